Source: an optimization exercise on an open RTL-to-GDS flow (aim: small area). Production flows keep margins and buffers that such runs may drop. At most, simulation tests tie the RTL to the original design; equivalence was not proved. Runs are listed by start time; runs that overlapped did not see each other's results, and the first one shown may already differ from the original design. Not every run is shown, and edits may drop behaviour that the tests do not exercise. No functional check of the RTL was part of run 1.

<file path="flow/constraint.sdc">
create_clock -name core_clock -period 10.0 [get_ports {clk_in}]
set_input_delay 2.0000 -clock core_clock [delete_from_list [all_inputs] [get_ports {clk_in}]]
set_output_delay 2.0000 -clock core_clock [all_outputs]
set_load 0.01 [all_outputs]
</file>
<file path="flow/config.mk">
export PLATFORM = sky130hd
export DESIGN_NAME = Top_SR
export DESIGN_NICKNAME = Top_SR
export VERILOG_FILES = /design/flow/design.v
export SDC_FILE = /design/flow/constraint.sdc
export NUM_CORES = 4
export LEC_CHECK = 0
export CAP_MARGIN = 20
export CORE_MARGIN = 2
export CORE_UTILIZATION = 40
export PLACE_DENSITY = 0.6
export SLEW_MARGIN = 20
</file>
<file path="flow/run.sh">
#!/bin/bash
# synth_recipe.tcl (not shown) runs the flow's synth.tcl, then flattens the netlist and writes it again
# the make line also repeats each setting of config.mk as NAME=value (left out here)
make -C /OpenROAD-flow-scripts/flow DESIGN_CONFIG=/design/flow/config.mk WORK_HOME=/design/flow/orfs CLKGATE_MAP_FILE= SYNTH_SCRIPT=/design/flow/synth_recipe.tcl finish
</file>
<file path="flow/design.v">
`timescale 1ns / 1ps
module SR_Control #(
    parameter DATA_WIDTH=170,  
    parameter CNT_WIDTH=8,  
    parameter SHIFT_DIRECTION=1  
   ) (
    input [DATA_WIDTH-1:0] din,  
    input clk,  
    input rst,  
    input start,  
    output reg data_out,  
    output reg load_sr,  
    output reg [CNT_WIDTH-1:0] count_delay,  
    output clk_sr_en  
    );
reg [4:0] current_state_out, next_state_out;
reg [CNT_WIDTH-1:0] count;
reg en_clk;
parameter s0=5'b00001;
parameter s1=5'b00010;
parameter s2=5'b00100;
parameter s3=5'b01000;
parameter s4=5'b10000;
assign clk_sr_en=en_clk;
always@(posedge clk or posedge rst)
 begin
  if(rst)
   begin
   current_state_out<=s0;
   end
  else
   begin
   current_state_out<=next_state_out;
   end
 end  
always@(current_state_out or rst or start or count)
 begin
  if(rst)
   begin
    next_state_out=s0;
   end
  else
   begin
    case(current_state_out)
     s0:
       begin
        if(start) begin next_state_out=s1; end
        else begin next_state_out=s0; end
       end
     s1,s2:
       begin
        if(count==DATA_WIDTH) 
         begin
         next_state_out=s3;
         end
        else
         begin
         next_state_out=s2;
         end
       end
     s3:
       begin
       next_state_out=s4;
       end
     s4:
       begin
       next_state_out=s0;
       end
     default: next_state_out=s0;
    endcase
   end
 end
always@(posedge clk)
 begin
  case(next_state_out)
    s1,s2:
      begin
        en_clk <= 1'b1;
      end
    default:
      begin
        en_clk <= 1'b0;
      end
  endcase
 end
always@(posedge clk or posedge rst)
begin
 if(rst)
  begin
  count<=0;
  count_delay<=0;
  data_out<=1'b0;
  load_sr<=1'b0;
  end
 else
  begin
   case(next_state_out)
    s0:
      begin
      count<=0;
      count_delay<=0;
      data_out<=1'b0;
      load_sr<=1'b0;
      end
    s1,s2:
      begin
       count<=count+1'b1;
       count_delay<=count_delay+1'b1;
       if(SHIFT_DIRECTION)
        begin
        data_out<=din[DATA_WIDTH-1-count];
        end
       else
        begin
        data_out<=din[count];
        end
       load_sr<=1'b0;
      end
    s3:
      begin
      count<=0;
      count_delay<=count_delay+1'b1;
      data_out<=1'b0;
      load_sr<=1'b1;
      end
    s4:
      begin
      count<=0;
      count_delay<=0;
      data_out<=1'b0;
      load_sr<=1'b0;
      end
    default:
      begin
      count<=0;
      count_delay<=0;
      data_out<=1'b0;
      load_sr<=1'b0;
      end
   endcase
  end
end
endmodule
`timescale 1ns / 1ps
module Receive_Data #(parameter DATA_WIDTH=170,   
                      parameter CNT_WIDTH=8,  
                      parameter SHIFT_DIRECTION=1,  
                      parameter READ_DELAY=0  
   ) (
    input data_in,  
    input clk,  
    input rst,  
    input start,  
    output reg [DATA_WIDTH-1:0] dout,  
    output reg valid  
    );
reg [2:0] current_state_in, next_state_in;
reg [DATA_WIDTH-1:0] dout_tmp;
reg [CNT_WIDTH:0] cnt;    
parameter s0=3'b001;
parameter s1=3'b010;
parameter s2=3'b100;
parameter s3=3'b000;
always@(posedge clk or posedge rst)
begin
if(rst)
 begin
 current_state_in<=s0;
 end
else
 begin
 current_state_in<=next_state_in;
 end
end
always@(current_state_in or rst or start or cnt)
begin
if(rst)
 begin
 next_state_in=s0;
 end
else
 begin
  case(current_state_in)
    s0: next_state_in=(start == 1'b1 && READ_DELAY == 0)?s2:
                      (start == 1'b1 && READ_DELAY == 1)?s3:
                      (start == 1'b1 && READ_DELAY == 2)?s1:s0; 
    s1: next_state_in=s3; 
    s3: next_state_in=s2;    
    s2: next_state_in=(cnt==DATA_WIDTH)?s0:s2;
    default: next_state_in=s0;
  endcase
 end
end
always@(posedge clk or posedge rst)
begin
 if(rst)
 begin
  cnt<=0;
  dout_tmp<=0;
 end
 else
 begin
  case(next_state_in)
   s0:
     begin
     cnt<=0;
     dout_tmp<=0;
     end
   s1,s3:  
     begin
     cnt<=0;
     dout_tmp<=0;
     end 
   s2:
     begin
     cnt<=cnt+1'b1;
     if(SHIFT_DIRECTION)
      begin
      dout_tmp[DATA_WIDTH-1-cnt]<=data_in;
      end
     else
      begin
      dout_tmp[cnt]<=data_in;
      end
     end
   default:
     begin
     cnt<=0;
     dout_tmp<=0;
     end
   endcase
 end
end
always@(posedge clk or posedge rst)
begin
 if(rst)
  begin
   dout<=0;
   valid<=0;
  end
 else
  begin
   if(cnt==DATA_WIDTH)
    begin
     dout<=dout_tmp;
     valid<=1;
    end
   else
    begin
     dout<=dout;
     valid<=0;
    end
  end
end
endmodule
`timescale 1ns / 1ps
module Format_Data #(parameter DATA_WIDTH=170,  
                     parameter VALID_WIDTH=32,  
                     parameter NUM_WIDTH=4,  
                     parameter FIFO_WIDTH=36,  
                     parameter NUMBER=DATA_WIDTH/VALID_WIDTH+1,  
                     parameter TOTAL_DATA_WIDTH=NUMBER*VALID_WIDTH  
   ) (
   input clk,
   input rst,
   input start,
   input [DATA_WIDTH-1:0] data_in,
   input fifo_full,
   input valid,
   output reg fifo_wr_en,
   output reg [FIFO_WIDTH-1:0] data_out
   );
reg [NUM_WIDTH-1:0] counter;
reg [TOTAL_DATA_WIDTH-1:0] multi;
reg [3:0] current_state, next_state;
parameter s0=4'b0001;
parameter s1=4'b0010;
parameter s2=4'b0100;
parameter s3=4'b1000;
always@(posedge clk or posedge rst)
begin
if(rst)
 begin
 current_state<=s0;
 end
else
 begin
 current_state<=next_state;
 end
end
always@(current_state or rst or valid or counter or start or fifo_full)
begin
 if(rst)
  begin
  next_state=s0;
  end
 else
  begin
   case(current_state)
     s0:next_state=(start==1)?s1:s0;
     s1:next_state=(valid==1&&fifo_full==0)?s2:s1;
     s2:next_state=(fifo_full==1)?s3:
                     (counter==0)?s0:s2;
     s3:next_state=(fifo_full==0)?s2:s3;                
     default:next_state=s0;
    endcase
  end
end
always@(posedge clk or posedge rst)
begin
if(rst)
 begin
 counter <= 0;
 multi <= 0;
 data_out <= 0;
 fifo_wr_en <= 0;
 end
else
 begin
  case(next_state)
   s0:
     begin
     counter <= 0;
     multi <= 0;
     data_out <= 0;
     fifo_wr_en <= 0;
     end
   s1:
     begin
     counter <= NUMBER;
     multi <= {VALID_WIDTH{1'b1}} << TOTAL_DATA_WIDTH-VALID_WIDTH;
     data_out <= 0;
     fifo_wr_en <= 0;
     end
   s2:
     begin
     counter <= counter - 1'b1;    
     data_out <= (data_in & multi)>> (counter-1'b1)*VALID_WIDTH;
     multi <= multi >> VALID_WIDTH;
     fifo_wr_en <= 1;
     end
   s3:
     begin
     counter <= counter;
     multi <= multi;
     data_out <= data_out;
     fifo_wr_en <= 0;
     end
   default:
     begin
     counter <= 0;
     multi <= 0;
     data_out <= 0;
     fifo_wr_en <= 0;
     end
  endcase
 end
end
endmodule
`timescale 1ns / 1ps
module Top_SR #(parameter WIDTH=170,  
                parameter CNT_WIDTH=8,  
                parameter VALID_WIDTH=32,  
                parameter NUM_WIDTH=4,  
                parameter FIFO_WIDTH=36,  
                parameter SHIFT_DIRECTION=1,  
                parameter READ_TRIG_SRC=0,  
                parameter READ_DELAY=1  
   ) (
    input clk_in,  
    input rst,  
    input start,  
    input [WIDTH-1:0] din,  
    input data_in,  
    input fifo_full,  
    output clk_sr_en,  
    output data_out,  
    output load_sr,  
    output fifo_wr_en,  
    output [FIFO_WIDTH-1:0] fifo_din  
    );
wire trig;
wire valid;
wire [CNT_WIDTH-1:0] count_delay;
wire [WIDTH-1:0] data_receive;
SR_Control #(.DATA_WIDTH(WIDTH), .CNT_WIDTH(CNT_WIDTH), .SHIFT_DIRECTION(SHIFT_DIRECTION))
     sr_control_0(
        .din(din),
        .clk(clk_in),
        .rst(rst),
        .start(start),
        .data_out(data_out),
        .load_sr(load_sr),
        .count_delay(count_delay),
        .clk_sr_en(clk_sr_en)
        );
assign trig= (READ_TRIG_SRC==1)? load_sr: start;
Receive_Data #(.DATA_WIDTH(WIDTH), .CNT_WIDTH(CNT_WIDTH), .SHIFT_DIRECTION(SHIFT_DIRECTION), .READ_DELAY(READ_DELAY))
     receive_data_0(
        .data_in(data_in),
        .clk(clk_in),
        .rst(rst),
        .start(trig),
        .valid(valid),
        .dout(data_receive)
        );
Format_Data #(.DATA_WIDTH(WIDTH), .VALID_WIDTH(VALID_WIDTH), .NUM_WIDTH(NUM_WIDTH), .FIFO_WIDTH(FIFO_WIDTH))
     format_data_inst (
        .clk(clk_in),
        .rst(rst),
        .start(start),
        .data_in(data_receive),
        .fifo_full(fifo_full),
        .valid(valid),
        .fifo_wr_en(fifo_wr_en),
        .data_out(fifo_din)
        );
endmodule
</file>
==> impl_metrics.yaml, run 1 <==
status:
  status: "no timing/DRC/antenna violations"
placement:
  dp_slack_ps: 4200
  placed_cells: 2811
  dp_hpwl_um: 49400
  gp_congestion: 0.907
  portBuffers: 214
sta:
  fin_ws_ps: 4070
  finalMaxSlewViolations: 0
  slew_headroom: 0.165
  clock_skew_ps: 29.5
  max_freq_mhz: 169
  fin_tns_setup_ps: 0
  rsz0062_at_grt: "false"
  finalHoldViolCount: 0
  min_period_ps: 5930
  fin_crit_sh: 0.593
  finalSetupViolCount: 0
  worst_pin_slew_ps: 1230
yosys:
  synthDistinctLibCells: 87
  netlist_area_sq_um: 21700
  ys.flop_type: "dfrtp_1"
  avgSynthCellArea_sq_um: 10.8
  ys_warn_count: 3
  synthCells: 2021
  ys_seq_area_frac: 0.482
  synth_edf_count: 0
  synth-seq-cells: 419
  async_flop_share: 0.998
clock_tree:
  clk_latency_ps: 600
  cts_buffers: 48
  cts_setup_buffers: 0
  cts_tree: "built"
  path_clk_slew_ps: 60
  hold_buffers: 0
  htreeDepth: 2
  clock_path_buffers: 3
  cts.sinks: 419
  post_cts_resized: 0
  cts_root_buffer: "clkbuf_16"
setup_path:
  ff2ff_path_depth: 15
  endpoint_kind: "flop"
  crit_path_start: "receive_data_0.cnt[1]$_DFF_PP0_"
  start_kind: "flop"
  worstSetupEndpoint: "receive_data_0.dout_tmp[158]$_DFF_PP0_"
  reg2reg_slack_ps: 4070
  path_max_fanout: 16
  r2r_end: "receive_data_0.dout_tmp[158]$_DFF_PP0_"
  critical_path_class: "flop to flop"
  critPathArrivalTime_ps: 6380
  cp.required_ps: 10460
  timing.rr.start: "receive_data_0.cnt[1]$_DFF_PP0_"
finish:
  fin_cells: 2901
  drive_gt1_frac: 0.178
  nFillCells: 4812
  utilization: 0.487
  layout.nets: 2359
  antennaDiodeCount: 0
  syn_to_final_growth_pct: 20.5
route:
  wirelength_um: 73500
  drc: 0
  via_per_inst: 6.23
  post_drt_wl_per_cell_um: 25.3
  vias: 18084
  drt_iter0_drc: 1886
  drt_pass1_iterations: 5
  antenna_left: 0
global_routing:
  antenna_found_initial: 2
  grt_max_degree: 174
  grt_pass1_vias: 17989
  grt.total_usage: 0.262
  grt_pass1_wl_um: 114000
  grt.overflow.total: 0
min_path:
  hold_class: "flop to flop"
floorplanning:
  rows: 85
  core_sq_um: 53800
  die_x_um: 237
  die_h_um: 237
  boundaryPins: 215
  fp.dieArea_sq_um: 56200
  initial_core_util: 0.404
flow_run:
  drv_cap: 0
==> cell usage in the layout, fill, tap and decap left out, drive strengths merged, types with 26 or more instances in the layout <==
| master | Yosys | routed |
|---|---|---|
| nor3 | 31 | 31 |
| dfrtp | 415 | 415 |
| clkbuf | 120 | 74 |
| a21oi | 127 | 127 |
| nor2 | 80 | 80 |
| o21ai | 139 | 139 |
| buf | 41 | 42 |
| inv | 24 | 26 |
| a22oi | 81 | 81 |
| mux2i | 64 | 64 |
| clkdlybuf4s50 | 0 | 213 |
| nand4 | 65 | 65 |
| mux4 | 48 | 48 |
| o31ai | 37 | 37 |
| mux2 | 170 | 170 |
| nand2 | 152 | 152 |
| nand3 | 109 | 109 |
==> sequential cells by signal (all words and copies together), names as in the netlist <==
| signal | flops |
|---|---|
| sr_control_0.count | 8 |
| sr_control_0.data_out | 1 |
| receive_data_0.dout_tmp | 170 |
| format_data_inst.fifo_wr_en | 1 |
| receive_data_0.cnt | 9 |
| receive_data_0.valid | 1 |
| format_data_inst.data_out | 36 |
| receive_data_0.current_state_in | 2 |
| format_data_inst.current_state | 4 |
| sr_control_0.en_clk | 1 |
| sr_control_0.load_sr | 1 |
| format_data_inst.multi | 6 |
| receive_data_0.dout | 170 |
| format_data_inst.counter | 4 |
| sr_control_0.current_state_out | 5 |
==> through the flow <==
stage	hold slack [ps]	instance area, sq um
after floorplan	471	21700
after global placement	464	24500
after detailed placement	470	24500
after CTS	483	26200
after global routing	505	26200
final	474	26200
==> final cells by class <==
cell class	instances	area [sq um]	area share
Clock buffer	74	1400	0.0534
Clock inverter	16	228	0.00869
Inverter	27	105	0.00401
Multi-Input combinational cell	1414	10600	0.406
Sequential cell	419	10500	0.400
Tap cell	696	871	0.0332
Timing Repair Buffer	255	2470	0.0942
==> cell families (layout without fill, tap and decap cells) <==
kind of cell,count (synthesis),count (layout),synth area share
XOR/XNOR,34,34,0.0140
adder cells (fa/ha/maj),19,19,0.0109
AND/OR/NAND/NOR,549,549,0.131
multiplexers,282,282,0.167
buffers and inverters,188,372,0.0342
flip-flops,419,419,0.482
AO/OA/AOI/OAI,530,530,0.160
==> Yosys cell counts, types with 9 or more instances <==
cell,count,share of area
o31ai_1,37,0.013
buf_2,28,0.0064
or3_1,13,0.0037
buf_1,12,0.0021
a22oi_1,81,0.028
nand4_1,65,0.019
inv_1,24,0.0041
xnor2_1,23,0.0093
nor2_1,77,0.013
nand2b_1,10,0.0029
xor2_1,10,0.0040
nor3_1,25,0.0058
mux2_2,170,0.088
a221oi_1,17,0.0068
nor4_1,16,0.0046
mux2i_1,64,0.029
o311ai_1,12,0.0048
dfrtp_1,415,0.48
clkbuf_1,120,0.021
ha_1,19,0.011
nand2_1,152,0.026
a31oi_1,9,0.0026
o41ai_1,14,0.0056
a21oi_1,127,0.029
mux4_2,48,0.050
nand3_1,109,0.025
and3_1,17,0.0049
o211ai_1,9,0.0031
and2_1,9,0.0026
o21ai_0,136,0.031
==> routing by layer <==
layer | up-vias | wire length (um) | GRT usage
met5 | - | 23 | 0
met4 | 4 | 1850 | 0.0783
met3 | 108 | 5280 | 0.0454
met2 | 714 | 32600 | 0.390
met1 | 9294 | 33700 | 0.390
li1 | 7964 | - | -
==> worst min path at each step <==
stage                                            startpoint                                            to  slack, ps  cells past startpoint
3_5_place_dp      format_data_inst.data_out[34]$_DFFE_PP0P_     format_data_inst.data_out[34]$_DFFE_PP0P_        470                      2
5_1_grt               receive_data_0.dout_tmp[28]$_DFF_PP0_           receive_data_0.dout[28]$_DFFE_PP0P_        500                      1
2_1_floorplan  receive_data_0.current_state_in[2]$_DFF_PP0_  receive_data_0.current_state_in[0]$_DFF_PP1_        470                      2
4_1_cts           format_data_inst.data_out[29]$_DFFE_PP0P_     format_data_inst.data_out[29]$_DFFE_PP0P_        480                      2
3_3_place_gp      format_data_inst.data_out[29]$_DFFE_PP0P_     format_data_inst.data_out[29]$_DFFE_PP0P_        460                      2
6_report          format_data_inst.data_out[29]$_DFFE_PP0P_     format_data_inst.data_out[29]$_DFFE_PP0P_        470                      2
==> critical path: stages, from the launching register on <==
cell and delay, ps:
dfrtp_1 560, inv_1 140, ha_1 400, or4b_1 610, nor3_2 170, o31ai_1 100, buf_4 190, or3_1 400
ha_1 220, or3_1 380, nor4_1 510, o211ai_1 370, nor3_2 990, buf_4 390, nand4_1 160, mux2i_1 180
Power of run 1 is not shown: the default activity estimate is doubtful for this run.
==> run 2: changes to the inputs <==
==> flow/design.v (replaced) <==
`timescale 1ns / 1ps
module SR_Control #(
    parameter DATA_WIDTH=170,
    parameter CNT_WIDTH=8
   ) (
    input [DATA_WIDTH-1:0] din,
    input clk,
    input rst,
    input start,
    output reg data_out,
    output reg load_sr,
    output reg clk_sr_en
    );
reg [CNT_WIDTH-1:0] count;
reg post;                                    
wire busy   = (count != 0);
wire last   = (count == DATA_WIDTH);
wire idle   = !busy && !load_sr && !post;
wire run    = (idle && start) || (busy && !last);
always @(posedge clk)
  clk_sr_en <= run && !rst;
always @(posedge clk or posedge rst)
  if (rst) begin
    count    <= 0;
    data_out <= 1'b0;
    load_sr  <= 1'b0;
    post     <= 1'b0;
  end else begin
    count    <= run ? count + 1'b1 : {CNT_WIDTH{1'b0}};
    data_out <= run & din[DATA_WIDTH-1-count];
    load_sr  <= busy && last;
    post     <= load_sr;
  end
endmodule
`timescale 1ns / 1ps
module Receive_Data #(parameter DATA_WIDTH=170,
                      parameter CNT_WIDTH=8
   ) (
    input data_in,
    input clk,
    input rst,
    input start,
    output reg [DATA_WIDTH-1:0] dout,
    output reg valid
    );
reg [CNT_WIDTH-1:0] cnt;
reg dly;                                     
reg [DATA_WIDTH:0] sr;
wire busy = (cnt != 0);
wire last = (cnt == DATA_WIDTH);
always @(posedge clk or posedge rst)
  if (rst) begin
    cnt   <= 0;
    dly   <= 1'b0;
    valid <= 1'b0;
  end else begin
    cnt   <= (dly || (busy && !last)) ? cnt + 1'b1 : {CNT_WIDTH{1'b0}};
    dly   <= !busy && !dly && start;
    valid <= last;
  end
always @(posedge clk)
  sr <= {sr[DATA_WIDTH-1:0], data_in};
always @(posedge clk)
  if (valid)
    dout <= sr[DATA_WIDTH:1];
endmodule
`timescale 1ns / 1ps
module Format_Data #(parameter DATA_WIDTH=170,
                     parameter VALID_WIDTH=32,
                     parameter FIFO_WIDTH=36
   ) (
    input clk,
    input rst,
    input start,
    input [DATA_WIDTH-1:0] data_in,
    input fifo_full,
    input valid,
    output reg fifo_wr_en,
    output [FIFO_WIDTH-1:0] data_out
    );
reg arm;                                     
reg hold;                                    
reg [3:0] k;                                 
reg z;                                       
wire idle = !arm && !fifo_wr_en && !hold;
wire go   = (arm && valid && !fifo_full) ||
            (fifo_wr_en && !fifo_full && k != 0) ||
            (hold && !fifo_full);
wire arm_n  = (idle && start) || (arm && !(valid && !fifo_full));
wire hold_n = (fifo_wr_en || hold) && fifo_full;
always @(posedge clk or posedge rst)
  if (rst) begin
    arm        <= 1'b0;
    fifo_wr_en <= 1'b0;
    hold       <= 1'b0;
  end else begin
    arm        <= arm_n;
    fifo_wr_en <= go;
    hold       <= hold_n;
  end
always @(posedge clk)
  if (arm_n) begin
    k <= 4'd6;
    z <= 1'b0;
  end else if (go) begin
    k <= k - 1'b1;
    z <= z || (k == 0);
  end
localparam NW = (DATA_WIDTH + VALID_WIDTH - 1) / VALID_WIDTH;
wire [NW*VALID_WIDTH-1:0] padded = {{(NW*VALID_WIDTH-DATA_WIDTH){1'b0}}, data_in};
reg [VALID_WIDTH-1:0] word;
integer i;
always @* begin
  word = {VALID_WIDTH{1'b0}};
  for (i = 0; i < NW; i = i + 1)
    if (!z && k == i)
      word = word | padded[i*VALID_WIDTH +: VALID_WIDTH];
end
assign data_out = {{(FIFO_WIDTH-VALID_WIDTH){1'b0}}, word};
endmodule
`timescale 1ns / 1ps
module Top_SR #(parameter WIDTH=170,
                parameter CNT_WIDTH=8,
                parameter VALID_WIDTH=32,
                parameter NUM_WIDTH=4,
                parameter FIFO_WIDTH=36,
                parameter SHIFT_DIRECTION=1,
                parameter READ_TRIG_SRC=0,
                parameter READ_DELAY=1
   ) (
    input clk_in,
    input rst,
    input start,
    input [WIDTH-1:0] din,
    input data_in,
    input fifo_full,
    output clk_sr_en,
    output data_out,
    output load_sr,
    output fifo_wr_en,
    output [FIFO_WIDTH-1:0] fifo_din
    );
wire valid;
wire [WIDTH-1:0] data_receive;
SR_Control #(.DATA_WIDTH(WIDTH), .CNT_WIDTH(CNT_WIDTH))
     sr_control_0(
        .din(din),
        .clk(clk_in),
        .rst(rst),
        .start(start),
        .data_out(data_out),
        .load_sr(load_sr),
        .clk_sr_en(clk_sr_en)
        );
Receive_Data #(.DATA_WIDTH(WIDTH), .CNT_WIDTH(CNT_WIDTH))
     receive_data_0(
        .data_in(data_in),
        .clk(clk_in),
        .rst(rst),
        .start(start),
        .valid(valid),
        .dout(data_receive)
        );
Format_Data #(.DATA_WIDTH(WIDTH), .VALID_WIDTH(VALID_WIDTH), .FIFO_WIDTH(FIFO_WIDTH))
     format_data_inst (
        .clk(clk_in),
        .rst(rst),
        .start(start),
        .data_in(data_receive),
        .fifo_full(fifo_full),
        .valid(valid),
        .fifo_wr_en(fifo_wr_en),
        .data_out(fifo_din)
        );
endmodule
==> impl_metrics.yaml, run 2 <==
status:
  status: "no timing/DRC/antenna violations"
setup_path:
  path_cells: "inv_1 -> ha_1 -> and3_1 -> buf_4 -> a22oi_1 -> nand3_1 -> clkdlybuf4s50_1"
  crit_path_start: "format_data_inst.k[0]$_SDFFE_PP0P_"
  path_max_fanout: 32
  critical_path_class: "flop to primary output"
  ff2ff_path_depth: 11
  critPathArrivalTime_ps: 2700
  start_kind: "flop"
  reg2reg_slack_ps: 6640
  timing.rr.start: "sr_control_0.count[1]$_DFF_PP0_"
  worstSetupEndpoint: "fifo_din[9]"
  endpoint_kind: "primary output"
  crit_path_top_delay_cell: "clkdlybuf4s50_1"
  r2r_end: "sr_control_0.data_out$_DFF_PP0_"
  cp_slowest_stage_delay_ps: 550
  cp.required_ps: 8000
min_path:
  hold_depth: 0
  hold_class: "flop to flop"
clock_tree:
  cts_buffers: 37
  htreeDepth: 2
  cts_setup_buffers: 0
  cts_tree: "built"
  path_clk_slew_ps: 60
  cts_root_buffer: "clkbuf_16"
  post_cts_resized: 0
  clock_path_buffers: 3
  hold_buffers: 0
  cts.sinks: 371
  clk_latency_ps: 520
yosys:
  synth.area.mux_share: 0.0816
  netlist_area_sq_um: 12500
  synth.area.top_cells: "edfxtp_1 (41%), dfxtp_1 (28%), mux4_2 (7.2%), dfrtp_1 (4.8%), a22oi_1 (4.5%)"
  ys.flop_type: "dfxtp_1"
  ys_seq_area_frac: 0.743
  synth_top_family_by_area: "multiplexers"
  avgSynthCellArea_sq_um: 15.9
  ys_warn_count: 3
  synth_compound_area_frac: 0.0655
  ys_top_cells_by_count: "dfxtp_1 (177), edfxtp_1 (170), a22oi_1 (75), nand2_1 (52), nand3_1 (42)"
  synth_xor_area_frac: 0.0140
  yosys.area_share.simple: 0.0616
  async_flop_share: 0.0647
  synth.most_common_cell: "dfxtp_1"
  synth_adder_area_share: 0.0131
  synthCells: 783
  synthDistinctLibCells: 53
  synth_edf_count: 170
  netlist.area_leader.share: 0.410
  synth-seq-cells: 371
  yosysTopAreaCell: "edfxtp_1"
floorplanning:
  initial_core_util: 0.407
  die_h_um: 180
  fp.dieArea_sq_um: 32600
  rows: 64
  core_sq_um: 30600
  die_x_um: 180
  boundaryPins: 215
route:
  drc: 0
  via_per_inst: 5.02
  post_drt_wl_per_cell_um: 19.0
  drt_pass1_iterations: 5
  drt_iter0_drc: 452
  vias: 7147
  wirelength_um: 27100
  antenna_left: 0
finish:
  largestRegisters: "receive_data_0.sr (171), receive_data_0.dout (170)"
  mostFrequentLayoutCells: "clkdlybuf4s50_1 (210), dfxtp_1 (177), edfxtp_1 (170)"
  largest_reg_flops: 171
  antennaDiodeCount: 0
  layout.nets: 1188
  syn_to_final_growth_pct: 29.3
  drive_gt1_frac: 0.115
  stdcell_area_sq_um: 16100
  ff_latch_area_sq_um: 9250
  layout_commonest_cell: "clkdlybuf4s50_1"
  multi_input_area_sq_um: 2960
  nFillCells: 2549
  regMostFlops: "receive_data_0.sr"
  fin_cells: 1424
placement:
  placed_cell_area_sq_um: 14900
  gp_congestion: 0.903
  portBuffers: 210
  placed_cells: 1357
  dp_hpwl_um: 18000
sta:
  max_freq_mhz: 213
  finalSetupViolCount: 0
  slew_headroom: 0.353
  fin_crit_sh: 0.470
  fin_tns_setup_ps: 0
  clock_skew_ps: 11.7
  worst_pin_slew_ps: 968
  finalHoldViolCount: 0
  min_period_ps: 4700
  rsz0062_at_grt: "false"
  finalMaxSlewViolations: 0
global_routing:
  grtUsageMet3: 0.0325
  grt_pass1_wl_um: 42800
  grt_max_degree: 62
  use_met2: 0.255
  grt.total_usage: 0.166
  grt.overflow.total: 0
  use_met1: 0.240
  grt_pass1_vias: 7436
  busiest_layer: "met2"
  antenna_found_initial: 0
flow_run:
  drv_cap: 0
==> run 2: cell types whose count changed after synthesis, moves of 57 or more <==
cell / change
o21ai_0: -131
nand4_1: -59
edfxtp_1: +170
mux2i_1: -57
a21oi_1: -121
mux2_2: -166
dfxtp_1: +176
clkbuf_1: -90
nand2_1: -100
nand3_1: -67
dfrtp_1: -391
==> run 2: per-layer routing <==
metal,vias up,part of all wire
li1,3382,-
met5,-,0
met3,48,0.050
met1,3520,0.48
met4,0,0.025
met2,197,0.45
==> run 2: worst min path at each step <==
stage / start / to / slack (ps)
floorplan: receive_data_0.sr[0]$_DFF_P_ / receive_data_0.sr[1]$_DFF_P_ / 310
global placement: receive_data_0.sr[0]$_DFF_P_ / receive_data_0.sr[1]$_DFF_P_ / 310
detailed placement: receive_data_0.sr[0]$_DFF_P_ / receive_data_0.sr[1]$_DFF_P_ / 310
CTS: receive_data_0.sr[0]$_DFF_P_ / receive_data_0.sr[1]$_DFF_P_ / 330
global route: receive_data_0.sr[0]$_DFF_P_ / receive_data_0.sr[1]$_DFF_P_ / 340
finish: receive_data_0.sr[0]$_DFF_P_ / receive_data_0.sr[1]$_DFF_P_ / 330
==> run 2: cell type report <==
cell class	count	area share
well taps	396	0.0308
flip-flops and latches	371	0.574
inverters	10	0.00233
repair buffers	221	0.136
multi-input cells	359	0.184
clock inverters	20	0.0102
clock buffers	47	0.0630
==> run 2: kinds of logic (layout without fill, tap and decap cells) <==
kind of cell,count (synthesis),after routing
AOI/OAI and AO/OA,111,111
and+or+nand+nor,161,161
adders and majority gates,13,13
buffers and inverters,56,298
other,1,4
muxes,51,51
xor gates and xnor gates,19,19
DFF,371,371
==> run 2: worst max-delay path: cells and delay by family (launching register included) <==
kind / cells / cell delay, ps
AO/OA/AOI/OAI: 1 / 170
AND/OR/NAND/NOR: 2 / 330
buffers and inverters: 3 / 1080
adder cells (fa/ha/maj): 1 / 230
flip-flops: 1 / 360
==> run 2: stage by stage <==
step | worst slack [ps] | hold slack, ps | util
after floorplan | 4840 | 310 | -
after global placement | 5830 | 314 | 0.488
after detailed placement | 5840 | 314 | 0.488
after CTS | 5280 | 335 | 0.527
after global routing | 5110 | 343 | 0.527
final | 5300 | 334 | 0.527
Power of run 2 is not shown: the default activity estimate is doubtful for this run.
==> run 3: changes to the inputs <==
--- a/flow/design.v
+++ b/flow/design.v
@@ -18,4 +18,25 @@
 wire idle   = !busy && !load_sr && !post;
 wire run    = (idle && start) || (busy && !last);
+wire [7:0] lo = 8'd1 << count[2:0];
+wire [20:0] hi;
+wire [20:0] grp;                             
+genvar g;
+generate for (g = 0; g < 21; g = g + 1) begin : gs
+  assign hi[g] = (count[7:3] == g);
+  wire [1:0] p;
+  SR_Aoi222 a0 (.a1(din[DATA_WIDTH-1-8*g]), .a2(lo[0]), .b1(din[DATA_WIDTH-2-8*g]), .b2(lo[1]),
+                .c1(din[DATA_WIDTH-3-8*g]), .c2(lo[2]), .y(p[0]));
+  SR_Aoi222 a1 (.a1(din[DATA_WIDTH-4-8*g]), .a2(lo[3]), .b1(din[DATA_WIDTH-5-8*g]), .b2(lo[4]),
+                .c1(din[DATA_WIDTH-6-8*g]), .c2(lo[5]), .y(p[1]));
+  SR_Tail  a2 (.p0(p[0]), .p1(p[1]), .a1(din[DATA_WIDTH-7-8*g]), .a2(lo[6]), .b1(din[DATA_WIDTH-8-8*g]), .b2(lo[7]),
+                .y(grp[g]));
+end endgenerate
+wire [7:0] part;                             
+generate for (g = 0; g < 7; g = g + 1) begin : fs
+  SR_Aoi222 f (.a1(grp[3*g]), .a2(hi[3*g]), .b1(grp[3*g+1]), .b2(hi[3*g+1]),
+               .c1(grp[3*g+2]), .c2(hi[3*g+2]), .y(part[g]));
+end endgenerate
+SR_Aoi22 ft (.a1(din[1]), .a2(count == 8'd168), .b1(din[0]), .b2(count == 8'd169), .y(part[7]));
+wire sel_bit = !(&part);
 always @(posedge clk)
   clk_sr_en <= run && !rst;
@@ -28,12 +49,30 @@
   end else begin
     count    <= run ? count + 1'b1 : {CNT_WIDTH{1'b0}};
-    data_out <= run & din[DATA_WIDTH-1-count];
+    data_out <= run & sel_bit;
     load_sr  <= busy && last;
     post     <= load_sr;
   end
 endmodule
+module SR_Aoi222 (
+    input a1, a2, b1, b2, c1, c2,
+    output y
+    );
+assign y = !((a1 & a2) | (b1 & b2) | (c1 & c2));
+endmodule
+module SR_Tail (
+    input p0, p1, a1, a2, b1, b2,
+    output y
+    );
+assign y = !(p0 & p1 & !((a1 & a2) | (b1 & b2)));
+endmodule
+module SR_Aoi22 (
+    input a1, a2, b1, b2,
+    output y
+    );
+assign y = !((a1 & a2) | (b1 & b2));
+endmodule
 `timescale 1ns / 1ps
 module Receive_Data #(parameter DATA_WIDTH=170,
-                      parameter CNT_WIDTH=8
+                      parameter TOP_WIDTH=10
    ) (
     input data_in,
@@ -41,12 +80,15 @@
     input rst,
     input start,
-    output reg [DATA_WIDTH-1:0] dout,
+    output reg [DATA_WIDTH-TOP_WIDTH-1:0] dout,
+    output [TOP_WIDTH-1:0] top,
     output reg valid
     );
-reg [CNT_WIDTH-1:0] cnt;
+localparam [7:0] LAST = 8'hB5;
+reg [7:0] cnt;
 reg dly;                                     
-reg [DATA_WIDTH:0] sr;
+reg [DATA_WIDTH+1:0] sr;
 wire busy = (cnt != 0);
-wire last = (cnt == DATA_WIDTH);
+wire last = (cnt == LAST);
+wire [7:0] cnt_step = {cnt[6:0], ~(cnt[7] ^ cnt[5] ^ cnt[4] ^ cnt[3])};
 always @(posedge clk or posedge rst)
   if (rst) begin
@@ -55,13 +97,25 @@
     valid <= 1'b0;
   end else begin
-    cnt   <= (dly || (busy && !last)) ? cnt + 1'b1 : {CNT_WIDTH{1'b0}};
+    cnt   <= (dly || (busy && !last)) ? cnt_step : 8'd0;
     dly   <= !busy && !dly && start;
     valid <= last;
   end
 always @(posedge clk)
-  sr <= {sr[DATA_WIDTH-1:0], data_in};
-always @(posedge clk)
-  if (valid)
-    dout <= sr[DATA_WIDTH:1];
+  sr <= {sr[DATA_WIDTH:0], data_in};
+wire load_n = !valid;
+wire [DATA_WIDTH-TOP_WIDTH-1:0] dout_d;
+genvar i;
+generate for (i = 0; i < DATA_WIDTH-TOP_WIDTH; i = i + 1) begin : h
+  RD_Hold m (.s(valid), .sn(load_n), .d1(sr[i+1]), .d0(dout[i]), .y(dout_d[i]));
+end endgenerate
+always @(posedge clk)
+  dout <= dout_d;
+assign top = sr[DATA_WIDTH+1:DATA_WIDTH-TOP_WIDTH+2];
+endmodule
+module RD_Hold (
+    input s, sn, d1, d0,
+    output y
+    );
+assign y = (s & d1) | (sn & d0);
 endmodule
 `timescale 1ns / 1ps
@@ -73,5 +127,6 @@
     input rst,
     input start,
-    input [DATA_WIDTH-1:0] data_in,
+    input [DATA_WIDTH-11:0] data_in,         
+    input [9:0] top,                         
     input fifo_full,
     input valid,
@@ -107,15 +162,42 @@
     z <= z || (k == 0);
   end
-localparam NW = (DATA_WIDTH + VALID_WIDTH - 1) / VALID_WIDTH;
-wire [NW*VALID_WIDTH-1:0] padded = {{(NW*VALID_WIDTH-DATA_WIDTH){1'b0}}, data_in};
-reg [VALID_WIDTH-1:0] word;
-integer i;
-always @* begin
-  word = {VALID_WIDTH{1'b0}};
-  for (i = 0; i < NW; i = i + 1)
-    if (!z && k == i)
-      word = word | padded[i*VALID_WIDTH +: VALID_WIDTH];
-end
+wire [5:0] e;
+genvar i;
+generate for (i = 0; i < 6; i = i + 1) begin : es
+  assign e[i] = !z && (k == i);
+end endgenerate
+wire [VALID_WIDTH-1:0] word;
+generate for (i = 0; i < VALID_WIDTH; i = i + 1) begin : ws
+  wire p0, p1;
+  FD_Aoi222 m0 (.a1(data_in[i]), .a2(e[0]), .b1(data_in[VALID_WIDTH+i]), .b2(e[1]),
+                .c1(data_in[2*VALID_WIDTH+i]), .c2(e[2]), .y(p0));
+  if (i < 10) begin : t
+    FD_Aoi222 m1 (.a1(data_in[3*VALID_WIDTH+i]), .a2(e[3]), .b1(data_in[4*VALID_WIDTH+i]), .b2(e[4]),
+                  .c1(top[i]), .c2(e[5]), .y(p1));
+    assign word[i] = !(p0 & p1);
+  end else begin : n
+    FD_Tail m1 (.p(p0), .a1(data_in[3*VALID_WIDTH+i]), .a2(e[3]), .b1(data_in[4*VALID_WIDTH+i]), .b2(e[4]),
+                 .y(word[i]));
+  end
+end endgenerate
 assign data_out = {{(FIFO_WIDTH-VALID_WIDTH){1'b0}}, word};
+endmodule
+module FD_Aoi222 (
+    input a1, a2, b1, b2, c1, c2,
+    output y
+    );
+assign y = !((a1 & a2) | (b1 & b2) | (c1 & c2));
+endmodule
+module FD_Tail (
+    input p, a1, a2, b1, b2,
+    output y
+    );
+assign y = !(p & !((a1 & a2) | (b1 & b2)));
+endmodule
+module FD_Aoi22 (
+    input a1, a2, b1, b2,
+    output y
+    );
+assign y = !((a1 & a2) | (b1 & b2));
 endmodule
 `timescale 1ns / 1ps
@@ -142,5 +224,6 @@
     );
 wire valid;
-wire [WIDTH-1:0] data_receive;
+wire [WIDTH-11:0] data_receive;
+wire [9:0] data_top;
 SR_Control #(.DATA_WIDTH(WIDTH), .CNT_WIDTH(CNT_WIDTH))
      sr_control_0(
@@ -153,5 +236,5 @@
         .clk_sr_en(clk_sr_en)
         );
-Receive_Data #(.DATA_WIDTH(WIDTH), .CNT_WIDTH(CNT_WIDTH))
+Receive_Data #(.DATA_WIDTH(WIDTH))
      receive_data_0(
         .data_in(data_in),
@@ -160,5 +243,6 @@
         .start(start),
         .valid(valid),
-        .dout(data_receive)
+        .dout(data_receive),
+        .top(data_top)
         );
 Format_Data #(.DATA_WIDTH(WIDTH), .VALID_WIDTH(VALID_WIDTH), .FIFO_WIDTH(FIFO_WIDTH))
@@ -168,4 +252,5 @@
         .start(start),
         .data_in(data_receive),
+        .top(data_top),
         .fifo_full(fifo_full),
         .valid(valid),
==> flow/flow/run.sh (new file) <==
#!/bin/bash
# The standard layout (standard.sh, all steps), except that the
# port buffers that global placement inserts are buf_1 cells rather than
# the buffer OpenROAD picks by default.
set -euo pipefail
cd "$(dirname "$0")/.."
export BUFFER_PORTS_ARGS="-buffer_cell sky130_fd_sc_hd__buf_1"
bash standard.sh finish > standard.log 2>&1
==> flow/standard.sh (new file) <==
#!/bin/bash
# synth_recipe.tcl (not shown) runs the flow's synth.tcl, then flattens the netlist and writes it again
# the make line also repeats each setting of config.mk as NAME=value (left out here)
make -C /OpenROAD-flow-scripts/flow DESIGN_CONFIG=/design/flow/config.mk WORK_HOME=/design/flow/orfs CLKGATE_MAP_FILE= SYNTH_SCRIPT=/design/flow/synth_recipe.tcl "${@:-finish}"
--- a/flow/config.mk
+++ b/flow/config.mk
@@ -8,5 +8,10 @@
 export CAP_MARGIN = 20
 export CORE_MARGIN = 2
-export CORE_UTILIZATION = 40
-export PLACE_DENSITY = 0.6
+export CORE_UTILIZATION = 50
+export CTS_BUF_LIST = sky130_fd_sc_hd__clkbuf_8
+export CTS_CLUSTER_DIAMETER = 40
+export CTS_CLUSTER_SIZE = 16
+export PLACE_DENSITY = 0.65
 export SLEW_MARGIN = 20
+export SYNTH_HIERARCHICAL = 1
+export SYNTH_MINIMUM_KEEP_SIZE = 0
removed: flow/run.sh
==> impl_metrics.yaml, run 3 <==
global_routing:
  grt_max_degree: 96
  grt.overflow.total: 0
  grt.total_usage: 0.231
  grt_pass1_vias: 8307
  antenna_found_initial: 0
  grt_pass1_wl_um: 45000
clock_tree:
  cts_setup_buffers: 0
  path_clk_slew_ps: 90
  clock_path_buffers: 3
  cts_tree: "built"
  clk_latency_ps: 530
  htreeDepth: 2
  cts_buffers: 35
  cts.sinks: 362
  hold_buffers: 0
  cts_root_buffer: "clkbuf_8"
  post_cts_resized: 0
finish:
  regMostFlops: "receive_data_0.sr"
  multi_input_area_sq_um: 3790
  syn_to_final_growth_pct: 16.4
  largest_reg_flops: 172
  layout_commonest_cell: "dfxtp_1"
  nFillCells: 1894
  mostFrequentLayoutCells: "dfxtp_1 (338), buf_1 (210), a22o_1 (160)"
  largestRegisters: "receive_data_0.sr (172), receive_data_0.dout (160)"
  drive_gt1_frac: 0.0784
  antennaDiodeCount: 0
  ff_latch_area_sq_um: 7370
  layout.nets: 1298
yosys:
  synth_compound_area_frac: 0.245
  netlist.area_leader.share: 0.597
  synth_adder_area_share: 0.0121
  ys.flop_type: "dfxtp_1"
  synthCells: 873
  synth_edf_count: 0
  ys_warn_count: 9
  synth.area.mux_share: 0.000883
  async_flop_share: 0.0663
  avgSynthCellArea_sq_um: 13.0
  synth.most_common_cell: "dfxtp_1"
  synth.area.top_cells: "dfxtp_1 (60%), a22o_1 (12%), a222oi_1 (8.0%), dfrtp_1 (5.3%), a22oi_1 (2.8%)"
  synth-seq-cells: 362
  yosys.area_share.simple: 0.0671
  synth_xor_area_frac: 0.00541
  synth_top_family_by_area: "compound AO/OA/AOI/OAI gates"
  ys_top_cells_by_count: "dfxtp_1 (338), a22o_1 (160), a222oi_1 (91), a22oi_1 (43), nand2_1 (36)"
  yosysTopAreaCell: "dfxtp_1"
  netlist_area_sq_um: 11300
  synthDistinctLibCells: 52
  ys_seq_area_frac: 0.650
floorplanning:
  boundaryPins: 215
  die_h_um: 155
  rows: 55
  die_x_um: 155
  fp.dieArea_sq_um: 23900
  core_sq_um: 22400
  initial_core_util: 0.505
sta:
  finalHoldViolCount: 0
  finalMaxSlewViolations: 0
  clock_skew_ps: 19.4
  min_period_ps: 5030
  max_freq_mhz: 199
  fin_tns_setup_ps: 0
  slew_headroom: 0.288
  fin_crit_sh: 0.503
  worst_pin_slew_ps: 1070
  finalSetupViolCount: 0
  rsz0062_at_grt: "false"
route:
  drc: 0
  drt_iter0_drc: 1207
  vias: 8503
  post_drt_wl_per_cell_um: 19.9
  antenna_left: 0
  wirelength_um: 28300
  via_per_inst: 5.99
  drt_pass1_iterations: 14
status:
  status: "no timing/DRC/antenna violations"
flow_run:
  drv_cap: 0
setup_path:
  ff2ff_path_depth: 10
  path_max_fanout: 17
  start_kind: "flop"
  critical_path_class: "flop to primary output"
  cp.required_ps: 8000
  endpoint_kind: "primary output"
  critPathArrivalTime_ps: 3030
min_path:
  hold_class: "flop to flop"
  hold_depth: 0
placement:
  portBuffers: 210
  gp_congestion: 0.937
  dp_hpwl_um: 18100
run 3: cell types whose count changed in the layout (fill, tap and decap cells not counted), sizes merged, moves of 16 or more:
cell and change:
a222oi +91, a22o +160, a22oi -31, buf +210
clkdlybuf4s50 -210, dfxtp +161, edfxtp -170, mux4 -40
nand2 -16, nand3 -17
run 3: through the flow:
step	utilization	std cells	hold WS (ps)	setup WS, ps	cell area [sq um]
4_1_cts	0.588	1420	336	4930	13200
3_5_place_dp	0.555	1360	315	5530	12400
3_3_place_gp	0.555	1360	311	5490	12400
5_1_grt	0.588	1420	339	4790	13200
2_1_floorplan	-	876	310	3420	11300
6_report	0.588	1420	333	4970	13200
run 3: final cells by class:
cell class / instances / share of cell area
inverter: 14 / 0.00417
clock inverter: 20 / 0.0148
timing repair buffer: 221 / 0.0660
tap: 285 / 0.0270
clock buffer: 40 / 0.0417
sequential: 362 / 0.559
multi-input combinational: 478 / 0.288
run 3: worst paths after layout:
check	endpoint	slack, ps	from
min in group asynchronous	format_data_inst.arm$_DFF_PP0_	1400	rst
max reg2reg	sr_control_0.data_out$_DFF_PP0_	6920	sr_control_0.count[0]$_DFF_PP0_
min	receive_data_0.sr[162]$_DFF_P_	330	receive_data_0.sr[161]$_DFF_P_
min reg2reg	receive_data_0.sr[162]$_DFF_P_	330	receive_data_0.sr[161]$_DFF_P_
max	fifo_din[5]	4970	format_data_inst.k[0]$_SDFFE_PP0P_
max in group asynchronous	sr_control_0.count[0]$_DFF_PP0_	8160	rst
run 3: per-layer routing:
| layer | vias up | wire (um) | GRT usage | share of wire |
|---|---|---|---|---|
| met5 | - | 0 | 0 | 0 |
| met4 | 0 | 474 | 0.0591 | 0.017 |
| met3 | 53 | 2440 | 0.0636 | 0.086 |
| met2 | 354 | 11600 | 0.315 | 0.41 |
| met1 | 4115 | 13800 | 0.360 | 0.49 |
| li1 | 3981 | - | - | - |
run 3: logic make-up (layout without fill, tap and decap cells):
| kind of cell | after synthesis | in the layout |
|---|---|---|
| AOI/OAI and AO/OA | 309 | 309 |
| xor gates and xnor gates | 7 | 7 |
| adders and majority gates | 11 | 11 |
| buffers and inverters | 36 | 295 |
| DFF | 362 | 362 |
| muxes | 1 | 1 |
| other | 1 | 4 |
| and+or+nand+nor | 146 | 146 |
run 3: per-module statistics from Yosys (local to each module, per instance), excerpt:
| module | times used | area (sq um) | cells | flip-flops and latches |
|---|---|---|---|---|
| SR_Aoi22 | 1 | 12.5 | 1 | 0 |
| SR_Tail | 21 | 12.5 | 2 | 0 |
| FD_Tail | 22 | 11.3 | 2 | 0 |
| FD_Aoi222 | 42 | 10.0 | 1 | 0 |
| SR_Aoi222 | 49 | 10.0 | 1 | 0 |
| RD_Hold | 160 | 8.76 | 1 | 0 |
run 3: critical path, cell delays in order (launching register included):
cell	delay, ps
dfxtp_1	370
inv_1	120
ha_1	200
nor4bb_4	950
buf_4	430
a222oi_1	120
nand2_1	140
buf_1	170
Power of run 3 is not shown: the default activity estimate is doubtful for this run.
==> run 4: changes to the inputs <==
==> flow/flow/run.sh (replaced) <==
#!/bin/bash
# The standard layout (standard.sh, all steps), except that
# - the port buffers that global placement inserts are buf_1 cells rather
#   than the buffer OpenROAD picks by default, and
# - clock tree synthesis inserts no dummy loads (CTS_ARGS replaces the
#   arguments cts.tcl builds from the CTS_* settings in config.mk; these are
#   the same settings plus -dont_use_dummy_load).
set -euo pipefail
cd "$(dirname "$0")/.."
export BUFFER_PORTS_ARGS="-buffer_cell sky130_fd_sc_hd__buf_1"
export CTS_ARGS="-sink_clustering_enable -repair_clock_nets -sink_clustering_size 16 -sink_clustering_max_diameter 40 -buf_list sky130_fd_sc_hd__clkbuf_8 -dont_use_dummy_load"
bash standard.sh finish > standard.log 2>&1
==> impl_metrics.yaml, run 4 <==
yosys:
  ys_seq_area_frac: 0.650
  netlist.area_leader.share: 0.597
  synth.most_common_cell: "dfxtp_1"
  ys_warn_count: 9
  synthCells: 873
  synth-seq-cells: 362
  async_flop_share: 0.0663
  ys.flop_type: "dfxtp_1"
  synthDistinctLibCells: 52
  netlist_area_sq_um: 11300
  synth.area.top_cells: "dfxtp_1 (60%), a22o_1 (12%), a222oi_1 (8.0%), dfrtp_1 (5.3%), a22oi_1 (2.8%)"
  avgSynthCellArea_sq_um: 13.0
  ys_top_cells_by_count: "dfxtp_1 (338), a22o_1 (160), a222oi_1 (91), a22oi_1 (43), nand2_1 (36)"
  synth_edf_count: 0
  yosysTopAreaCell: "dfxtp_1"
clock_tree:
  clk_latency_ps: 530
  post_cts_resized: 0
  htreeDepth: 2
  path_clk_slew_ps: 90
  cts_root_buffer: "clkbuf_8"
  clock_path_buffers: 3
  cts_setup_buffers: 0
  hold_buffers: 0
  cts_buffers: 35
  cts_tree: "built"
  cts.sinks: 362
placement:
  placed_cell_area_sq_um: 12400
  dp_hpwl_um: 18100
  portBuffers: 210
  dp_slack_ps: 5530
  gp_congestion: 0.937
sta:
  finalSetupViolCount: 0
  rsz0062_at_grt: "false"
  clock_skew_ps: 62.7
  fin_ws_ps: 4990
  min_period_ps: 5010
  whs_ps: 310
  finalMaxSlewViolations: 0
  finalHoldViolCount: 0
  max_freq_mhz: 200
  worst_pin_slew_ps: 1060
  slew_headroom: 0.289
  fin_tns_setup_ps: 0
  fin_crit_sh: 0.501
flow_run:
  drv_cap: 0
setup_path:
  r2r_end: "sr_control_0.data_out$_DFF_PP0_"
  crit_path_top_delay_cell: "nor4bb_4"
  critPathTopFamily: "simple AND/OR/NAND/NOR gates"
  critPathArrivalTime_ps: 3010
  critical_path_class: "flop to primary output"
  critPathBufInv: 3
  endpoint_kind: "primary output"
  path_max_fanout: 17
  reg2reg_slack_ps: 6950
  start_kind: "flop"
  ff2ff_path_depth: 10
  timing.rr.start: "sr_control_0.count[0]$_DFF_PP0_"
  cp_slowest_stage_delay_ps: 950
  path_cells: "inv_1 -> ha_1 -> nor4bb_4 -> buf_4 -> a222oi_1 -> nand2_1 -> buf_1"
  cp.required_ps: 8000
route:
  antenna_left: 0
  post_drt_wl_per_cell_um: 20.1
  vias: 8393
  wirelength_um: 28100
  drc: 0
  drt_pass1_iterations: 11
  via_per_inst: 6.02
  drt_iter0_drc: 1216
floorplanning:
  rows: 55
  die_h_um: 155
  boundaryPins: 215
  die_x_um: 155
  core_sq_um: 22400
  fp.dieArea_sq_um: 23900
  initial_core_util: 0.505
status:
  status: "no timing/DRC/antenna violations"
finish:
  syn_to_final_growth_pct: 14.1
  largestRegisters: "receive_data_0.sr (172), receive_data_0.dout (160)"
  mostFrequentLayoutCells: "dfxtp_1 (338), buf_1 (210), a22o_1 (160)"
  layout_commonest_cell: "dfxtp_1"
  nFillCells: 1916
  largest_reg_flops: 172
  regMostFlops: "receive_data_0.sr"
  layout.nets: 1298
  drive_gt1_frac: 0.0595
  stdcell_area_sq_um: 12900
  antennaDiodeCount: 0
min_path:
  hold_class: "flop to flop"
  hold_depth: 0
  hold-path-endpoint: "receive_data_0.sr[34]$_DFF_P_"
  min_from: "receive_data_0.sr[33]$_DFF_P_"
global_routing:
  grt_pass1_vias: 8240
  antenna_found_initial: 0
  grt.total_usage: 0.230
  grt_pass1_wl_um: 44800
  grt_max_degree: 96
  grt.overflow.total: 0
==> run 4: cell counts after synthesis <==
Identical to the previous run, type by type.
==> run 4: layer usage <==
metal	vias up	global-route usage	routed length [um]
li1	3957	-	-
met1	4029	0.362	13800
met2	370	0.311	11200
met3	37	0.0625	2620
met4	0	0.0573	346
met5	-	0	0
==> run 4: through the flow <==
stage,cells,utilization
after floorplan,876,-
after global placement,1360,0.555
after detailed placement,1360,0.555
after CTS,1395,0.576
after global routing,1395,0.576
final,1395,0.576
==> run 4: how the worst max path moves through the flow <==
stage,from,endpoint,slack (ps),cells past startpoint
4_1_cts,format_data_inst.k[0]$_SDFFE_PP0P_,fifo_din[4],4940,7
2_1_floorplan,receive_data_0.valid$_DFF_PP0_,receive_data_0.dout[0]$_DFF_P_,3420,2
3_5_place_dp,format_data_inst.k[0]$_SDFFE_PP0P_,fifo_din[4],5530,7
3_3_place_gp,format_data_inst.k[0]$_SDFFE_PP0P_,fifo_din[4],5490,7
5_1_grt,format_data_inst.k[0]$_SDFFE_PP0P_,fifo_din[5],4800,7
6_report,format_data_inst.k[0]$_SDFFE_PP0P_,fifo_din[4],4990,7
==> run 4: kinds of logic (layout without fill, tap and decap cells) <==
| logic type | count (synthesis) | count (layout) | share of synthesized area |
|---|---|---|---|
| other | 1 | 4 | 0.000331 |
| muxes | 1 | 1 | 0.000883 |
| DFF | 362 | 362 | 0.650 |
| xor gates and xnor gates | 7 | 7 | 0.00541 |
| and+or+nand+nor | 146 | 146 | 0.0671 |
| AOI/OAI and AO/OA | 309 | 309 | 0.245 |
| buffers and inverters | 36 | 270 | 0.0187 |
| adders and majority gates | 11 | 11 | 0.0121 |
==> run 4: per-module statistics from Yosys, one instance, submodules excluded, excerpt <==
module,times used,cell area (sq um),cells inside
SR_Tail,21,12.5,2
FD_Aoi222,42,10.0,1
FD_Tail,22,11.3,2
SR_Aoi222,49,10.0,1
RD_Hold,160,8.76,1
SR_Aoi22,1,12.5,1
==> run 4: area by class of cell <==
type / count / area [sq um] / area share
Sequential cell: 362 / 7370 / 0.570
Multi-Input combinational cell: 478 / 3790 / 0.293
Timing Repair Buffer: 221 / 871 / 0.0674
Clock buffer: 35 / 482 / 0.0373
Tap cell: 285 / 357 / 0.0276
Inverter: 14 / 55.1 / 0.00426
Power of run 4 is not shown: the default activity estimate is doubtful for this run.
==> run 5: changes to the inputs <==
--- a/flow/design.v
+++ b/flow/design.v
@@ -13,9 +13,9 @@
     );
 reg [CNT_WIDTH-1:0] count;
-reg post;                                    
-wire busy   = (count != 0);
-wire last   = (count == DATA_WIDTH);
-wire idle   = !busy && !load_sr && !post;
-wire run    = (idle && start) || (busy && !last);
+wire idle   = (count == 0);
+wire run    = idle ? start : (count < DATA_WIDTH);
+wire step   = idle ? start : (count != DATA_WIDTH + 2);
+always @*
+  load_sr = (count == DATA_WIDTH + 1);
 wire [7:0] lo = 8'd1 << count[2:0];
 wire [20:0] hi;
@@ -45,11 +45,7 @@
     count    <= 0;
     data_out <= 1'b0;
-    load_sr  <= 1'b0;
-    post     <= 1'b0;
   end else begin
-    count    <= run ? count + 1'b1 : {CNT_WIDTH{1'b0}};
+    count    <= step ? count + 1'b1 : {CNT_WIDTH{1'b0}};
     data_out <= run & sel_bit;
-    load_sr  <= busy && last;
-    post     <= load_sr;
   end
 endmodule
@@ -84,21 +80,18 @@
     output reg valid
     );
-localparam [7:0] LAST = 8'hB5;
+localparam [7:0] S1   = 8'h01;
+localparam [7:0] S172 = 8'hD5;
 reg [7:0] cnt;
-reg dly;                                     
 reg [DATA_WIDTH+1:0] sr;
-wire busy = (cnt != 0);
-wire last = (cnt == LAST);
 wire [7:0] cnt_step = {cnt[6:0], ~(cnt[7] ^ cnt[5] ^ cnt[4] ^ cnt[3])};
+wire done = (cnt == S172);
+wire idle = (cnt == 8'd0) || done;
 always @(posedge clk or posedge rst)
-  if (rst) begin
-    cnt   <= 0;
-    dly   <= 1'b0;
-    valid <= 1'b0;
-  end else begin
-    cnt   <= (dly || (busy && !last)) ? cnt_step : 8'd0;
-    dly   <= !busy && !dly && start;
-    valid <= last;
-  end
+  if (rst)
+    cnt <= 8'd0;
+  else
+    cnt <= idle ? (start ? S1 : 8'd0) : cnt_step;
+always @*
+  valid = done;
 always @(posedge clk)
   sr <= {sr[DATA_WIDTH:0], data_in};
@@ -134,24 +127,23 @@
     output [FIFO_WIDTH-1:0] data_out
     );
-reg arm;                                     
-reg hold;                                    
+reg [1:0] st;
 reg [3:0] k;                                 
 reg z;                                       
-wire idle = !arm && !fifo_wr_en && !hold;
+wire arm  = (st == 2'b01);
+wire wr   = (st == 2'b11);
+wire hold = (st == 2'b10);
+wire idle = (st == 2'b00);
 wire go   = (arm && valid && !fifo_full) ||
-            (fifo_wr_en && !fifo_full && k != 0) ||
+            (wr && !fifo_full && k != 0) ||
             (hold && !fifo_full);
 wire arm_n  = (idle && start) || (arm && !(valid && !fifo_full));
-wire hold_n = (fifo_wr_en || hold) && fifo_full;
+wire hold_n = (wr || hold) && fifo_full;
 always @(posedge clk or posedge rst)
-  if (rst) begin
-    arm        <= 1'b0;
-    fifo_wr_en <= 1'b0;
-    hold       <= 1'b0;
-  end else begin
-    arm        <= arm_n;
-    fifo_wr_en <= go;
-    hold       <= hold_n;
-  end
+  if (rst)
+    st <= 2'b00;
+  else
+    st <= {go || hold_n, go || arm_n};
+always @*
+  fifo_wr_en = wr;
 always @(posedge clk)
   if (arm_n) begin
==> impl_metrics.yaml, run 5 <==
route:
  vias: 8208
  post_drt_wl_per_cell_um: 18.8
  drt_iter0_drc: 902
  drt_pass1_iterations: 10
  wirelength_um: 26000
  antenna_left: 0
  drc: 0
  via_per_inst: 5.94
sta:
  finalSetupViolCount: 0
  slew_headroom: 0.287
  fin_crit_sh: 0.441
  clock_skew_ps: 51.1
  finalMaxSlewViolations: 0
  worst_pin_slew_ps: 1070
  rsz0062_at_grt: "false"
  finalHoldViolCount: 0
  min_period_ps: 4410
  max_freq_mhz: 227
  fin_ws_ps: 5590
  fin_tns_setup_ps: 0
yosys:
  ys_seq_area_frac: 0.647
  synth.area.top_cells: "dfxtp_1 (60%), a22o_1 (13%), a222oi_1 (8.1%), dfrtp_1 (4.2%), a22oi_1 (2.9%)"
  async_flop_share: 0.0532
  synthDistinctLibCells: 47
  synth_compound_area_frac: 0.248
  synth_adder_area_share: 0.0123
  synth_top_family_by_area: "compound AO/OA/AOI/OAI gates"
  avgSynthCellArea_sq_um: 12.9
  synthCells: 869
  synth.area.mux_share: 0.00268
  synth_edf_count: 0
  yosys.area_share.simple: 0.0660
  ys_warn_count: 9
  netlist.area_leader.share: 0.605
  synth.most_common_cell: "dfxtp_1"
  yosysTopAreaCell: "dfxtp_1"
  netlist_area_sq_um: 11200
  synth_xor_area_frac: 0.00548
  ys_top_cells_by_count: "dfxtp_1 (338), a22o_1 (160), a222oi_1 (91), a22oi_1 (43), nand2_1 (37)"
  ys.flop_type: "dfxtp_1"
  synth-seq-cells: 357
placement:
  portBuffers: 210
  dp_hpwl_um: 16500
  dp_slack_ps: 6170
  gp_congestion: 0.847
setup_path:
  start_kind: "flop"
  cp.required_ps: 8000
  critPathArrivalTime_ps: 2410
  path_max_fanout: 32
  reg2reg_slack_ps: 6810
  critical_path_class: "flop to primary output"
  endpoint_kind: "primary output"
finish:
  ff_latch_area_sq_um: 7240
  syn_to_final_growth_pct: 13.8
  utilization: 0.581
  largestRegisters: "receive_data_0.sr (172), receive_data_0.dout (160)"
  layout.nets: 1290
  drive_gt1_frac: 0.0490
  mostFrequentLayoutCells: "dfxtp_1 (338), buf_1 (210), a22o_1 (160)"
  regMostFlops: "receive_data_0.sr"
  nFillCells: 1894
  largest_reg_flops: 172
  layout_commonest_cell: "dfxtp_1"
  multi_input_area_sq_um: 3780
  antennaDiodeCount: 0
floorplanning:
  fp.dieArea_sq_um: 23600
  die_h_um: 154
  die_x_um: 154
  core_sq_um: 21900
  rows: 54
  boundaryPins: 215
  initial_core_util: 0.511
clock_tree:
  post_cts_resized: 0
  cts_buffers: 31
  cts_setup_buffers: 0
  path_clk_slew_ps: 90
  clk_latency_ps: 570
  cts_root_buffer: "clkbuf_8"
  htreeDepth: 1
  cts.sinks: 357
  cts_tree: "built"
  hold_buffers: 0
  clock_path_buffers: 3
global_routing:
  grt.total_usage: 0.208
  antenna_found_initial: 0
  grt_pass1_wl_um: 41200
  grt_max_degree: 99
  grt_pass1_vias: 7992
  grt.overflow.total: 0
min_path:
  hold_class: "flop to flop"
status:
  status: "no timing/DRC/antenna violations"
flow_run:
  drv_cap: 0
==> run 5: changes by cell type after synthesis, sizes merged, moves of 2 or more <==
cell,previous run,this run
and2,10,14
nor4,3,1
mux2i,1,3
nor3,8,12
a31oi,0,3
dfrtp,24,19
nor2,34,26
==> run 5: through the flow <==
stage / hold WS, ps / std cells / area, sq um
6_report: 325 / 1382 / 12700
5_1_grt: 327 / 1382 / 12700
4_1_cts: 320 / 1382 / 12700
3_5_place_dp: 320 / 1351 / 12300
3_3_place_gp: 312 / 1351 / 12300
2_1_floorplan: 310 / 872 / 11200
==> run 5: area by class of cell <==
type	count	share of cell area
tap	280	0.0275
timing repair buffer	221	0.0684
sequential	357	0.569
inverter	14	0.00433
clock buffer	31	0.0335
multi-input combinational	479	0.297
==> run 5: kinds of logic after synthesis <==
kind of cell / Yosys count
AOI/OAI and AO/OA: 311
xor gates and xnor gates: 7
adders and majority gates: 11
buffers and inverters: 36
DFF: 357
muxes: 3
other: 1
and+or+nand+nor: 143
==> run 5: per-module statistics from Yosys (local to each module, per instance), a selection <==
module | cell area (sq um) | flops+latches
SR_Aoi22 | 12.5 | 0
SR_Tail | 12.5 | 0
RD_Hold | 8.76 | 0
FD_Tail | 11.3 | 0
FD_Aoi222 | 10.0 | 0
SR_Aoi222 | 10.0 | 0
==> run 5: path summary, 6_finish.rpt <==
path | start | end | cells after the start
setup / recovery | format_data_inst.k[0]$_SDFFE_PP0P_ | fifo_din[13] | 7
hold / removal | receive_data_0.sr[49]$_DFF_P_ | receive_data_0.sr[50]$_DFF_P_ | 0
setup reg to reg | receive_data_0.cnt[5]$_DFF_PP0_ | receive_data_0.dout[13]$_DFF_P_ | 6
hold reg to reg | receive_data_0.sr[49]$_DFF_P_ | receive_data_0.sr[50]$_DFF_P_ | 0
max in group asynchronous | rst | sr_control_0.count[4]$_DFF_PP0_ | 2
min in group asynchronous | rst | format_data_inst.st[1]$_DFF_PP0_ | 2
==> run 5: critical path, stage by stage (launching register included) <==
cell	delay (ps)
dfxtp_1	430
inv_1	110
ha_1	230
and2_1	140
buf_4	260
a222oi_1	410
nand2_1	130
buf_1	150
==> run 5: metal layers <==
layer	vias up	GRT usage	share of wire
li1	3932	-	-
met1	3928	0.282	0.43
met2	302	0.349	0.48
met3	46	0.0318	0.066
met4	0	0.0581	0.023
met5	-	0	0
Power of run 5 is not shown: the default activity estimate is doubtful for this run.
==> run 6: changes to the inputs <==
--- a/flow/flow/run.sh
+++ b/flow/flow/run.sh
@@ -9,4 +9,4 @@
 cd "$(dirname "$0")/.."
 export BUFFER_PORTS_ARGS="-buffer_cell sky130_fd_sc_hd__buf_1"
-export CTS_ARGS="-sink_clustering_enable -repair_clock_nets -sink_clustering_size 16 -sink_clustering_max_diameter 40 -buf_list sky130_fd_sc_hd__clkbuf_8 -dont_use_dummy_load"
+export CTS_ARGS="-sink_clustering_enable -repair_clock_nets -sink_clustering_size 20 -sink_clustering_max_diameter 45 -buf_list sky130_fd_sc_hd__clkbuf_8 -dont_use_dummy_load"
 bash standard.sh finish > standard.log 2>&1
--- a/flow/config.mk
+++ b/flow/config.mk
@@ -7,10 +7,12 @@
 export LEC_CHECK = 0
 export CAP_MARGIN = 20
+export CELL_PAD_IN_SITES_DETAIL_PLACEMENT = 1
+export CELL_PAD_IN_SITES_GLOBAL_PLACEMENT = 1
 export CORE_MARGIN = 2
-export CORE_UTILIZATION = 50
+export CORE_UTILIZATION = 45
 export CTS_BUF_LIST = sky130_fd_sc_hd__clkbuf_8
-export CTS_CLUSTER_DIAMETER = 40
-export CTS_CLUSTER_SIZE = 16
-export PLACE_DENSITY = 0.65
+export CTS_CLUSTER_DIAMETER = 45
+export CTS_CLUSTER_SIZE = 20
+export PLACE_DENSITY = 0.6
 export SLEW_MARGIN = 20
 export SYNTH_HIERARCHICAL = 1
==> impl_metrics.yaml, run 6 <==
placement:
  portBuffers: 210
  placed_cell_area_sq_um: 12400
  gp_congestion: 0.849
  dp_hpwl_um: 18900
setup_path:
  reg2reg_slack_ps: 6520
  critPathBufInv: 2
  cp_slowest_stage_delay_ps: 720
  cp.required_ps: 8000
  path_max_fanout: 17
  critPathTopFamily: "simple AND/OR/NAND/NOR gates"
  critical_path_class: "flop to primary output"
  crit_path_start: "format_data_inst.k[3]$_SDFFE_PP0P_"
  critPathArrivalTime_ps: 2900
  path_cells: "nor3_1 -> and2_1 -> buf_4 -> a222oi_1 -> nand2_1 -> buf_1"
  r2r_end: "receive_data_0.dout[77]$_DFF_P_"
  crit_path_top_delay_cell: "and2_1"
  endpoint_kind: "primary output"
  timing.rr.start: "receive_data_0.cnt[5]$_DFF_PP0_"
  ff2ff_path_depth: 7
  start_kind: "flop"
clock_tree:
  cts.sinks: 357
  clock_path_buffers: 3
  path_clk_slew_ps: 100
  cts_root_buffer: "clkbuf_8"
  cts_buffers: 30
  cts_tree: "built"
  hold_buffers: 0
  clk_latency_ps: 600
  htreeDepth: 1
  post_cts_resized: 0
  cts_setup_buffers: 0
floorplanning:
  initial_core_util: 0.459
  core_sq_um: 24400
  die_x_um: 162
  fp.dieArea_sq_um: 26100
  rows: 57
  boundaryPins: 215
  die_h_um: 162
yosys:
  synthCells: 869
  synthDistinctLibCells: 47
  ys_top_cells_by_count: "dfxtp_1 (338), a22o_1 (160), a222oi_1 (91), a22oi_1 (43), nand2_1 (37)"
  ys.flop_type: "dfxtp_1"
  netlist_area_sq_um: 11200
  synth-seq-cells: 357
  yosysTopAreaCell: "dfxtp_1"
  ys_seq_area_frac: 0.647
  synth_edf_count: 0
  synth.most_common_cell: "dfxtp_1"
  async_flop_share: 0.0532
  netlist.area_leader.share: 0.605
  synth.area.top_cells: "dfxtp_1 (60%), a22o_1 (13%), a222oi_1 (8.1%), dfrtp_1 (4.2%), a22oi_1 (2.9%)"
  avgSynthCellArea_sq_um: 12.9
  ys_warn_count: 9
sta:
  slew_headroom: 0.326
  finalHoldViolCount: 0
  max_freq_mhz: 204
  finalSetupViolCount: 0
  fin_tns_setup_ps: 0
  clock_skew_ps: 87.6
  whs_ps: 308
  fin_crit_sh: 0.490
  min_period_ps: 4900
  finalMaxSlewViolations: 0
  worst_pin_slew_ps: 1010
  rsz0062_at_grt: "false"
route:
  drt_pass1_iterations: 12
  post_drt_wl_per_cell_um: 20.8
  antenna_left: 0
  wirelength_um: 29600
  drc: 0
  via_per_inst: 5.95
  drt_iter0_drc: 994
  vias: 8478
global_routing:
  grt_pass1_vias: 8622
  grt_max_degree: 166
  antenna_found_initial: 0
  grt.total_usage: 0.220
  grt_pass1_wl_um: 47100
  grt.overflow.total: 0
finish:
  antennaDiodeCount: 0
  syn_to_final_growth_pct: 14.5
  largest_reg_flops: 172
  largestRegisters: "receive_data_0.sr (172), receive_data_0.dout (160)"
  mostFrequentLayoutCells: "dfxtp_1 (338), buf_1 (210), a22o_1 (160)"
  drive_gt1_frac: 0.0499
  layout.nets: 1290
  utilization: 0.525
  layout_commonest_cell: "dfxtp_1"
  stdcell_area_sq_um: 12800
  nFillCells: 2624
  regMostFlops: "receive_data_0.sr"
flow_run:
  drv_cap: 0
min_path:
  hold_class: "flop to flop"
  hold_depth: 0
  min_from: "receive_data_0.sr[98]$_DFF_P_"
  hold-path-endpoint: "receive_data_0.sr[99]$_DFF_P_"
status:
  status: "no timing/DRC/antenna violations"
[run 6: cell counts after synthesis]
No cell type changed its count.
[run 6: area by class of cell]
cell class | instances | area (sq um) | share of cell area
Clock buffer | 30 | 413 | 0.0322
Inverter | 14 | 55.1 | 0.00430
Multi-Input combinational cell | 479 | 3800 | 0.297
Sequential cell | 357 | 7240 | 0.565
Tap cell | 324 | 405 | 0.0317
Timing Repair Buffer | 222 | 895 | 0.0699
[run 6: worst max path at each step]
stage                                                     to  slack (ps)  cells past startpoint
after floorplan           format_data_inst.k[2]$_SDFFE_PP1P_         960                      6
after global placement                           fifo_din[6]        5520                      7
after detailed placement                         fifo_din[6]        5470                      7
after CTS                                        fifo_din[6]        4810                      7
after global routing                             fifo_din[6]        4860                      6
final                                            fifo_din[6]        5100                      6
[run 6: per-layer routing]
layer,vias up,wire [um],track usage
li1,3927,-,-
met1,4264,13800,0.308
met2,233,13600,0.357
met3,54,1560,0.0365
met4,0,668,0.0575
met5,-,0,0
[run 6: kinds of logic (layout without fill, tap and decap cells)]
logic type               Yosys count  count (layout)  share of synthesized area
flip-flops                       357             357                      0.647
AO/OA/AOI/OAI                    311             311                      0.248
AND/OR/NAND/NOR                  143             143                     0.0660
buffers and inverters             36             266                     0.0176
adder cells (fa/ha/maj)           11              11                     0.0123
XOR/XNOR                           7               7                    0.00548
multiplexers                       3               3                    0.00268
other                              1               4                   0.000335
[run 6: through the flow]
stage / setup slack (ps) / instances
after floorplan: 961 / 872
after global placement: 5520 / 1395
after detailed placement: 5470 / 1395
after CTS: 4810 / 1425
after global routing: 4860 / 1426
final: 5100 / 1426
[run 6: worst reg2reg max path, delay by kind of cell (launching register included)]
kind / cells / cell delay [ps]
AND/OR/NAND/NOR: 2 / 470
AO/OA/AOI/OAI: 1 / 300
flip-flops: 1 / 420
buffers and inverters: 4 / 2200
[run 6: per-module statistics from Yosys (local to each module, per instance), a selection]
module	area, sq um	copies in the design	cells inside
SR_Aoi22	12.5	1	1
FD_Tail	11.3	22	2
SR_Aoi222	10.0	49	1
SR_Tail	12.5	21	2
RD_Hold	8.76	160	1
FD_Aoi222	10.0	42	1
Power of run 6 is not shown: the default activity estimate is doubtful for this run.
==> run 7: changes to the inputs <==
--- a/flow/design.v
+++ b/flow/design.v
@@ -16,6 +16,4 @@
 wire run    = idle ? start : (count < DATA_WIDTH);
 wire step   = idle ? start : (count != DATA_WIDTH + 2);
-always @*
-  load_sr = (count == DATA_WIDTH + 1);
 wire [7:0] lo = 8'd1 << count[2:0];
 wire [20:0] hi;
@@ -45,7 +43,9 @@
     count    <= 0;
     data_out <= 1'b0;
+    load_sr  <= 1'b0;
   end else begin
     count    <= step ? count + 1'b1 : {CNT_WIDTH{1'b0}};
     data_out <= run & sel_bit;
+    load_sr  <= (count == DATA_WIDTH);
   end
 endmodule
--- a/flow/flow/run.sh
+++ b/flow/flow/run.sh
@@ -9,4 +9,4 @@
 cd "$(dirname "$0")/.."
 export BUFFER_PORTS_ARGS="-buffer_cell sky130_fd_sc_hd__buf_1"
-export CTS_ARGS="-sink_clustering_enable -repair_clock_nets -sink_clustering_size 20 -sink_clustering_max_diameter 45 -buf_list sky130_fd_sc_hd__clkbuf_8 -dont_use_dummy_load"
+export CTS_ARGS="-sink_clustering_enable -repair_clock_nets -sink_clustering_size 16 -sink_clustering_max_diameter 40 -buf_list sky130_fd_sc_hd__clkbuf_8 -dont_use_dummy_load"
 bash standard.sh finish > standard.log 2>&1
==> flow/config.mk (replaced) <==
export PLATFORM = sky130hd
export DESIGN_NAME = Top_SR
export DESIGN_NICKNAME = Top_SR
export VERILOG_FILES = /design/flow/design.v
export SDC_FILE = /design/flow/constraint.sdc
export NUM_CORES = 4
export LEC_CHECK = 0
export CAP_MARGIN = 20
export CORE_MARGIN = 2
export CORE_UTILIZATION = 50
export CTS_BUF_LIST = sky130_fd_sc_hd__clkbuf_8
export CTS_CLUSTER_DIAMETER = 40
export CTS_CLUSTER_SIZE = 16
export PLACE_DENSITY = 0.65
export SLEW_MARGIN = 20
export SYNTH_HIERARCHICAL = 1
export SYNTH_MINIMUM_KEEP_SIZE = 0
==> impl_metrics.yaml, run 7 <==
yosys:
  ys_warn_count: 9
  yosys.area_share.simple: 0.0649
  synth_edf_count: 0
  synth.area.top_cells: "dfxtp_1 (60%), a22o_1 (12%), a222oi_1 (8.1%), dfrtp_1 (4.5%), a22oi_1 (2.9%)"
  synth_adder_area_share: 0.0123
  avgSynthCellArea_sq_um: 12.9
  netlist_area_sq_um: 11200
  ys_seq_area_frac: 0.648
  synth_top_family_by_area: "compound AO/OA/AOI/OAI gates"
  synthDistinctLibCells: 47
  ys_top_cells_by_count: "dfxtp_1 (338), a22o_1 (160), a222oi_1 (91), a22oi_1 (43), nand2_1 (37)"
  synth.most_common_cell: "dfxtp_1"
  synth-seq-cells: 358
  synthCells: 870
  yosysTopAreaCell: "dfxtp_1"
  netlist.area_leader.share: 0.603
  synth_compound_area_frac: 0.248
  ys.flop_type: "dfxtp_1"
  synth.area.mux_share: 0.00268
  async_flop_share: 0.0559
  synth_xor_area_frac: 0.00547
sta:
  worst_pin_slew_ps: 1070
  clock_skew_ps: 59.9
  finalSetupViolCount: 0
  rsz0062_at_grt: "false"
  fin_crit_sh: 0.434
  finalMaxSlewViolations: 0
  min_period_ps: 4340
  max_freq_mhz: 230
  fin_tns_setup_ps: 0
  slew_headroom: 0.284
  finalHoldViolCount: 0
global_routing:
  antenna_found_initial: 0
  grt_max_degree: 102
  grt_pass1_vias: 8106
  grt.overflow.total: 0
  grt.total_usage: 0.210
  grt_pass1_wl_um: 41200
route:
  vias: 8323
  drc: 0
  drt_pass1_iterations: 9
  wirelength_um: 26200
  antenna_left: 0
  via_per_inst: 5.99
  drt_iter0_drc: 904
  post_drt_wl_per_cell_um: 18.8
floorplanning:
  initial_core_util: 0.512
  fp.dieArea_sq_um: 23600
  rows: 54
  core_sq_um: 21900
  boundaryPins: 215
  die_h_um: 154
  die_x_um: 154
clock_tree:
  clk_latency_ps: 550
  htreeDepth: 2
  post_cts_resized: 0
  clock_path_buffers: 3
  cts_root_buffer: "clkbuf_8"
  cts_buffers: 36
  hold_buffers: 0
  cts.sinks: 358
  cts_tree: "built"
  cts_setup_buffers: 0
  path_clk_slew_ps: 100
setup_path:
  critPathTopFamily: "buffers and inverters"
  cp.required_ps: 8000
  cp_slowest_stage_delay_ps: 420
  path_max_fanout: 32
  path_cells: "inv_1 -> ha_1 -> and2_1 -> buf_4 -> a222oi_1 -> nand2_1 -> buf_1"
  start_kind: "flop"
  critical_path_class: "flop to primary output"
  critPathArrivalTime_ps: 2340
  endpoint_kind: "primary output"
  crit_path_top_delay_cell: "dfxtp_1"
  critPathBufInv: 3
finish:
  regMostFlops: "receive_data_0.sr"
  largestRegisters: "receive_data_0.sr (172), receive_data_0.dout (160)"
  largest_reg_flops: 172
  syn_to_final_growth_pct: 14.4
  ff_latch_area_sq_um: 7270
  antennaDiodeCount: 0
  multi_input_area_sq_um: 3770
  mostFrequentLayoutCells: "dfxtp_1 (338), buf_1 (210), a22o_1 (160)"
  drive_gt1_frac: 0.0586
  nFillCells: 1821
  stdcell_area_sq_um: 12800
  layout.nets: 1298
  layout_commonest_cell: "dfxtp_1"
placement:
  placed_cell_area_sq_um: 12300
  dp_hpwl_um: 16400
  gp_congestion: 0.847
  portBuffers: 210
flow_run:
  drv_cap: 0
status:
  status: "no timing/DRC/antenna violations"
min_path:
  hold_class: "flop to flop"
[run 7: kinds of logic (layout without fill, tap and decap cells)]
kind of cell / Yosys count / count (layout)
buffers and inverters: 38 / 275
xor gates and xnor gates: 7 / 7
other: 1 / 4
DFF: 358 / 358
and+or+nand+nor: 142 / 142
AOI/OAI and AO/OA: 310 / 310
adders and majority gates: 11 / 11
muxes: 3 / 3
[run 7: cell type report]
type	instances	area share
Sequential cell	358	0.566
Multi-Input combinational cell	477	0.294
Timing Repair Buffer	224	0.0696
Clock buffer	36	0.0386
Tap cell	280	0.0273
Inverter	15	0.00458
[run 7: per-module statistics from Yosys (local to each module, per instance), excerpt]
| module | copies in the design | flops+latches | area [sq um] | cells |
|---|---|---|---|---|
| FD_Aoi222 | 42 | 0 | 10.0 | 1 |
| FD_Tail | 22 | 0 | 11.3 | 2 |
| SR_Aoi222 | 49 | 0 | 10.0 | 1 |
| SR_Tail | 21 | 0 | 12.5 | 2 |
| SR_Aoi22 | 1 | 0 | 12.5 | 1 |
| RD_Hold | 160 | 0 | 8.76 | 1 |
[run 7: final timing paths]
| check | slack, ps | depth (start not counted) | to | startpoint |
|---|---|---|---|---|
| setup / recovery | 5660 | 7 | fifo_din[13] | format_data_inst.k[0]$_SDFFE_PP0P_ |
| hold / removal | 310 | 0 | receive_data_0.sr[116]$_DFF_P_ | receive_data_0.sr[115]$_DFF_P_ |
| setup reg to reg | 6870 | 6 | receive_data_0.dout[118]$_DFF_P_ | receive_data_0.cnt[5]$_DFF_PP0_ |
| hold reg to reg | 310 | 0 | receive_data_0.sr[116]$_DFF_P_ | receive_data_0.sr[115]$_DFF_P_ |
| max in group asynchronous | 8130 | 2 | sr_control_0.count[6]$_DFF_PP0_ | rst |
| min in group asynchronous | 1450 | 2 | format_data_inst.st[1]$_DFF_PP0_ | rst |
[run 7: routing by layer]
metal  share of wire  up-vias  track usage
li1                -     3943            -
met1            0.43     4017        0.264
met2            0.48      309        0.364
met3           0.059       54       0.0375
met4           0.027        0       0.0760
met5               0        -            0
[run 7: metrics by stage]
step | setup WS, ps | std cells | hold slack (ps) | utilization
CTS | 5610 | 1390 | 315 | 0.586
finish | 5660 | 1390 | 315 | 0.586
global placement | 6170 | 1354 | 310 | 0.564
detailed placement | 6140 | 1354 | 315 | 0.564
floorplan | 961 | 873 | 310 | -
global route | 5460 | 1390 | 312 | 0.586
Power of run 7 is not shown: the default activity estimate is doubtful for this run.

## separate check: timing with driven ports
How much do the figures lean on ideal ports? The routed layouts below were timed once more, with nothing changed but the port constraints.
Step 1 sets driving cells, clkbuf_16 on the clock port and buf_2 on the other inputs (assumed; they add their load-dependent delay and slew).
Step 2 moves the port delays by t, midway between the first and last clock arrival at a register: inputs arrive t later, outputs are due t later. That takes back most of the time a late clock gives input paths.
Slacks: no drivers / after step 1 / after step 2; pairs: no drivers / after step 1.
run | t (ns) | setup slack, ns | worst setup path after step 2
run 1 | 0.641 | 4.075 / 4.075 / 4.075 | register to register
run 2 | 0.561 | 5.300 / 5.252 / 5.814 | register to output
run 3 | 0.565 | 4.966 / 4.925 / 5.489 | register to output
run 4 | 0.542 | 4.990 / 4.951 / 5.493 | register to output
run 5 | 0.587 | 5.591 / 5.553 / 6.139 | register to output
run 6 | 0.603 | 5.096 / 5.048 / 5.651 | register to output
run 7 | 0.553 | 5.657 / 5.616 / 6.169 | register to output
After both steps every run listed still meets setup and hold.
